This design comes from an exercise in tuning for a short achievable clock period and few clock cycles on the open sky130 flow, not from production work. In this exercise RTL edits were held to simulation tests only and were not proved equivalent to the original. The runs stand in the order in which they began. Some may have run side by side, so a run need not build on the results above it, and the first need not be the original design. Some runs may be left out. An edit can pass the tests and still lose a function that they never use. Power and IR drop assume default switching activity.

<file path="design/flow/run.sh">
#!/bin/bash
# synth_recipe.tcl (not shown) runs the flow's synth.tcl, then flattens the netlist and writes it again
# the make line also repeats each setting of config.mk as NAME=value (left out here)
make -C /OpenROAD-flow-scripts/flow DESIGN_CONFIG=/design/flow/config.mk WORK_HOME=/design/flow/orfs CLKGATE_MAP_FILE= SYNTH_SCRIPT=/design/flow/synth_recipe.tcl finish
</file>
<file path="design/flow/config.mk">
export PLATFORM = sky130hd
export DESIGN_NAME = cpu
export DESIGN_NICKNAME = cpu
export VERILOG_FILES = /design/flow/design.v
export SDC_FILE = /design/flow/constraint.sdc
export NUM_CORES = 4
export LEC_CHECK = 0
export ABC_CLOCK_PERIOD_IN_PS = 2500
export CAP_MARGIN = 20
export CORE_MARGIN = 2
export CORE_UTILIZATION = 40
export PLACE_DENSITY = 0.6
export SETUP_SLACK_MARGIN = 4.5
export SLEW_MARGIN = 20
export TNS_END_PERCENT = 100
</file>
<file path="design/flow/constraint.sdc">
create_clock -name core_clock -period 7.5 [get_ports {clk}]
set_input_delay 1.5000 -clock core_clock [delete_from_list [all_inputs] [get_ports {clk}]]
set_output_delay 1.5000 -clock core_clock [all_outputs]
set_load 0.01 [all_outputs]
</file>
<file path="design/flow/design.v">
module cpu #(
    parameter W = 32
) (
    input wire clk, rst,
    output wire[W-1:0] pc,
    input wire[W-1:0] read_inst,
    output reg load_en,
    output reg[W-1:0] l_addr,
    input wire[W-1:0] l_data,
    output reg store_en,
    output reg[W-1:0] s_addr,
    output reg[W-1:0] s_data
);
    reg [31:0] pc_r;
    assign pc = pc_r;
    reg        vD;
    reg [31:0] ir;
    reg [31:0] pcD;
    reg        vE;
    reg [31:0] A, B, SD, ALT;
    reg        e_add, e_sub, e_inv, e_and, e_or, e_xor, e_nor, e_slt, e_sltu, e_sll, e_srl, e_sra;
    reg        e_load, e_store, e_we;
    reg [4:0]  e_dest;
    reg [2:0]  e_mode;
    reg        e_br, e_jr, e_pred;
    reg [2:0]  e_bt;             
    reg        m_we, m_load;
    reg [4:0]  m_dest;
    reg [2:0]  m_mode;
    reg [31:0] m_res;
    reg [31:0] regs [1:31];
    reg [31:0] ld_ext;
    always @(*) begin
        case (m_mode)
            3'd1: ld_ext = {{16{l_data[15]}}, l_data[15:0]};    
            3'd2: ld_ext = {16'b0, l_data[15:0]};               
            3'd3: ld_ext = {{24{l_data[7]}}, l_data[7:0]};      
            3'd4: ld_ext = {24'b0, l_data[7:0]};                
            default: ld_ext = l_data;                           
        endcase
    end
    wire [31:0] wb_val = m_load ? ld_ext : m_res;
    always @(posedge clk) begin
        if (m_we) regs[m_dest] <= wb_val;
    end
    wire [31:0] Bx = e_inv ? ~B : B;
    wire [32:0] sum = {1'b0, A} + {1'b0, Bx} + {32'b0, e_inv};
    wire        lt_s = (A[31] ^ B[31]) ? A[31] : sum[31];
    wire        lt_u = ~sum[32];
    wire [4:0]  sa = B[4:0];
    wire [31:0] sh_l = A << sa;
    wire [31:0] sh_r = $signed({e_sra & A[31], A}) >>> sa;
    wire [31:0] e_result =
          ({32{e_add | e_sub}} & sum[31:0])
        | ({32{e_and}} & (A & B))
        | ({32{e_or}}  & (A | B))
        | ({32{e_xor}} & (A ^ B))
        | ({32{e_nor}} & ~(A | B))
        | ({32{e_slt}} & {31'b0, lt_s})
        | ({32{e_sltu}} & {31'b0, lt_u})
        | ({32{e_sll}} & sh_l)
        | ({32{e_srl | e_sra}} & sh_r);
    wire a_zero = (A == 32'b0);
    wire a_eq_b = (A == B);
    reg  taken;
    always @(*) begin
        case (e_bt)
            3'd0: taken = a_eq_b;
            3'd1: taken = ~a_eq_b;
            3'd2: taken = A[31] | a_zero;
            3'd3: taken = ~A[31] & ~a_zero;
            3'd4: taken = A[31];
            default: taken = ~A[31];
        endcase
    end
    wire e_redirect = vE & (e_jr | (e_br & (taken ^ e_pred)));
    wire [31:0] e_target = ALT;
    wire [5:0] op = ir[31:26];
    wire [5:0] fn = ir[5:0];
    wire [4:0] rs = ir[25:21];
    wire [4:0] rt = ir[20:16];
    wire [4:0] rd = ir[15:11];
    wire [15:0] im = ir[15:0];
    wire rtype = (op == 6'b000000);
    wire d_shi  = rtype & (fn == 6'b000000 || fn == 6'b000010 || fn == 6'b000011);
    wire d_shv  = rtype & (fn == 6'b000100 || fn == 6'b000110 || fn == 6'b000111);
    wire d_jr   = rtype & (fn == 6'b001000);
    wire d_jalr = rtype & (fn == 6'b001001);
    wire d_rr   = rtype & fn[5];                       
    wire d_jal  = (op == 6'b000011);
    wire d_beq  = (op == 6'b000100);
    wire d_bne  = (op == 6'b000101);
    wire d_blez = (op == 6'b000110);
    wire d_bgtz = (op == 6'b000111);
    wire d_rimm = (op == 6'b000001);
    wire d_bcond = d_beq | d_bne | d_blez | d_bgtz | d_rimm;
    wire d_br   = d_bcond & (im != 16'b0);             
    wire d_imm  = (op[5:3] == 3'b001);                 
    wire d_lui  = (op == 6'b001111);
    wire d_load = (op[5:3] == 3'b100);
    wire d_store = (op[5:3] == 3'b101);
    wire use_rs = d_rr | d_shv | d_jr | d_jalr | d_bcond | (d_imm & ~d_lui) | d_load | d_store;
    wire use_rt = d_rr | d_shi | d_shv | d_beq | d_bne | d_store;
    reg [4:0] d_dest;
    always @(*) begin
        if (rtype) d_dest = (d_rr | d_shi | d_shv | d_jalr) ? rd : 5'd0;
        else if (d_jal) d_dest = 5'd31;
        else if (d_imm | d_load) d_dest = rt;
        else d_dest = 5'd0;
    end
    wire d_we = (d_dest != 5'd0);
    wire stall = vD & vE & e_load &
                 ((use_rs & (rs == e_dest)) | (use_rt & (rt == e_dest)));
    wire e_fwd_ok = vE & e_we & ~e_load;
    wire [31:0] rf_rs = (rs == 5'd0) ? 32'b0 : regs[rs];
    wire [31:0] rf_rt = (rt == 5'd0) ? 32'b0 : regs[rt];
    wire [31:0] rs_v = (e_fwd_ok & (e_dest == rs)) ? e_result :
                       (m_we & (m_dest == rs))     ? wb_val : rf_rs;
    wire [31:0] rt_v = (e_fwd_ok & (e_dest == rt)) ? e_result :
                       (m_we & (m_dest == rt))     ? wb_val : rf_rt;
    wire [31:0] sext = {{16{im[15]}}, im};
    wire [31:0] zext = {16'b0, im};
    wire [31:0] pc4D = pcD + 32'd4;
    wire [31:0] btgt = pc4D + {sext[29:0], 2'b00};
    wire d_back = im[15];
    wire d_redirect = vD & d_br & d_back & ~stall;
    wire [5:0] f_op = read_inst[31:26];
    wire f_j = (f_op == 6'b000010) | (f_op == 6'b000011);
    wire [31:0] f_jt = {4'b0000, read_inst[25:0], 2'b00};
    always @(posedge clk) begin
        if (rst) pc_r <= 32'b0;
        else if (e_redirect) pc_r <= e_target;
        else if (stall) pc_r <= pc_r;
        else if (d_redirect) pc_r <= btgt;
        else if (f_j) pc_r <= f_jt;
        else pc_r <= pc_r + 32'd4;
    end
    always @(posedge clk) begin
        if (rst | e_redirect) vD <= 1'b0;
        else if (!stall) vD <= ~d_redirect;
        if (!stall) begin
            ir <= read_inst;
            pcD <= pc_r;
        end
    end
    wire go_E = vD & ~stall & ~e_redirect;
    always @(posedge clk) begin
        if (rst) vE <= 1'b0;
        else vE <= go_E;
        if (d_jal | d_jalr) A <= pc4D;
        else if (d_lui) A <= 32'b0;
        else if (d_shi | d_shv) A <= rt_v;
        else A <= rs_v;
        if (d_jal | d_jalr) B <= 32'b0;
        else if (d_shi) B <= {27'b0, ir[10:6]};
        else if (d_shv) B <= rs_v;
        else if (d_lui) B <= {im, 16'b0};
        else if (d_imm & op[2]) B <= zext;             
        else if (d_imm | d_load | d_store) B <= sext;
        else B <= rt_v;
        case (op[1:0])
            2'b00: SD <= {{24{rt_v[7]}}, rt_v[7:0]};
            2'b01: SD <= {{16{rt_v[15]}}, rt_v[15:0]};
            default: SD <= rt_v;
        endcase
        if (d_jr | d_jalr) ALT <= rs_v;
        else if (d_back) ALT <= pc4D;
        else ALT <= btgt;
        e_add  <= (d_rr & (fn[3:1] == 3'b000)) | d_load | d_store |
                  (d_imm & (op[2:1] == 2'b00));
        e_sub  <= d_rr & (fn[3:1] == 3'b001);
        e_inv  <= (d_rr & ((fn[3:1] == 3'b001) | (fn[3:1] == 3'b101))) | (d_imm & (op[2:1] == 2'b01));
        e_and  <= (d_rr & (fn[3:0] == 4'b0100)) | (d_imm & (op[2:0] == 3'b100));
        e_or   <= (d_rr & (fn[3:0] == 4'b0101)) | (d_imm & (op[2:0] == 3'b101)) |
                  d_lui | d_jal | d_jalr;
        e_xor  <= (d_rr & (fn[3:0] == 4'b0110)) | (d_imm & (op[2:0] == 3'b110));
        e_nor  <= (d_rr & (fn[3:0] == 4'b0111));
        e_slt  <= (d_rr & (fn[3:0] == 4'b1010)) | (d_imm & (op[2:0] == 3'b010));
        e_sltu <= (d_rr & (fn[3:0] == 4'b1011)) | (d_imm & (op[2:0] == 3'b011));
        e_sll  <= (d_shi | d_shv) & (fn[1:0] == 2'b00);
        e_srl  <= (d_shi | d_shv) & (fn[1:0] == 2'b10);
        e_sra  <= (d_shi | d_shv) & (fn[1:0] == 2'b11);
        e_load  <= d_load;
        e_store <= d_store;
        e_we    <= d_we;
        e_dest  <= d_dest;
        case (op)
            6'b100001: e_mode <= 3'd1;
            6'b100101: e_mode <= 3'd2;
            6'b100000: e_mode <= 3'd3;
            6'b100100: e_mode <= 3'd4;
            default:   e_mode <= 3'd0;
        endcase
        e_br   <= d_br;
        e_jr   <= d_jr | d_jalr;
        e_pred <= d_back;
        if (d_beq) e_bt <= 3'd0;
        else if (d_bne) e_bt <= 3'd1;
        else if (d_blez) e_bt <= 3'd2;
        else if (d_bgtz) e_bt <= 3'd3;
        else if (rt[0]) e_bt <= 3'd5;
        else e_bt <= 3'd4;
    end
    always @(posedge clk) begin
        if (rst) begin
            m_we <= 1'b0;
            load_en <= 1'b0;
            store_en <= 1'b0;
        end else begin
            m_we <= vE & e_we;
            load_en <= vE & e_load;
            store_en <= vE & e_store;
        end
        m_load <= e_load;
        m_dest <= e_dest;
        m_mode <= e_mode;
        m_res <= e_result;
        l_addr <= sum[31:0];
        s_addr <= sum[31:0];
        s_data <= SD;
    end
endmodule
</file>
==> results_dict.tcl, run 1 <==
set metrics [dict create \
    status "timing/DRC/antenna clean" \
    via_count 55300 \
    tightest_slew_ps 1160 \
    routed_via_density 6.66 \
    ios 196 \
    wl_met1_um 106000 \
    slew_headroom_pct 21.4 \
    ys_seq_elements 1365 \
    dr_wl_met3_um 32000 \
    root_buffer "clkbuf_16" \
    first_global_vias 53800 \
    num_rows 154 \
    intPower_uw 15900 \
    cts_buffers 152 \
    gp_congestion 1.01 \
    clock_path_buffers 3 \
    synth_flop_cell "edfxtp_1" \
    clock_latency_ps 840 \
    cts.hold.buffers_added 0 \
    post-route-period-util_pct 52.2 \
    top_layer "met5" \
    dr.pass1.iters 8 \
    fmax_mhz 255 \
    setup_viol 0 \
    grt_pass1_wl_um 422000 \
    start_kind "register" \
    met2_length_um 141000 \
    cp_max_fo 7 \
    drv_cap 0 \
    place_hpwl_um 180000 \
    power_uw 23100 \
    synth_edf_count 1056 \
    hp-class "register to register" \
    synth-seq-area-share_pct 53.1 \
    synth.distinct_cells 91 \
    yosysWarnings 1 \
    combPwrFrac_pct 27.0 \
    numPortBuffers 195 \
    cellPowerDensity_nw_per_um2 246 \
    cts_max_level 4 \
    syn_to_final_growth_pct 31.7 \
    fill_cells 14100 \
    syn_inst 5120 \
    clock_sinks 1365 \
    overflow 0 \
    dieArea_um2 182000 \
    drive_gt1_share_pct 42.2 \
    die_h_um 426 \
    finalSetupTns_ps 0 \
    pwr-share-clk_pct 33.5 \
    p_seq_share_pct 39.4 \
    wl_um 307000 \
    antenna_found_initial 14 \
    cts_tree "done" \
    finalHoldViolations 0 \
    syn_area_um2 71300 \
    syn_avg_cell_area_um2 13.9 \
    holdWs_ps 324 \
    multiInputGateArea_um2 36800 \
    finalNetCount 6041 \
    initial_core_util_pct 40.4 \
    power_switching_uw 7130 \
    drt_iter0_markers 7566 \
    grt_setup_unrepaired "yes" \
    fp.dieW_um 426 \
    wire_per_inst_um 36.9 \
    p_sw_share_pct 30.9 \
    synthArstFlopShare_pct 0 \
    p_leak_uw 0.0332 \
    finalMaxSlewViolations 0 \
    peakVddDrop_uv 210 \
    grt_usage_pct 33.1 \
    coreArea_um2 177000 \
    endpoint_kind "register" \
    drcViolationCount 0 \
    ant_nets 0 \
    path_class "register to register" \
    final.min_clock_period_ps 3920 \
    fin_skew_ps 42.5 \
    crit_arrival_ps 4610 \
    worstPathRequired_ps 8190 \
    grt_max_degree 60 \
    synth_fp_nets 5318 \
    seq_area_um2 38100 \
    clk_pin_slew_ps 70 \
]
state kept, by name, summed over array words and instances, names as in the netlist, 32 cells and up, named ones only:
name / flops
pc_r: 32
regs: 992
ALT: 32
s_data: 32
SD: 32
m_res: 32
s_addr: 32
B: 32
ir: 32
A: 32
pcD: 32
stage by stage:
step                      utilization (%)  instance area (µm²)  instances  setup slack (ps)
after floorplan                         -                72200       5120              4030
after global placement               43.3                76500       7408              2290
after detailed placement             43.3                76500       7409              2380
after CTS                            51.6                91300       8153              3690
after global routing                 53.1                93900       8308              3540
final                                53.1                93900       8314              3580
cells in the mapped netlist, drive strengths merged (86+ instances only):
cell type	instances	area share [%]
nor2	311	1.6
nand2	309	1.7
a21oi	273	1.9
a211oi	146	1.5
inv	130	0.68
xor2	86	1.1
dfxtp	309	8.7
ha	130	2.3
mux2i	190	2.7
o211ai	98	1.0
mux4	601	19
o21ai	200	1.4
clkbuf	227	1.2
edfxtp	1056	44
nand3	90	0.63
buf	179	1.5
power by group through the flow:
stage               combinational (µW)  sequential, µW  clock (µW)
floorplan                         2500            9110           0
global placement                  4060            9300           0
detailed placement                4070            9290           0
CTS                               5560            9070        7790
global route                      6410            9090        8100
finish                            6240            9090        7730
cell usage in the layout (no fill, tap or decap), drive strengths merged, types with 22 or more instances in the layout:
| master | Yosys | final |
|---|---|---|
| and3 | 35 | 36 |
| nor3 | 46 | 46 |
| nor2 | 311 | 312 |
| clkdlybuf4s50 | 0 | 66 |
| a21o | 31 | 31 |
| nand2 | 309 | 310 |
| nor4 | 30 | 30 |
| dfxtp | 309 | 309 |
| buf | 179 | 727 |
| a21oi | 273 | 288 |
| xnor2 | 70 | 70 |
| inv | 130 | 132 |
| o21a | 25 | 26 |
| edfxtp | 1056 | 1056 |
| o21ai | 200 | 200 |
| xor2 | 86 | 86 |
| mux2 | 62 | 62 |
| a221oi | 37 | 37 |
| nand3 | 90 | 93 |
| a31oi | 27 | 27 |
| dlygate4sd2 | 0 | 70 |
| o31ai | 22 | 22 |
| a22oi | 33 | 33 |
| ha | 130 | 130 |
| clkbuf | 227 | 200 |
| o221ai | 29 | 29 |
| a211oi | 146 | 146 |
| clkinv | 4 | 63 |
| mux2i | 190 | 190 |
| and2 | 36 | 36 |
| mux4 | 601 | 601 |
| o211ai | 98 | 98 |
| nand4 | 32 | 32 |
| clkdlybuf4s15 | 0 | 50 |
final cells by class:
cell class	instances	area share (%)
Sequential cell	1365	40.6
Multi-Input combinational cell	3239	39.2
Timing Repair Buffer	942	11.0
Clock buffer	191	4.37
Tap cell	2340	3.12
Clock inverter	88	1.05
Inverter	134	0.670
Timing Repair inverter	9	0.0813
Antenna cell	6	0.0160
routing by layer:
| metal | up-vias | global-route usage (%) |
|---|---|---|
| li1 | 22000 | - |
| met1 | 28400 | 39.4 |
| met2 | 3788 | 52.2 |
| met3 | 1178 | 8.60 |
| met4 | 6 | 24.0 |
| met5 | - | 0 |
worst max-delay path, stage by stage, from the launching register on:
cell and delay, ps:
dfxtp_4 440, xor2_1 210, ha_1 280, and2_4 150, or4_4 560, o211ai_1 390, nand3_2 170, a311o_1 390
xor2_2 260, a221o_2 490, o21ai_4 210, buf_12 160, a21oi_2 60
repair_timing:
item / in CTS / in global routing
buffers inserted: 409 / 148
setup endpoints to repair: 854 / 498
pin swaps: 278 / 205
gates resized for setup: 1267 / 301
cloned: 56 / 6
cells by family after synthesis:
| group | count (synthesis) | synth area share [%] |
|---|---|---|
| fa+ha+maj | 132 | 2.34 |
| simple gates | 997 | 6.50 |
| xor+xnor | 156 | 1.92 |
| flops | 1365 | 53.1 |
| mux | 853 | 22.7 |
| buf+inv | 540 | 3.42 |
| compound gates | 1077 | 10.0 |
worst paths after layout:
kind,cells after the start,slack (ps),from,endpoint
max,12,3580,e_inv,ALT[27]
max reg2reg,12,3580,e_inv,ALT[27]
min reg2reg,0,320,e_mode[0],m_mode[0]
min,0,320,e_mode[0],m_mode[0]
Testbench counts, summed over its fixed seeds: cycles 60,175.
==> run 2: changes to the inputs <==
--- a/design/flow/design.v
+++ b/design/flow/design.v
@@ -13,3 +13,4 @@
 );
-    reg [31:0] pc_r;
+    reg [31:0] pc_r;             
+    reg [31:0] pc_n;             
     assign pc = pc_r;
@@ -17,3 +18,4 @@
     reg [31:0] ir;
-    reg [31:0] pcD;
+    reg [31:0] pcD, pc4D;
+    reg        fhitD, fokD, fptD;    
     reg        vE;
@@ -26,2 +28,5 @@
     reg [2:0]  e_bt;             
+    reg        e_sdld;           
+    reg [1:0]  e_sdm;            
+    reg [31:0] pcE, e_btgt;
     reg        m_we, m_load;
@@ -31,2 +36,8 @@
     reg [31:0] regs [1:31];
+    localparam NB = 8;
+    reg [31:0] bt_tag [0:NB-1];
+    reg [31:0] bt_tgt [0:NB-1];
+    reg [1:0]  bt_ctr [0:NB-1];
+    reg [NB-1:0] bt_v;
+    reg [2:0]  bt_ptr;
     reg [31:0] ld_ext;
@@ -89,2 +100,3 @@
     wire d_rr   = rtype & fn[5];                       
+    wire d_j    = (op == 6'b000010) | (op == 6'b000011);
     wire d_jal  = (op == 6'b000011);
@@ -111,4 +123,7 @@
     wire d_we = (d_dest != 5'd0);
-    wire stall = vD & vE & e_load &
-                 ((use_rs & (rs == e_dest)) | (use_rt & (rt == e_dest)));
+    wire e_ld = vE & e_load & e_we;
+    wire use_rt_x = use_rt & ~d_store;      
+    wire stall = vD & e_ld &
+                 ((use_rs & (rs == e_dest)) | (use_rt_x & (rt == e_dest)));
+    wire d_sdld = e_ld & (rt == e_dest);
     wire e_fwd_ok = vE & e_we & ~e_load;
@@ -116,12 +131,20 @@
     wire [31:0] rf_rt = (rt == 5'd0) ? 32'b0 : regs[rt];
-    wire [31:0] rs_v = (e_fwd_ok & (e_dest == rs)) ? e_result :
-                       (m_we & (m_dest == rs))     ? wb_val : rf_rs;
-    wire [31:0] rt_v = (e_fwd_ok & (e_dest == rt)) ? e_result :
-                       (m_we & (m_dest == rt))     ? wb_val : rf_rt;
+    wire fE_rs = e_fwd_ok & (e_dest == rs);
+    wire fE_rt = e_fwd_ok & (e_dest == rt);
+    wire fL_rs = m_we & m_load & (m_dest == rs);
+    wire fL_rt = m_we & m_load & (m_dest == rt);
+    wire [31:0] rs_r = (m_we & ~m_load & (m_dest == rs)) ? m_res : rf_rs;
+    wire [31:0] rt_r = (m_we & ~m_load & (m_dest == rt)) ? m_res : rf_rt;
+    wire [31:0] rs_m = fL_rs ? ld_ext : rs_r;
+    wire [31:0] rt_m = fL_rt ? ld_ext : rt_r;
     wire [31:0] sext = {{16{im[15]}}, im};
     wire [31:0] zext = {16'b0, im};
-    wire [31:0] pc4D = pcD + 32'd4;
     wire [31:0] btgt = pc4D + {sext[29:0], 2'b00};
+    wire [31:0] jtD = {4'b0000, ir[25:0], 2'b00};
     wire d_back = im[15];
-    wire d_redirect = vD & d_br & d_back & ~stall;
+    wire d_hit = fhitD & fokD;
+    wire d_bogus = fptD & ~fokD;            
+    wire d_pred = d_hit ? fptD : d_back;
+    wire d_redirect = vD & ~stall & (d_bogus | (d_br & d_back & ~d_hit));
+    wire [31:0] d_target = (d_br & d_back) ? btgt : d_j ? jtD : pc4D;
     wire [5:0] f_op = read_inst[31:26];
@@ -129,9 +152,34 @@
     wire [31:0] f_jt = {4'b0000, read_inst[25:0], 2'b00};
-    always @(posedge clk) begin
-        if (rst) pc_r <= 32'b0;
-        else if (e_redirect) pc_r <= e_target;
-        else if (stall) pc_r <= pc_r;
-        else if (d_redirect) pc_r <= btgt;
-        else if (f_j) pc_r <= f_jt;
-        else pc_r <= pc_r + 32'd4;
+    reg [NB-1:0] f_hitv;
+    reg [31:0] f_tgt;
+    reg f_pt, f_ok;
+    integer i;
+    always @(*) begin
+        f_tgt = 32'b0;
+        f_pt = 1'b0;
+        f_ok = 1'b0;
+        for (i = 0; i < NB; i = i + 1) begin
+            f_hitv[i] = bt_v[i] & (bt_tag[i][11:2] == ~pc_n[11:2]);
+            if (f_hitv[i] & bt_ctr[i][1]) begin
+                f_pt = 1'b1;
+                f_tgt = f_tgt | bt_tgt[i];
+            end
+            if (f_hitv[i] & (bt_tag[i] == ~pc_n)) f_ok = 1'b1;
+        end
+    end
+    wire f_hit = |f_hitv;
+    wire [31:0] pc_p4 = pc_r + 32'd4;
+    reg [31:0] pc_next;
+    always @(*) begin
+        if (rst) pc_next = 32'b0;
+        else if (e_redirect) pc_next = e_target;
+        else if (stall) pc_next = pc_r;
+        else if (d_redirect) pc_next = d_target;
+        else if (f_pt) pc_next = f_tgt;
+        else if (f_j) pc_next = f_jt;
+        else pc_next = pc_p4;
+    end
+    always @(posedge clk) begin
+        pc_r <= pc_next;
+        pc_n <= ~pc_next;
     end
@@ -143,3 +191,31 @@
             pcD <= pc_r;
-        end
+            pc4D <= pc_p4;
+            fhitD <= f_hit;
+            fokD <= f_ok;
+            fptD <= f_pt;
+        end
+    end
+    wire selA_pc = d_jal | d_jalr;
+    wire selA_rt = d_shi | d_shv;
+    wire selA_rs = ~selA_pc & ~d_lui & ~selA_rt;
+    wire selA_fwd = (selA_rs & fE_rs) | (selA_rt & fE_rt);
+    reg [31:0] A_early;
+    always @(*) begin
+        if (selA_pc) A_early = pc4D;
+        else if (d_lui) A_early = 32'b0;
+        else if (selA_rt) A_early = rt_m;
+        else A_early = rs_m;
+    end
+    wire selB_rs = d_shv;
+    wire selB_rt = ~selA_pc & ~d_shi & ~d_shv & ~d_imm & ~d_load & ~d_store;
+    wire selB_fwd = (selB_rs & fE_rs) | (selB_rt & fE_rt);
+    reg [31:0] B_early;
+    always @(*) begin
+        if (selA_pc) B_early = 32'b0;
+        else if (d_shi) B_early = {27'b0, ir[10:6]};
+        else if (d_shv) B_early = rs_m;
+        else if (d_lui) B_early = {im, 16'b0};
+        else if (d_imm & op[2]) B_early = zext;             
+        else if (d_imm | d_load | d_store) B_early = sext;
+        else B_early = rt_m;
     end
@@ -149,21 +225,15 @@
         else vE <= go_E;
-        if (d_jal | d_jalr) A <= pc4D;
-        else if (d_lui) A <= 32'b0;
-        else if (d_shi | d_shv) A <= rt_v;
-        else A <= rs_v;
-        if (d_jal | d_jalr) B <= 32'b0;
-        else if (d_shi) B <= {27'b0, ir[10:6]};
-        else if (d_shv) B <= rs_v;
-        else if (d_lui) B <= {im, 16'b0};
-        else if (d_imm & op[2]) B <= zext;             
-        else if (d_imm | d_load | d_store) B <= sext;
-        else B <= rt_v;
-        case (op[1:0])
-            2'b00: SD <= {{24{rt_v[7]}}, rt_v[7:0]};
-            2'b01: SD <= {{16{rt_v[15]}}, rt_v[15:0]};
-            default: SD <= rt_v;
-        endcase
-        if (d_jr | d_jalr) ALT <= rs_v;
-        else if (d_back) ALT <= pc4D;
+        if (selA_fwd) A <= e_result;
+        else A <= A_early;
+        if (selB_fwd) B <= e_result;
+        else B <= B_early;
+        if (fE_rt) SD <= e_result;
+        else SD <= rt_m;
+        if (d_jr | d_jalr) ALT <= fE_rs ? e_result : rs_m;
+        else if (d_pred) ALT <= pc4D;
         else ALT <= btgt;
+        pcE <= pcD;
+        e_btgt <= btgt;
+        e_sdld <= d_sdld;
+        e_sdm <= op[1:0];
         e_add  <= (d_rr & (fn[3:1] == 3'b000)) | d_load | d_store |
@@ -195,3 +265,3 @@
         e_jr   <= d_jr | d_jalr;
-        e_pred <= d_back;
+        e_pred <= d_pred;
         if (d_beq) e_bt <= 3'd0;
@@ -203,2 +273,3 @@
     end
+    wire [31:0] sd_v = e_sdld ? ld_ext : SD;
     always @(posedge clk) begin
@@ -219,3 +290,46 @@
         s_addr <= sum[31:0];
-        s_data <= SD;
+        case (e_sdm)
+            2'b00: s_data <= {{24{sd_v[7]}}, sd_v[7:0]};
+            2'b01: s_data <= {{16{sd_v[15]}}, sd_v[15:0]};
+            default: s_data <= sd_v;
+        endcase
+    end
+    reg        u_v, u_taken;
+    reg [31:0] u_pc, u_tgt;
+    always @(posedge clk) begin
+        u_v <= vE & e_br & ~rst;
+        u_taken <= taken;
+        u_pc <= pcE;
+        u_tgt <= e_btgt;
+    end
+    reg [NB-1:0] u_hitv, u_phitv;
+    integer k;
+    always @(*)
+        for (k = 0; k < NB; k = k + 1) begin
+            u_phitv[k] = bt_v[k] & (bt_tag[k][11:2] == u_pc[11:2]);
+            u_hitv[k] = u_phitv[k] & (bt_tag[k] == u_pc);
+        end
+    wire [NB-1:0] u_slot = (|u_phitv) ? u_phitv : ({{(NB-1){1'b0}}, 1'b1} << bt_ptr);
+    always @(posedge clk) begin
+        if (rst) begin
+            bt_v <= {NB{1'b0}};
+            bt_ptr <= 3'd0;
+        end else if (u_v) begin
+            if (|u_hitv) begin
+                for (k = 0; k < NB; k = k + 1)
+                    if (u_hitv[k]) begin
+                        if (u_taken & (bt_ctr[k] != 2'd3)) bt_ctr[k] <= bt_ctr[k] + 2'd1;
+                        if (~u_taken & (bt_ctr[k] != 2'd0)) bt_ctr[k] <= bt_ctr[k] - 2'd1;
+                    end
+            end else if (u_taken) begin
+                for (k = 0; k < NB; k = k + 1)
+                    if (u_slot[k]) begin
+                        bt_v[k] <= 1'b1;
+                        bt_tag[k] <= u_pc;
+                        bt_tgt[k] <= u_tgt;
+                        bt_ctr[k] <= 2'd2;
+                    end
+                if (~|u_phitv) bt_ptr <= bt_ptr + 3'd1;
+            end
+        end
     end
==> run 2 against run 1 <==
Net effect: largest cell class unchanged; critical path depth is 2 higher; sequential power rose by about 50%; first-iteration DRC count is 55% higher; area after synthesis up 41%; sequential cell count rose by 717; clock power rose by 47%; synthesized cell count rose by 41%; still clean; register-to-register slack gained 190 ps.
==> results_dict.tcl, run 2 <==
set metrics [dict create \
    grt_max_degree 66 \
    root_buffer "clkbuf_16" \
    clock_latency_ps 940 \
    yosysMostFrequentCell "edfxtp_1" \
    path_class "register to register" \
    fin_skew_ps 103 \
    cts_max_level 4 \
    overflow 0 \
    drive_gt1_share_pct 36.3 \
    tightest_slew_ps 1170 \
    cts.hold.buffers_added 0 \
    top_register "regs" \
    die_h_um 505 \
    syn_area_um2 100000 \
    finalNetCount 8306 \
    dr.pass1.iters 6 \
    wire_per_inst_um 35.4 \
    cts_tree "done" \
    crit_arrival_ps 4460 \
    cts_buffers 219 \
    ios 196 \
    reg_top3 "regs (992), bt_tgt (254), bt_tag (242)" \
    yosysTopAreaCellShare_pct 47.9 \
    slowest_delay_ps 400 \
    ys_seq_elements 2082 \
    ant_nets 0 \
    cellPowerDensity_nw_per_um2 241 \
    p_leak_uw 0.0455 \
    grt_usage_pct 31.0 \
    place_hpwl_um 239000 \
    yosysTopAreaCell "edfxtp_1" \
    gp_congestion 1.03 \
    initial_core_util_pct 40.3 \
    post-route-period-util_pct 49.7 \
    finalSetupTns_ps 0 \
    final_cells 11600 \
    fmax_mhz 269 \
    clock_sinks 2082 \
    slew_headroom_pct 21.7 \
    first_global_vias 71300 \
    critPathBufInv 1 \
    syn_inst 7228 \
    fp.dieW_um 505 \
    critPathTopFamily "compound AO/OA/AOI/OAI gates" \
    routed_via_density 6.45 \
    num_rows 183 \
    setup_viol 0 \
    coreArea_um2 249000 \
    synth_flop_cell "edfxtp_1" \
    start_kind "register" \
    yosysWarnings 4 \
    finalHoldViolations 0 \
    numPortBuffers 195 \
    synthArstFlopShare_pct 0 \
    synth.distinct_cells 94 \
    hp-class "register to register" \
    drt_iter0_markers 11700 \
    drv_cap 0 \
    syn_avg_cell_area_um2 13.9 \
    drcViolationCount 0 \
    place_inst 10400 \
    layout_commonest_cell "edfxtp_1" \
    r2r_slack_ps 3780 \
    peakVddDrop_uv 283 \
    grt_pass1_wl_um 561000 \
    syn_to_final_growth_pct 29.5 \
    synth_edf_count 1601 \
    worstPathRequired_ps 8240 \
    via_count 75100 \
    synth-seq-area-share_pct 57.6 \
    cp_max_fo 4 \
    dieArea_um2 255000 \
    synth_area_leaders "edfxtp_1 (48%), mux4_2 (13%), dfxtp_1 (9.6%)" \
    clk_pin_slew_ps 70 \
    largest_register_ffs 992 \
    finalMaxSlewViolations 0 \
    path_cells "xor2_1 -> ha_1 -> and3_4 -> and2_4 -> a221o_1 -> a21o_4 -> a21bo_4 -> a31o_4 -> xor2_4 -> a211oi_4 -> buf_12 -> nand2_2 -> o211ai_1 -> o21ai_1" \
    antenna_found_initial 22 \
    clock_path_buffers 3 \
    endpoint_kind "register" \
    status "timing/DRC/antenna clean" \
    synth_fp_nets 7428 \
    crit_slowest_cell "o211ai_1" \
    layout_common_cells "edfxtp_1 (1601), mux4_2 (592), buf_4 (529)" \
    wl_um 412000 \
    grt_setup_unrepaired "yes" \
    synth_common_cells "edfxtp_1 (1601), mux4_2 (592), dfxtp_1 (481), xor2_1 (452), nor2_1 (451)" \
    final.min_clock_period_ps 3720 \
]
run 2: per-stage QoR:
step                worst slack [ps]  util, %  instance area [µm²]  hold WS (ps)  power (µW)
floorplan                       3960        -               101000           309       16300
global placement                2330     42.8               106000           310       18200
global route                    3730     52.1               130000           282       32000
finish                          3780     52.2               130000           265       31200
detailed placement              2300     42.8               106000           312       18300
CTS                             3900     50.3               125000           278       30600
run 2: worst register-to-register path, stage by stage, from the launching register on:
cell and delay [ps]:
dfxtp_4 390, xor2_1 170, ha_1 330, and3_4 170, and2_4 160, a221o_1 320, a21o_4 240, a21bo_4 260
a31o_4 250, xor2_4 180, a211oi_4 250, buf_12 160, nand2_2 50, o211ai_1 400, o21ai_1 230
run 2: logic make-up (layout without fill, tap and decap cells):
| kind of cell | after synthesis | in the layout | share of synthesized area [%] |
|---|---|---|---|
| flops | 2082 | 2082 | 57.6 |
| simple gates | 1386 | 1400 | 6.59 |
| compound gates | 1359 | 1363 | 8.88 |
| mux | 905 | 905 | 16.5 |
| buf+inv | 704 | 1756 | 3.06 |
| xor+xnor | 658 | 658 | 5.75 |
| fa+ha+maj | 134 | 134 | 1.69 |
| other cells | 0 | 11 | 0 |
run 2: final cells by class:
class / count / area, µm²
Fill cell: 20200 / 119000
Timing Repair Buffer: 1171 / 14000
Timing Repair inverter: 11 / 85.1
Antenna cell: 11 / 27.5
Sequential cell: 2082 / 58100
Inverter: 161 / 738
Clock buffer: 274 / 5980
Clock inverter: 139 / 1580
Multi-Input combinational cell: 4460 / 45200
Tap cell: 3330 / 4170
run 2: final timing paths:
| check | startpoint | end | cells after the start |
|---|---|---|---|
| worst max-delay path | B[8] | ALT[17] | 14 |
| worst min-delay path | e_btgt[30] | u_tgt[30] | 0 |
| worst max register to register | B[8] | ALT[17] | 14 |
| worst min register to register | e_btgt[30] | u_tgt[30] | 0 |
run 2: power by group:
part | internal, µW | leakage, µW | total (µW) | switching, µW
Combinational | 2580 | 0.0230 | 6250 | 3680
Clock | 6460 | 0.00368 | 11400 | 4940
Sequential | 13100 | 0.0188 | 13600 | 459
Total | 22200 | 0.0455 | 31200 | 9080
run 2: what timing repair did:
| item | in CTS | in global routing |
|---|---|---|
| buffers inserted | 489 | 206 |
| setup endpoints to repair | 1723 | 1565 |
| resized for setup | 1582 | 495 |
| cloned | 95 | 31 |
| pin swaps | 144 | 155 |
run 2: metal layers:
metal | global-route usage [%] | wire length, µm | vias to the layer above
li1 | - | - | 30000
met1 | 40.5 | 150000 | 38300
met2 | 46.9 | 184000 | 5564
met3 | 7.97 | 50200 | 1225
met4 | 17.6 | 28100 | 6
met5 | 0 | 39 | -
Testbench counts for the RTL of run 2, summed over its fixed seeds: cycles 53,454.
==> run 3: changes to the inputs <==
--- a/design/flow/design.v
+++ b/design/flow/design.v
@@ -19,2 +19,3 @@
     reg [31:0] pcD, pc4D;
+    reg [31:1] rs_oh, rt_oh;     
     reg        fhitD, fokD, fptD;    
@@ -22,3 +23,4 @@
     reg [31:0] A, B, SD, ALT;
-    reg        e_add, e_sub, e_inv, e_and, e_or, e_xor, e_nor, e_slt, e_sltu, e_sll, e_srl, e_sra;
+    reg [31:0] An;               
+    reg        e_add, e_sub, e_and, e_or, e_xor, e_nor, e_slt, e_sltu, e_sll, e_srl, e_sra;
     reg        e_load, e_store, e_we;
@@ -28,2 +30,3 @@
     reg [2:0]  e_bt;             
+    reg        r_eq, r_ne, r_le, r_gt, r_lt, r_ge, r_jr;
     reg        e_sdld;           
@@ -56,6 +59,24 @@
     end
-    wire [31:0] Bx = e_inv ? ~B : B;
-    wire [32:0] sum = {1'b0, A} + {1'b0, Bx} + {32'b0, e_inv};
-    wire        lt_s = (A[31] ^ B[31]) ? A[31] : sum[31];
-    wire        lt_u = ~sum[32];
+    function [32:0] ks_add;          
+        input [31:0] x, g, t;        
+        input cin;
+        reg [31:0] G, T;
+        begin
+            G = g;
+            G[0] = g[0] | (t[0] & cin);
+            T = t;
+            G = G | (T & {G[30:0], 1'b0});    T = T & {T[30:0], 1'b1};
+            G = G | (T & {G[29:0], 2'b0});    T = T & {T[29:0], 2'b11};
+            G = G | (T & {G[27:0], 4'b0});    T = T & {T[27:0], 4'hf};
+            G = G | (T & {G[23:0], 8'b0});    T = T & {T[23:0], 8'hff};
+            G = G | (T & {G[15:0], 16'b0});
+            ks_add = {G[31], x ^ {G[30:0], cin}};
+        end
+    endfunction
+    wire [32:0] add_r = ks_add(~(An ^ B), A & B, A | B, 1'b0);
+    wire [32:0] sub_r = ks_add(An ^ B, A & ~B, A | ~B, 1'b1);
+    wire [31:0] sum_a = add_r[31:0];
+    wire [31:0] sum_s = sub_r[31:0];
+    wire        lt_s = (A[31] ^ B[31]) ? A[31] : sum_s[31];
+    wire        lt_u = ~sub_r[32];
     wire [4:0]  sa = B[4:0];
@@ -63,7 +84,6 @@
     wire [31:0] sh_r = $signed({e_sra & A[31], A}) >>> sa;
-    wire [31:0] e_result =
-          ({32{e_add | e_sub}} & sum[31:0])
-        | ({32{e_and}} & (A & B))
+    wire [31:0] e_rest =
+          ({32{e_and}} & (A & B))
         | ({32{e_or}}  & (A | B))
-        | ({32{e_xor}} & (A ^ B))
+        | ({32{e_xor}} & ~(An ^ B))
         | ({32{e_nor}} & ~(A | B))
@@ -73,4 +93,5 @@
         | ({32{e_srl | e_sra}} & sh_r);
+    wire [31:0] e_result = e_add ? sum_a : e_sub ? sum_s : e_rest;
     wire a_zero = (A == 32'b0);
-    wire a_eq_b = (A == B);
+    wire a_eq_b = &(An ^ B);
     reg  taken;
@@ -86,3 +107,5 @@
     end
-    wire e_redirect = vE & (e_jr | (e_br & (taken ^ e_pred)));
+    wire e_redirect = r_jr | (r_eq & a_eq_b) | (r_ne & ~a_eq_b) |
+                      (r_le & (A[31] | a_zero)) | (r_gt & ~A[31] & ~a_zero) |
+                      (r_lt & A[31]) | (r_ge & ~A[31]);
     wire [31:0] e_target = ALT;
@@ -129,4 +152,12 @@
     wire e_fwd_ok = vE & e_we & ~e_load;
-    wire [31:0] rf_rs = (rs == 5'd0) ? 32'b0 : regs[rs];
-    wire [31:0] rf_rt = (rt == 5'd0) ? 32'b0 : regs[rt];
+    reg [31:0] rf_rs, rf_rt;
+    integer j;
+    always @(*) begin
+        rf_rs = 32'b0;
+        rf_rt = 32'b0;
+        for (j = 1; j < 32; j = j + 1) begin
+            rf_rs = rf_rs | ({32{rs_oh[j]}} & regs[j]);
+            rf_rt = rf_rt | ({32{rt_oh[j]}} & regs[j]);
+        end
+    end
     wire fE_rs = e_fwd_ok & (e_dest == rs);
@@ -171,12 +202,11 @@
     wire [31:0] pc_p4 = pc_r + 32'd4;
-    reg [31:0] pc_next;
+    reg [31:0] pc_seq;
     always @(*) begin
-        if (rst) pc_next = 32'b0;
-        else if (e_redirect) pc_next = e_target;
-        else if (stall) pc_next = pc_r;
-        else if (d_redirect) pc_next = d_target;
-        else if (f_pt) pc_next = f_tgt;
-        else if (f_j) pc_next = f_jt;
-        else pc_next = pc_p4;
+        if (stall) pc_seq = pc_r;
+        else if (d_redirect) pc_seq = d_target;
+        else if (f_pt) pc_seq = f_tgt;
+        else if (f_j) pc_seq = f_jt;
+        else pc_seq = pc_p4;
     end
+    wire [31:0] pc_next = rst ? 32'b0 : e_redirect ? e_target : pc_seq;
     always @(posedge clk) begin
@@ -190,2 +220,6 @@
             ir <= read_inst;
+            for (j = 1; j < 32; j = j + 1) begin
+                rs_oh[j] <= (read_inst[25:21] == j);
+                rt_oh[j] <= (read_inst[20:16] == j);
+            end
             pcD <= pc_r;
@@ -221,3 +255,5 @@
     end
-    wire go_E = vD & ~stall & ~e_redirect;
+    wire [31:0] A_nx = (selA_fwd & e_add) ? sum_a : (selA_fwd & e_sub) ? sum_s :
+                       selA_fwd ? e_rest : A_early;
+    wire go_E = vD & ~stall & ~e_redirect & ~rst;
     always @(posedge clk) begin
@@ -225,9 +261,13 @@
         else vE <= go_E;
-        if (selA_fwd) A <= e_result;
-        else A <= A_early;
-        if (selB_fwd) B <= e_result;
+        A <= A_nx;
+        An <= ~A_nx;
+        if (selB_fwd & e_add) B <= sum_a;
+        else if (selB_fwd & e_sub) B <= sum_s;
+        else if (selB_fwd) B <= e_rest;
         else B <= B_early;
-        if (fE_rt) SD <= e_result;
+        if (fE_rt & e_add) SD <= sum_a;
+        else if (fE_rt & e_sub) SD <= sum_s;
+        else if (fE_rt) SD <= e_rest;
         else SD <= rt_m;
-        if (d_jr | d_jalr) ALT <= fE_rs ? e_result : rs_m;
+        if (d_jr | d_jalr) ALT <= (fE_rs & e_add) ? sum_a : (fE_rs & e_sub) ? sum_s : fE_rs ? e_rest : rs_m;
         else if (d_pred) ALT <= pc4D;
@@ -241,3 +281,2 @@
         e_sub  <= d_rr & (fn[3:1] == 3'b001);
-        e_inv  <= (d_rr & ((fn[3:1] == 3'b001) | (fn[3:1] == 3'b101))) | (d_imm & (op[2:1] == 2'b01));
         e_and  <= (d_rr & (fn[3:0] == 4'b0100)) | (d_imm & (op[2:0] == 3'b100));
@@ -264,2 +303,9 @@
         e_br   <= d_br;
+        r_jr <= go_E & (d_jr | d_jalr);
+        r_eq <= go_E & d_br & ((d_beq & ~d_pred) | (d_bne & d_pred));
+        r_ne <= go_E & d_br & ((d_bne & ~d_pred) | (d_beq & d_pred));
+        r_le <= go_E & d_br & ((d_blez & ~d_pred) | (d_bgtz & d_pred));
+        r_gt <= go_E & d_br & ((d_bgtz & ~d_pred) | (d_blez & d_pred));
+        r_lt <= go_E & d_br & d_rimm & ((~rt[0] & ~d_pred) | (rt[0] & d_pred));
+        r_ge <= go_E & d_br & d_rimm & ((rt[0] & ~d_pred) | (~rt[0] & d_pred));
         e_jr   <= d_jr | d_jalr;
@@ -288,4 +334,4 @@
         m_res <= e_result;
-        l_addr <= sum[31:0];
-        s_addr <= sum[31:0];
+        l_addr <= sum_a;
+        s_addr <= sum_a;
         case (e_sdm)
@@ -312,2 +358,3 @@
     wire [NB-1:0] u_slot = (|u_phitv) ? u_phitv : ({{(NB-1){1'b0}}, 1'b1} << bt_ptr);
+    wire u_hit = |u_hitv;
     always @(posedge clk) begin
@@ -317,11 +364,5 @@
         end else if (u_v) begin
-            if (|u_hitv) begin
-                for (k = 0; k < NB; k = k + 1)
-                    if (u_hitv[k]) begin
-                        if (u_taken & (bt_ctr[k] != 2'd3)) bt_ctr[k] <= bt_ctr[k] + 2'd1;
-                        if (~u_taken & (bt_ctr[k] != 2'd0)) bt_ctr[k] <= bt_ctr[k] - 2'd1;
-                    end
-            end else if (u_taken) begin
-                for (k = 0; k < NB; k = k + 1)
-                    if (u_slot[k]) begin
+            for (k = 0; k < NB; k = k + 1)
+                if (u_slot[k]) begin
+                    if (u_taken) begin
                         bt_v[k] <= 1'b1;
@@ -329,6 +370,10 @@
                         bt_tgt[k] <= u_tgt;
-                        bt_ctr[k] <= 2'd2;
                     end
-                if (~|u_phitv) bt_ptr <= bt_ptr + 3'd1;
-            end
+                    if (u_hit) begin
+                        if (u_taken & (bt_ctr[k] != 2'd3)) bt_ctr[k] <= bt_ctr[k] + 2'd1;
+                        if (~u_taken & (bt_ctr[k] != 2'd0)) bt_ctr[k] <= bt_ctr[k] - 2'd1;
+                    end else if (u_taken)
+                        bt_ctr[k] <= 2'd2;
+                end
+            if (u_taken & ~|u_phitv) bt_ptr <= bt_ptr + 3'd1;
         end
==> run 3 against run 2 <==
Net effect: design area shrank 1.1%; sequential share of layout area increased by 2.4 points; clock power grew 4%; critical endpoint is now pc_n[22]; sequential cell count rose by 88; largest cell class unchanged; critical path type unchanged.
==> results_dict.tcl, run 3 <==
set metrics [dict create \
    status "timing/DRC/antenna clean" \
    p_leak_uw 0.0452 \
    met2_length_um 204000 \
    hp-class "register to register" \
    syn_to_final_growth_pct 29.8 \
    die_h_um 501 \
    synth-seq-area-share_pct 60.7 \
    clock_latency_ps 950 \
    clk_pin_slew_ps 60 \
    synth.distinct_cells 93 \
    yosysTopAreaCell "edfxtp_1" \
    largest_register_ffs 992 \
    peakVddDrop_uv 255 \
    critPathBufInv 1 \
    finalHoldViolations 0 \
    drcViolationCount 0 \
    dr.pass1.iters 15 \
    worstPathRequired_ps 8310 \
    endpoint_kind "register" \
    cts_buffers 226 \
    numPortBuffers 195 \
    ios 196 \
    grt_usage_pct 37.0 \
    r2r_slack_ps 3910 \
    coreArea_um2 246000 \
    wire_per_inst_um 40.1 \
    overflow 0 \
    top_register "regs" \
    clock_sinks 2170 \
    dr_wl_met3_um 74600 \
    crit_slowest_cell "edfxtp_1" \
    slowest_delay_ps 440 \
    crit_arrival_ps 4400 \
    layout_commonest_cell "edfxtp_1" \
    synthArstFlopShare_pct 0 \
    reg2reg_depth 14 \
    cp_max_fo 3 \
    post-route-period-util_pct 47.9 \
    synth_common_cells "edfxtp_1 (1663), dfxtp_1 (507), clkbuf_1 (482), xor2_1 (474), nor2_1 (473)" \
    grt_pass1_wl_um 652000 \
    synth_edf_count 1663 \
    fin_skew_ps 118 \
    yosysMostFrequentCell "edfxtp_1" \
    syn_avg_cell_area_um2 12.4 \
    routed_via_density 7.13 \
    place_hpwl_um 283000 \
    whs_path_depth 0 \
    start_kind "register" \
    syn_area_um2 98900 \
    synth_area_leaders "edfxtp_1 (50%), dfxtp_1 (10%), xor2_1 (4.2%)" \
    gp_congestion 1.02 \
    antenna_found_initial 31 \
    final.min_clock_period_ps 3590 \
    layout_common_cells "edfxtp_1 (1663), buf_4 (679), xor2_1 (443)" \
    cts_max_level 4 \
    syn_inst 7994 \
    drive_gt1_share_pct 30.0 \
    drt_iter0_markers 17400 \
    yosysTopAreaCellShare_pct 50.5 \
    r2r_end "pc_n[22]" \
    tightest_slew_ps 1360 \
    top_layer "met5" \
    path_cells "ha_2 -> fa_2 -> a21o_1 -> a21oi_2 -> o21bai_1 -> a31o_2 -> a41o_1 -> a41o_1 -> buf_6 -> o41ai_4 -> xnor2_2 -> o21ai_1 -> o2111a_1 -> or3_1" \
    ant_nets 0 \
    place_inst 11100 \
    synth_fp_nets 8101 \
    wl_met1_um 163000 \
    wl_um 494000 \
    cpMostUsedCell "a41o_1" \
    fmax_mhz 278 \
    final_cells 12300 \
    fill_cells 20400 \
    dieArea_um2 251000 \
    min_to "u_pc[28]" \
    timing.rr.start "pc4D[2]" \
    path_class "register to register" \
    seq_area_um2 60500 \
    multiInputGateArea_um2 42700 \
    yosysWarnings 4 \
    finalNetCount 8949 \
    via_count 87700 \
    fp.dieW_um 501 \
    synth_flop_cell "edfxtp_1" \
    cellPowerDensity_nw_per_um2 256 \
    num_rows 182 \
    ys_seq_elements 2170 \
    finalMaxSlewViolations 0 \
    clock_path_buffers 3 \
    root_buffer "clkbuf_16" \
    first_global_vias 80300 \
    cts_tree "done" \
    grt_setup_unrepaired "yes" \
    slew_headroom_pct 8.82 \
    reg_top3 "regs (992), bt_tag (256), bt_tgt (240)" \
    initial_core_util_pct 40.2 \
    min-delay-start "pcE[28]" \
    setup_viol 0 \
    drv_cap 0 \
    finalSetupTns_ps 0 \
    grt_max_degree 70 \
    critPathTopFamily "compound AO/OA/AOI/OAI gates" \
]
==> run 3: metal layers <==
metal	track usage (%)	vias up
met5	1.47	-
met4	28.8	39
met3	14.5	2910
met2	53.5	9053
met1	43.9	42500
li1	-	33200
==> run 3: area by class of cell <==
class                      instances  share of cell area, %
inverter                         153                  0.518
timing repair inverter             7                 0.0409
clock inverter                   137                   1.26
tap                             3220                   3.14
multi-input combinational       5055                   33.2
timing repair buffer            1229                   9.76
sequential                      2170                   47.1
antenna                           34                 0.0663
clock buffer                     294                   4.84
==> run 3: metrics by stage <==
step / hold WS, ps / total power, µW / setup WS [ps] / util, % / instance area (µm²)
3_5_place_dp: 312 / 19000 / 2520 / 43.0 / 106000
6_report: 311 / 32800 / 3910 / 52.2 / 128000
3_3_place_gp: 311 / 19000 / 2560 / 43.0 / 106000
2_1_floorplan: 310 / 16900 / 4220 / - / 99700
5_1_grt: 322 / 33500 / 3820 / 52.2 / 128000
4_1_cts: 311 / 31600 / 4000 / 49.9 / 123000
==> run 3: where the power goes <==
part | total, µW | switching (µW) | internal, µW | leakage (µW)
sequential | 14300 | 597 | 13700 | 0.0198
combinational | 6760 | 4100 | 2660 | 0.0216
clock | 11800 | 5160 | 6610 | 0.00380
==> run 3: kinds of logic after synthesis <==
| kind of cell | Yosys count | synth area share [%] |
|---|---|---|
| fa+ha+maj | 78 | 0.907 |
| buf+inv | 793 | 3.23 |
| mux | 245 | 3.24 |
| simple gates | 1796 | 8.89 |
| xor+xnor | 685 | 6.06 |
| flops | 2170 | 60.7 |
| compound gates | 2227 | 16.9 |
==> run 3: how the worst max path moves through the flow <==
stage | startpoint | endpoint | cells after the start
floorplan | rst | bt_tag[0][0] | 4
global placement | l_data[0] | B[0] | 10
detailed placement | l_data[0] | B[0] | 10
CTS | pc4D[2] | ALT[24] | 13
global route | pc4D[2] | pc_n[22] | 14
finish | pc4D[2] | pc_n[22] | 14
==> run 3: repair_timing <==
| item | CTS | global route |
|---|---|---|
| pin swaps | 240 | 311 |
| gates cloned | 51 | 21 |
| gates resized for setup | 1562 | 768 |
| hold buffers | 0 | 0 |
| setup buffers | 413 | 260 |
| endpoints found under the setup margin | 1654 | 896 |
==> run 3: worst register-to-register path, cell delays in order, from the launching register on <==
cell and delay, ps:
edfxtp_1 440, ha_2 220, fa_2 350, a21o_1 170, a21oi_2 160, o21bai_1 110
a31o_2 270, a41o_1 260, a41o_1 270, buf_6 150, o41ai_4 330, xnor2_2 210
o21ai_1 110, o2111a_1 160, or3_1 300
Testbench counts for the RTL of run 3, summed over its fixed seeds: cycles 53,454.
==> run 4: changes to the inputs <==
--- a/design/flow/design.v
+++ b/design/flow/design.v
@@ -19,2 +19,3 @@
     reg [31:0] pcD, pc4D;
+    reg [31:0] pc4Dn;            
     reg [31:1] rs_oh, rt_oh;     
@@ -43,2 +44,5 @@
     reg [1:0]  bt_ctr [0:NB-1];
+    reg [4:0]  bt_cur [0:NB-1];
+    reg [4:0]  bt_trip [0:NB-1];
+    reg [NB-1:0] bt_tv, bt_ex;
     reg [NB-1:0] bt_v;
@@ -172,3 +176,5 @@
     wire [31:0] zext = {16'b0, im};
-    wire [31:0] btgt = pc4D + {sext[29:0], 2'b00};
+    wire [31:0] boff = {sext[29:0], 2'b00};
+    wire [32:0] btgt_r = ks_add(~(pc4Dn ^ boff), pc4D & boff, pc4D | boff, 1'b0);
+    wire [31:0] btgt = btgt_r[31:0];
     wire [31:0] jtD = {4'b0000, ir[25:0], 2'b00};
@@ -193,3 +199,3 @@
             f_hitv[i] = bt_v[i] & (bt_tag[i][11:2] == ~pc_n[11:2]);
-            if (f_hitv[i] & bt_ctr[i][1]) begin
+            if (f_hitv[i] & bt_ctr[i][1] & ~bt_ex[i]) begin
                 f_pt = 1'b1;
@@ -226,2 +232,3 @@
             pc4D <= pc_p4;
+            pc4Dn <= ~pc_p4;
             fhitD <= f_hit;
@@ -303,2 +310,3 @@
         e_br   <= d_br;
+        e_back <= d_back;
         r_jr <= go_E & (d_jr | d_jalr);
@@ -342,3 +350,3 @@
     end
-    reg        u_v, u_taken;
+    reg        u_v, u_taken, u_back, e_back;
     reg [31:0] u_pc, u_tgt;
@@ -347,2 +355,3 @@
         u_taken <= taken;
+        u_back <= e_back;
         u_pc <= pcE;
@@ -374,4 +383,20 @@
                         if (~u_taken & (bt_ctr[k] != 2'd0)) bt_ctr[k] <= bt_ctr[k] - 2'd1;
-                    end else if (u_taken)
+                        if (u_taken) begin
+                            if (bt_cur[k] != 5'd31) bt_cur[k] <= bt_cur[k] + 5'd1;
+                            bt_ex[k] <= bt_tv[k] & (bt_cur[k] != 5'd31) &
+                                        (bt_cur[k] + 5'd1 == bt_trip[k]);
+                        end else begin
+                            bt_cur[k] <= 5'd0;
+                            if (u_back) begin
+                                bt_trip[k] <= bt_cur[k];
+                                bt_tv[k] <= (bt_cur[k] != 5'd31);
+                            end
+                            bt_ex[k] <= u_back & (bt_cur[k] == 5'd0);
+                        end
+                    end else if (u_taken) begin
                         bt_ctr[k] <= 2'd2;
+                        bt_cur[k] <= 5'd1;
+                        bt_tv[k] <= 1'b0;
+                        bt_ex[k] <= 1'b0;
+                    end
                 end
==> run 4 against run 3 <==
Net effect: still clean; clock power increased by 9%; global-route usage up 0.71 points; non-clock buffer count shrank 29; sequential power rose by 7%; wire length increased by 7.1%; setup slack got worse by 16 ps; die area rose by 6.2%; synthesized cell count is 5.9% higher; combinational power grew 3%; power up 7.0%; area after synthesis grew 6.2%; critical path depth stayed put; critical path type unchanged; critical endpoint is now ALT[8]; largest power group unchanged.
==> results_dict.tcl, run 4 <==
set metrics [dict create \
    status "timing/DRC/antenna clean" \
    hp-class "register to register" \
    largest_register_ffs 992 \
    cts_tree "done" \
    cts_buffers 237 \
    grt_setup_unrepaired "yes" \
    slew_headroom_pct 14.4 \
    synth_fp_nets 8566 \
    layout_common_cells "edfxtp_1 (1806), buf_4 (639), xor2_1 (424)" \
    synth.distinct_cells 105 \
    drt_iter0_markers 20300 \
    timing.rr.start "B[0]" \
    synth_common_cells "edfxtp_1 (1806), nor2_1 (526), dfxtp_1 (513), clkbuf_1 (505), xor2_1 (451)" \
    clock_latency_ps 990 \
    cts.hold.buffers_added 0 \
    place_hpwl_um 305000 \
    drcViolationCount 0 \
    yosysTopAreaCellShare_pct 51.6 \
    finalMaxSlewViolations 0 \
    antenna_found_initial 50 \
    wire_per_inst_um 40.6 \
    syn_avg_cell_area_um2 12.4 \
    finalHoldViolations 0 \
    setup_viol 0 \
    endpoint_kind "register" \
    finalNetCount 9379 \
    combPwrFrac_pct 19.7 \
    p_leak_uw 0.0468 \
    grt_usage_pct 37.7 \
    num_rows 188 \
    dieArea_um2 267000 \
    p_seq_share_pct 43.6 \
    synth-seq-area-share_pct 61.4 \
    gp_congestion 1.02 \
    initial_core_util_pct 40.1 \
    clock_sinks 2319 \
    pwr-share-clk_pct 36.7 \
    reg_top3 "regs (992), bt_tag (256), bt_tgt (256)" \
    reg2reg_depth 14 \
    tightest_slew_ps 1280 \
    cp_max_fo 5 \
    ios 196 \
    fin_ws_ps 3890 \
    grt-busiest-layer "met2" \
    intPower_uw 24600 \
    numPortBuffers 195 \
    p_sw_share_pct 29.9 \
    fin_skew_ps 150 \
    cts_max_level 4 \
    finalSetupTns_ps 0 \
    first_global_vias 85300 \
    routed_via_density 7.07 \
    synthArstFlopShare_pct 0 \
    peakVddDrop_uv 288 \
    min-delay-start "e_mode[1]" \
    dr.pass1.iters 17 \
    fp.dieW_um 517 \
    min_to "m_mode[1]" \
    coreArea_um2 262000 \
    syn_inst 8465 \
    via_count 92100 \
    use_met1_pct 46.5 \
    grt_pass1_wl_um 700000 \
    layout_commonest_cell "edfxtp_1" \
    r2r_slack_ps 3890 \
    globalRouteMet2Util_pct 51.4 \
    fmax_mhz 277 \
    clock_path_buffers 3 \
    r2r_end "ALT[8]" \
    yosysMostFrequentCell "edfxtp_1" \
    ys_seq_elements 2319 \
    use_met3_pct 17.7 \
    syn_to_final_growth_pct 28.9 \
    whs_path_depth 0 \
    power_uw 35100 \
    dp_slack_ps 2500 \
    root_buffer "clkbuf_16" \
    drv_cap 0 \
    synth_area_leaders "edfxtp_1 (52%), dfxtp_1 (9.8%), xor2_1 (3.8%)" \
    crit_arrival_ps 4300 \
    path_class "register to register" \
    ant_nets 0 \
    cellPowerDensity_nw_per_um2 259 \
    grt_max_degree 70 \
    syn_area_um2 105000 \
    power_switching_uw 10500 \
    worstPathRequired_ps 8190 \
    die_h_um 517 \
    overflow 0 \
    synth_flop_cell "edfxtp_1" \
    synth_edf_count 1806 \
    yosysTopAreaCell "edfxtp_1" \
    wl_um 529000 \
    top_register "regs" \
    yosysWarnings 6 \
    post-route-period-util_pct 48.1 \
    start_kind "register" \
    clk_pin_slew_ps 80 \
    final_util_pct 51.7 \
    final.min_clock_period_ps 3610 \
    drive_gt1_share_pct 29.0 \
]
[run 4: routing by layer]
metal	vias up	wire [µm]	share of wire, %
met5	-	442	0.084
li1	34800	-	-
met2	9760	207000	39
met1	44800	178000	34
met4	44	50400	9.5
met3	2732	92600	18
[run 4: final cells by class]
class                   instances  area (µm²)
well taps                    3515        4400
inverters                     177         704
diodes                         23        57.6
fillers                     21800      126000
repair inverters                6        77.6
flip-flops and latches       2319       64900
clock inverters               170        2110
multi-input cells            5337       44300
clock buffers                 283        6440
repair buffers               1200       12400
[run 4: critical path, stage by stage (launching register included)]
cell      delay (ps)
dfxtp_4          420
buf_6            130
buf_6             90
buf_12           100
mux2_2           330
a21oi_1          240
a21oi_1          220
o21ai_1          260
o21ai_2          120
a221o_1          350
o221ai_2         120
buf_4            200
nor2_1            60
a211oi_4         660
a31oi_1          100
[run 4: cell families after synthesis]
| group | Yosys count | share of synthesized area (%) |
|---|---|---|
| flip-flops | 2319 | 61.4 |
| multiplexers | 202 | 2.68 |
| AO/OA/AOI/OAI | 2279 | 16.2 |
| AND/OR/NAND/NOR | 1987 | 9.37 |
| buffers and inverters | 846 | 3.26 |
| XOR/XNOR | 767 | 6.39 |
| adder cells (fa/ha/maj) | 65 | 0.704 |
[run 4: worst max path at each step]
stage,from,end,slack [ps],cells after the start
CTS,B[0],ALT[21],4020,12
floorplan,rst,bt_tag[0][0],4060,5
detailed placement,l_data[7],An[30],2500,9
finish,B[0],ALT[8],3890,14
global placement,l_data[7],An[22],2540,9
global route,B[0],ALT[21],3930,12
[run 4: timing repair]
action                                  in CTS  in global routing
endpoints found under the setup margin    1957               1089
pin swaps                                  289                205
resized for setup                         1832                505
cloned                                      63                 29
buffers inserted                           484                135
[run 4: per-stage QoR]
step / instances / area [µm²] / hold WS [ps]
floorplan: 8465 / 106000 / 310
global placement: 11800 / 112000 / 310
detailed placement: 11800 / 113000 / 312
CTS: 12800 / 131000 / 304
global route: 13000 / 135000 / 299
finish: 13000 / 135000 / 297
[run 4: power by group through the flow]
stage	sequential, µW	combinational [µW]	clock (µW)
6_report	15300	6930	12900
5_1_grt	15300	7020	13400
4_1_cts	15300	6120	12900
3_5_place_dp	15600	4670	0
3_3_place_gp	15500	4650	0
2_1_floorplan	15200	2790	0
Testbench counts for the RTL of run 4, summed over its fixed seeds: cycles 52,872.
==> run 5: changes to the inputs <==
--- a/design/flow/design.v
+++ b/design/flow/design.v
@@ -20,4 +20,8 @@
     reg [31:0] pc4Dn;            
-    reg [31:1] rs_oh, rt_oh;     
+    reg [31:0] rsF, rtF;         
+    reg        w_we;             
+    reg [4:0]  w_dest;
+    reg [31:0] w_val;
     reg        fhitD, fokD, fptD;    
+    reg        pd_bb, pd_j, pd_rs, pd_rt;
     reg        vE;
@@ -62,2 +66,5 @@
         if (m_we) regs[m_dest] <= wb_val;
+        w_we <= m_we & ~rst;
+        w_dest <= m_dest;
+        w_val <= wb_val;
     end
@@ -153,15 +160,11 @@
     wire stall = vD & e_ld &
-                 ((use_rs & (rs == e_dest)) | (use_rt_x & (rt == e_dest)));
+                 ((pd_rs & (rs == e_dest)) | (pd_rt & (rt == e_dest)));
     wire d_sdld = e_ld & (rt == e_dest);
     wire e_fwd_ok = vE & e_we & ~e_load;
-    reg [31:0] rf_rs, rf_rt;
-    integer j;
-    always @(*) begin
-        rf_rs = 32'b0;
-        rf_rt = 32'b0;
-        for (j = 1; j < 32; j = j + 1) begin
-            rf_rs = rf_rs | ({32{rs_oh[j]}} & regs[j]);
-            rf_rt = rf_rt | ({32{rt_oh[j]}} & regs[j]);
-        end
-    end
+    wire [4:0] f_rs = read_inst[25:21];
+    wire [4:0] f_rt = read_inst[20:16];
+    wire [31:0] f_rsv = (f_rs == 5'd0) ? 32'b0 : regs[f_rs];
+    wire [31:0] f_rtv = (f_rt == 5'd0) ? 32'b0 : regs[f_rt];
+    wire [31:0] rf_rs = (w_we & (w_dest == rs)) ? w_val : rsF;
+    wire [31:0] rf_rt = (w_we & (w_dest == rt)) ? w_val : rtF;
     wire fE_rs = e_fwd_ok & (e_dest == rs);
@@ -184,4 +187,4 @@
     wire d_pred = d_hit ? fptD : d_back;
-    wire d_redirect = vD & ~stall & (d_bogus | (d_br & d_back & ~d_hit));
-    wire [31:0] d_target = (d_br & d_back) ? btgt : d_j ? jtD : pc4D;
+    wire d_redirect = vD & ~stall & (d_bogus | (pd_bb & ~d_hit));
+    wire [31:0] d_target = pd_bb ? btgt : pd_j ? jtD : pc4D;
     wire [5:0] f_op = read_inst[31:26];
@@ -189,2 +192,15 @@
     wire [31:0] f_jt = {4'b0000, read_inst[25:0], 2'b00};
+    wire [5:0] f_fn = read_inst[5:0];
+    wire f_rtype = (f_op == 6'b000000);
+    wire f_bcond = (f_op[5:2] == 4'b0001) | (f_op == 6'b000001);
+    wire f_imm = (f_op[5:3] == 3'b001);
+    wire f_lui = (f_op == 6'b001111);
+    wire f_load = (f_op[5:3] == 3'b100);
+    wire f_store = (f_op[5:3] == 3'b101);
+    wire f_shi = f_rtype & (f_fn == 6'b000000 || f_fn == 6'b000010 || f_fn == 6'b000011);
+    wire f_shv = f_rtype & (f_fn == 6'b000100 || f_fn == 6'b000110 || f_fn == 6'b000111);
+    wire f_jrr = f_rtype & (f_fn[5:1] == 5'b00100);     
+    wire f_rr = f_rtype & f_fn[5];
+    wire f_use_rs = f_rr | f_shv | f_jrr | f_bcond | (f_imm & ~f_lui) | f_load | f_store;
+    wire f_use_rt = f_rr | f_shi | f_shv | (f_op[5:1] == 5'b00010);    
     reg [NB-1:0] f_hitv;
@@ -224,8 +240,10 @@
         else if (!stall) vD <= ~d_redirect;
+        if (stall) begin
+            rsF <= rs_m;
+            rtF <= rt_m;
+        end
         if (!stall) begin
             ir <= read_inst;
-            for (j = 1; j < 32; j = j + 1) begin
-                rs_oh[j] <= (read_inst[25:21] == j);
-                rt_oh[j] <= (read_inst[20:16] == j);
-            end
+            rsF <= f_rsv;
+            rtF <= f_rtv;
             pcD <= pc_r;
@@ -234,2 +252,6 @@
             fhitD <= f_hit;
+            pd_bb <= f_bcond & (read_inst[15:0] != 16'b0) & read_inst[15];
+            pd_j <= f_j;
+            pd_rs <= f_use_rs;
+            pd_rt <= f_use_rt;
             fokD <= f_ok;
==> run 5 against run 4 <==
Net effect: synthesized cell count is 1.1% lower; combinational power rose by 2%; sequential power about the same; largest cell class unchanged; largest power group unchanged; critical path type unchanged; still clean on timing, DRC and antenna; design area increased by 6.6%; setup slack gained 54 ps; power rose by 1.3%; non-clock buffer count is 9 lower; clock power about the same.
==> results_dict.tcl, run 5 <==
set metrics [dict create \
    status "timing/DRC/antenna clean" \
    syn_inst 8375 \
    path_class "register to register" \
    yosysMostFrequentCell "edfxtp_1" \
    p_leak_uw 0.0499 \
    fmax_mhz 281 \
    first_global_vias 81800 \
    ys_seq_elements 2363 \
    yosysTopAreaCellShare_pct 46.3 \
    tightest_slew_ps 1260 \
    dr_wl_met3_um 62300 \
    coreArea_um2 282000 \
    ant_nets 0 \
    top_layer "met5" \
    fin_skew_ps 86.2 \
    synth_simple_gate_area_share_pct 7.27 \
    dr.pass1.iters 10 \
    synthArstFlopShare_pct 0 \
    reg_top3 "regs (992), bt_tag (256), bt_tgt (256)" \
    cts.hold.buffers_added 0 \
    clk_pin_slew_ps 70 \
    synthAdderAreaFrac_pct 0.591 \
    clock_path_buffers 4 \
    worstPathRequired_ps 8230 \
    root_buffer "clkbuf_16" \
    start_kind "register" \
    clock_sinks 2363 \
    synth_fp_nets 8476 \
    clock_latency_ps 920 \
    crit_slowest_cell "o211ai_1" \
    antenna_found_initial 35 \
    grt_usage_pct 31.0 \
    met2_length_um 202000 \
    synth_edf_count 1748 \
    crit_arrival_ps 4290 \
    layout_commonest_cell "edfxtp_1" \
    pwr-share-clk_pct 36.2 \
    num_rows 195 \
    drt_iter0_markers 13800 \
    p_sw_share_pct 29.3 \
    wl_um 469000 \
    syn_avg_cell_area_um2 13.5 \
    drv_cap 0 \
    routed_via_density 6.56 \
    synth-seq-area-share_pct 57.1 \
    path_cells "buf_12 -> buf_12 -> buf_6 -> mux4_2 -> mux4_2 -> nand2_2 -> nand4_1 -> o21ai_4 -> inv_2 -> o211ai_1 -> o21ai_1" \
    syn_area_um2 113000 \
    slowest_delay_ps 980 \
    power_uw 35600 \
    final_util_pct 51.2 \
    via_count 86300 \
    wire_per_inst_um 35.6 \
    fp.dieW_um 537 \
    p_seq_share_pct 43.9 \
    intPower_uw 25200 \
    post-route-period-util_pct 47.4 \
    final.min_clock_period_ps 3550 \
    holdWs_ps 309 \
    final_cells 13200 \
    place_inst 11900 \
    endpoint_kind "register" \
    synth_common_cells "edfxtp_1 (1748), mux4_2 (626), dfxtp_1 (615), nor2_1 (566), xor2_1 (491)" \
    finalHoldViolations 0 \
    synth_area_leaders "edfxtp_1 (46%), mux4_2 (12%), dfxtp_1 (11%)" \
    cts_max_level 5 \
    drive_gt1_share_pct 35.4 \
    fill_cells 23100 \
    finalMaxSlewViolations 0 \
    slew_headroom_pct 15.8 \
    peakVddDrop_uv 183 \
    finalNetCount 9297 \
    cp_max_fo 6 \
    grt_setup_unrepaired "yes" \
    dieArea_um2 288000 \
    yosysWarnings 6 \
    numPortBuffers 195 \
    synth_compound_area_share_pct 9.75 \
    layout_common_cells "edfxtp_1 (1748), mux4_2 (627), buf_4 (622)" \
    synth_flop_cell "edfxtp_1" \
    gp_congestion 0.991 \
    cts_buffers 263 \
    wl_met1_um 172000 \
    overflow 0 \
    ios 196 \
    grt_pass1_wl_um 634000 \
    finalSetupTns_ps 0 \
    cts_tree "done" \
    cellPowerDensity_nw_per_um2 246 \
    die_h_um 537 \
    largest_register_ffs 992 \
    synth_xor_area_share_pct 5.97 \
    syn_to_final_growth_pct 27.2 \
    hp-class "register to register" \
    setup_viol 0 \
    drcViolationCount 0 \
    initial_core_util_pct 40.2 \
    place_hpwl_um 265000 \
    combPwrFrac_pct 19.9 \
    power_switching_uw 10400 \
    grt_max_degree 92 \
    muxShareOfSynthArea_pct 16.0 \
    yosysTopAreaCell "edfxtp_1" \
    synth.distinct_cells 134 \
    synth_top_family_by_area "multiplexers" \
    top_register "regs" \
]
[run 5: cell types whose count changed in the layout (fill, tap and decap cells not counted), moves of 82 or more]
cell      delta
nand4_1    -122
a22oi_1    -261
mux4_2     +566
a221oi_1   -331
mux2i_1    +189
a22o_1     -327
dfxtp_1     +86
o22ai_1     +82
[run 5: cell type report]
class	instances	area [µm²]	area share (%)
inverter	200	812	0.562
clock buffer	350	7250	5.02
sequential	2363	65300	45.2
multi-input combinational	5174	51900	35.9
timing repair buffer	1191	13200	9.17
timing repair inverter	3	28.8	0.0199
tap	3743	4680	3.24
antenna	19	47.5	0.0329
clock inverter	124	1140	0.790
[run 5: routing by layer]
layer,track usage (%),up-vias
met2,45.5,6828
li1,-,34200
met4,17.4,20
met1,41.0,43700
met5,0,-
met3,9.29,1521
[run 5: logic make-up (layout without fill, tap and decap cells)]
group,after synthesis,count (layout)
AND/OR/NAND/NOR,1682,1693
adder cells (fa/ha/maj),58,58
XOR/XNOR,770,770
buffers and inverters,865,1868
flip-flops,2363,2363
multiplexers,1018,1018
AO/OA/AOI/OAI,1619,1635
other,0,19
[run 5: power by group through the flow]
stage	clock network, µW	registers, µW	logic (µW)
6_report	12900	15600	7080
5_1_grt	13400	15700	7280
3_3_place_gp	0	15900	4880
3_5_place_dp	0	15900	4920
2_1_floorplan	0	15500	3250
4_1_cts	12900	15600	6300
[run 5: timing repair]
action                                  in CTS  in global routing
gates resized for setup                   1767                576
setup buffers                              505                210
cloned                                      79                 28
endpoints found under the setup margin    2000               1297
pin swaps                                  301                228
[run 5: critical path: cells and delay by family (launching register included)]
family                 cells  cell delay, ps
AND/OR/NAND/NOR            2             250
flip-flops                 1             420
AO/OA/AOI/OAI              3            1310
buffers and inverters      4             410
multiplexers               2             990
[run 5: per-stage QoR]
step           area, µm²  setup slack [ps]
2_1_floorplan     115000              4050
3_3_place_gp      119000              2370
5_1_grt           144000              4040
4_1_cts           140000              4110
3_5_place_dp      119000              2370
6_report          144000              3950
[run 5: final timing paths]
path                            startpoint  slack (ps)       end  cells after the start
worst max-delay path                  B[0]        3950    ALT[1]                     11
worst min-delay path               pcE[27]         310  u_pc[27]                      0
worst max register to register        B[0]        3950    ALT[1]                     11
worst min register to register     pcE[27]         310  u_pc[27]                      0
Testbench counts for the RTL of run 5, summed over its fixed seeds: cycles 52,872.
==> run 6: changes to the inputs <==
--- a/design/flow/design.v
+++ b/design/flow/design.v
@@ -37,2 +37,3 @@
     reg        e_sdld;           
+    reg        e_sdfw, e_altfw;   
     reg [1:0]  e_sdm;            
@@ -121,3 +122,3 @@
                       (r_lt & A[31]) | (r_ge & ~A[31]);
-    wire [31:0] e_target = ALT;
+    wire [31:0] e_target = e_altfw ? m_res : ALT;
     wire [5:0] op = ir[31:26];
@@ -296,7 +297,6 @@
         else B <= B_early;
-        if (fE_rt & e_add) SD <= sum_a;
-        else if (fE_rt & e_sub) SD <= sum_s;
-        else if (fE_rt) SD <= e_rest;
-        else SD <= rt_m;
-        if (d_jr | d_jalr) ALT <= (fE_rs & e_add) ? sum_a : (fE_rs & e_sub) ? sum_s : fE_rs ? e_rest : rs_m;
+        SD <= rt_m;
+        e_sdfw <= fE_rt;
+        e_altfw <= (d_jr | d_jalr) & fE_rs;
+        if (d_jr | d_jalr) ALT <= rs_m;
         else if (d_pred) ALT <= pc4D;
@@ -349,3 +349,3 @@
     end
-    wire [31:0] sd_v = e_sdld ? ld_ext : SD;
+    wire [31:0] sd_v = e_sdld ? ld_ext : e_sdfw ? m_res : SD;
     always @(posedge clk) begin
==> run 6 against run 5 <==
Net effect: sequential cell count is 2 higher; power is 0.65% lower; area after synthesis is 1.0% lower; sequential share of layout area is 0.11 points higher; first-iteration DRC count is 7.7% lower; setup slack better by 270 ps; wire length is 2.7% lower; clock skew is 20 ps higher; non-clock buffer count is 74 higher; combinational power is 7.1% lower; clock power hardly changed; die area is 1.0% lower; critical endpoint is now pc_r[30].
==> results_dict.tcl, run 6 <==
set metrics [dict create \
    finalSetupTns_ps 0 \
    drcViolationCount 0 \
    fin_skew_ps 106 \
    coreArea_um2 279000 \
    grt_usage_pct 30.0 \
    tightest_slew_ps 1150 \
    synth_edf_count 1748 \
    hp-class "register to register" \
    path_class "register to register" \
    crit_arrival_ps 4000 \
    dieArea_um2 285000 \
    layout_commonest_cell "edfxtp_1" \
    synthArstFlopShare_pct 0 \
    post-route-period-util_pct 43.8 \
    synth-seq-area-share_pct 57.7 \
    yosysTopAreaCell "edfxtp_1" \
    top_register "regs" \
    clock_path_buffers 4 \
    peakVddDrop_uv 156 \
    first_global_vias 79400 \
    drv_cap 0 \
    cts_max_level 5 \
    critPathLaunch "ir[20]" \
    finalNetCount 9256 \
    syn_to_final_growth_pct 28.3 \
    slew_headroom_pct 22.1 \
    fp.dieW_um 534 \
    ys_seq_elements 2365 \
    clock_sinks 2365 \
    synth_fp_nets 8364 \
    largest_register_ffs 992 \
    dr.pass1.iters 8 \
    gp_congestion 0.992 \
    setup_viol 0 \
    initial_core_util_pct 40.2 \
    worstPathRequired_ps 8210 \
    cts_buffers 263 \
    grt_pass1_wl_um 612000 \
    final.min_clock_period_ps 3290 \
    min-delay-start "pcE[13]" \
    final_cells 13100 \
    clock_latency_ps 920 \
    via_count 84000 \
    finalHoldViolations 0 \
    wl_um 456000 \
    syn_avg_cell_area_um2 13.6 \
    ant_nets 0 \
    status "timing/DRC/antenna clean" \
    grt_setup_unrepaired "yes" \
    synth_flop_cell "edfxtp_1" \
    overflow 0 \
    place_inst 11700 \
    grt_max_degree 78 \
    p_leak_uw 0.0503 \
    reg_top3 "regs (992), bt_tag (256), bt_tgt (256)" \
    root_buffer "clkbuf_16" \
    final_util_pct 51.6 \
    syn_inst 8263 \
    synth.distinct_cells 110 \
    cellPowerDensity_nw_per_um2 245 \
    wire_per_inst_um 34.8 \
    cts_tree "done" \
    timing.rr.start "ir[20]" \
    clk_pin_slew_ps 60 \
    fmax_mhz 304 \
    routed_via_density 6.41 \
    die_h_um 534 \
    layout_common_cells "edfxtp_1 (1748), buf_4 (698), mux4_2 (606)" \
    yosysMostFrequentCell "edfxtp_1" \
    yosysWarnings 6 \
    ios 196 \
    numPortBuffers 195 \
    cp_max_fo 7 \
    start_kind "register" \
    drt_iter0_markers 12700 \
    place_hpwl_um 263000 \
    yosysTopAreaCellShare_pct 46.7 \
    num_rows 194 \
    endpoint_kind "register" \
    syn_area_um2 112000 \
    synth_common_cells "edfxtp_1 (1748), dfxtp_1 (617), mux4_2 (606), nor2_1 (535), xor2_1 (509)" \
    cts.hold.buffers_added 0 \
    finalMaxSlewViolations 0 \
    synth_area_leaders "edfxtp_1 (47%), mux4_2 (12%), dfxtp_1 (11%)" \
    antenna_found_initial 29 \
    drive_gt1_share_pct 35.8 \
]
-- run 6: kinds of logic (layout without fill, tap and decap cells) --
group | count (synthesis) | in the layout | synth area share, %
other cells | 0 | 8 | 0
compound gates | 1525 | 1527 | 9.00
simple gates | 1598 | 1608 | 6.93
xor+xnor | 781 | 781 | 6.10
fa+ha+maj | 71 | 71 | 0.720
buf+inv | 850 | 1939 | 3.13
mux | 1073 | 1073 | 16.4
flops | 2365 | 2365 | 57.7
-- run 6: worst paths after layout --
path | cells after the start | slack (ps) | to
setup / recovery | 13 | 4210 | pc_r[30]
hold reg to reg | 0 | 270 | u_pc[13]
setup reg to reg | 13 | 4210 | pc_r[30]
hold / removal | 0 | 270 | u_pc[13]
-- run 6: final cells by class --
type	instances	area [µm²]
repair buffers	1265	14100
flip-flops and latches	2365	65300
repair inverters	3	26.3
diodes	8	20.0
well taps	3724	4660
clock inverters	127	1360
fillers	22700	135000
inverters	197	825
clock buffers	347	7180
multi-input cells	5060	50600
-- run 6: report_power, final --
| group | internal, µW | leakage, µW | switching (µW) |
|---|---|---|---|
| clock | 7420 | 0.00416 | 5600 |
| combinational | 2720 | 0.0250 | 3850 |
| sequential | 14900 | 0.0212 | 806 |
-- run 6: timing repair --
item	in CTS	in global routing
pin swaps	255	348
buffers inserted	513	256
endpoints found under the setup margin	1528	1367
resized for setup	1635	718
gates cloned	66	47
-- run 6: layer usage --
metal  part of all wire (%)  global-route usage [%]  vias to the layer above
met4                    7.6                    17.2                       18
met1                     36                    39.2                    42400
met2                     44                    45.6                     6300
met5                  0.054                       0                        -
met3                     13                    7.40                     1528
li1                       -                       -                    33700
-- run 6: worst max-delay path, stage by stage, from the launching register on --
cell and delay [ps]:
edfxtp_1 500, xnor2_1 210, nand3_1 150, or4b_4 530
a21oi_4 250, nand3b_1 210, buf_6 140, buf_6 120
buf_12 140, nand4_1 240, a21oi_2 190, or3_1 150
a2bb2oi_2 170, a211oi_1 100
-- run 6: stage by stage --
step           hold WS (ps)  cell area, µm²  total power [µW]  setup slack (ps)
2_1_floorplan           310          113000             18600              3980
3_3_place_gp            311          118000             20800              2530
3_5_place_dp            312          118000             20800              2480
4_1_cts                 265          138000             34500              4230
5_1_grt                 288          144000             36100              4150
6_report                269          144000             35300              4210
Testbench counts for the RTL of run 6, summed over its fixed seeds: cycles 52,872.
==> run 7: changes to the inputs <==
--- a/design/flow/design.v
+++ b/design/flow/design.v
@@ -119,5 +119,5 @@
     end
-    wire e_redirect = r_jr | (r_eq & a_eq_b) | (r_ne & ~a_eq_b) |
+    wire e_redirect = vE & (r_jr | (r_eq & a_eq_b) | (r_ne & ~a_eq_b) |
                       (r_le & (A[31] | a_zero)) | (r_gt & ~A[31] & ~a_zero) |
-                      (r_lt & A[31]) | (r_ge & ~A[31]);
+                      (r_lt & A[31]) | (r_ge & ~A[31]));
     wire [31:0] e_target = e_altfw ? m_res : ALT;
@@ -288,2 +288,3 @@
     wire go_E = vD & ~stall & ~e_redirect & ~rst;
+    wire go_Er = vD & ~stall & ~rst;         
     always @(posedge clk) begin
@@ -333,9 +334,9 @@
         e_back <= d_back;
-        r_jr <= go_E & (d_jr | d_jalr);
-        r_eq <= go_E & d_br & ((d_beq & ~d_pred) | (d_bne & d_pred));
-        r_ne <= go_E & d_br & ((d_bne & ~d_pred) | (d_beq & d_pred));
-        r_le <= go_E & d_br & ((d_blez & ~d_pred) | (d_bgtz & d_pred));
-        r_gt <= go_E & d_br & ((d_bgtz & ~d_pred) | (d_blez & d_pred));
-        r_lt <= go_E & d_br & d_rimm & ((~rt[0] & ~d_pred) | (rt[0] & d_pred));
-        r_ge <= go_E & d_br & d_rimm & ((rt[0] & ~d_pred) | (~rt[0] & d_pred));
+        r_jr <= go_Er & (d_jr | d_jalr);
+        r_eq <= go_Er & d_br & ((d_beq & ~d_pred) | (d_bne & d_pred));
+        r_ne <= go_Er & d_br & ((d_bne & ~d_pred) | (d_beq & d_pred));
+        r_le <= go_Er & d_br & ((d_blez & ~d_pred) | (d_bgtz & d_pred));
+        r_gt <= go_Er & d_br & ((d_bgtz & ~d_pred) | (d_blez & d_pred));
+        r_lt <= go_Er & d_br & d_rimm & ((~rt[0] & ~d_pred) | (rt[0] & d_pred));
+        r_ge <= go_Er & d_br & d_rimm & ((rt[0] & ~d_pred) | (~rt[0] & d_pred));
         e_jr   <= d_jr | d_jalr;
==> run 7 against run 6 <==
Net effect: core utilization about the same; sequential cell count unchanged; still clean; combinational power grew 3.6%; clock skew down 23 ps; design area increased by 0.11%; register-to-register slack lost 160 ps; worst hold slack improved by 51 ps; global-route usage increased by 0.48 points; largest power group unchanged.
==> results_dict.tcl, run 7 <==
set metrics [dict create \
    grt_max_degree 92 \
    cts.hold.buffers_added 0 \
    drive_gt1_share_pct 35.3 \
    layout_common_cells "edfxtp_1 (1748), buf_4 (702), mux4_2 (614)" \
    fill_cells 23000 \
    syn_inst 8376 \
    largest_register_ffs 992 \
    antenna_found_initial 29 \
    intPower_uw 25400 \
    place_hpwl_um 268000 \
    start_kind "register" \
    slew_headroom_pct 23.5 \
    p_sw_share_pct 28.9 \
    use_met1_pct 40.0 \
    pwr-share-clk_pct 37.0 \
    routed_via_density 6.39 \
    setup_viol 0 \
    fp.dieW_um 535 \
    multiInputGateArea_um2 50600 \
    drv_cap 0 \
    finalSetupTns_ps 0 \
    synthArstFlopShare_pct 0 \
    critPathTopFamily "simple AND/OR/NAND/NOR gates" \
    critPathBufInv 1 \
    cellPowerDensity_nw_per_um2 248 \
    tightest_slew_ps 1120 \
    cts_buffers 262 \
    grt_usage_pct 30.5 \
    drcViolationCount 0 \
    p_seq_share_pct 43.9 \
    power_switching_uw 10300 \
    syn_to_final_growth_pct 28.0 \
    first_global_vias 79900 \
    clock_latency_ps 920 \
    wl_um 460000 \
    layout_commonest_cell "edfxtp_1" \
    synth-seq-area-share_pct 57.5 \
    crit_arrival_ps 4160 \
    via_count 84400 \
    fmax_mhz 290 \
    muxShareOfSynthArea_pct 16.2 \
    clock_sinks 2365 \
    grt_pass1_wl_um 621000 \
    worstPathRequired_ps 8220 \
    root_buffer "clkbuf_16" \
    ys_seq_elements 2365 \
    synth_compound_area_share_pct 9.22 \
    grt-busiest-layer "met2" \
    synth_simple_gate_area_share_pct 7.28 \
    ios 196 \
    synth_area_leaders "edfxtp_1 (47%), mux4_2 (12%), dfxtp_1 (11%)" \
    seq_area_um2 65300 \
    numPortBuffers 195 \
    num_rows 194 \
    initial_core_util_pct 40.3 \
    endpoint_kind "register" \
    die_h_um 535 \
    overflow 0 \
    yosysMostFrequentCell "edfxtp_1" \
    globalRouteMet2Util_pct 46.8 \
    dp_slack_ps 2660 \
    p_leak_uw 0.0504 \
    place_inst 11900 \
    reg_top3 "regs (992), bt_tag (256), bt_tgt (256)" \
    fin_ws_ps 4050 \
    top_register "regs" \
    synthAdderAreaFrac_pct 0.665 \
    clk_pin_slew_ps 60 \
    synth_xor_area_share_pct 6.03 \
    dieArea_um2 286000 \
    final_cells 13200 \
    drt_iter0_markers 11700 \
    peakVddDrop_uv 189 \
    synth_fp_nets 8477 \
    gp_congestion 0.994 \
    finalHoldViolations 0 \
    cts_max_level 5 \
    grt_setup_unrepaired "yes" \
    synth.distinct_cells 89 \
    yosysTopAreaCell "edfxtp_1" \
    slowest_delay_ps 570 \
    synth_edf_count 1748 \
    combPwrFrac_pct 19.1 \
    path_class "register to register" \
    path_cells "xnor2_2 -> nor2_1 -> nand4_1 -> nor4_4 -> buf_4 -> mux2i_4 -> a31oi_4 -> or2_4 -> nor2_4 -> o21ai_2 -> o32a_1" \
    synth_top_family_by_area "multiplexers" \
    coreArea_um2 280000 \
    cp_max_fo 12 \
    syn_area_um2 113000 \
    use_met3_pct 6.91 \
    final.min_clock_period_ps 3450 \
    post-route-period-util_pct 45.9 \
    status "timing/DRC/antenna clean" \
    ant_nets 0 \
    holdWs_ps 320 \
    crit_slowest_cell "dfxtp_2" \
    hp-class "register to register" \
    yosysTopAreaCellShare_pct 46.6 \
    syn_avg_cell_area_um2 13.5 \
    synth_common_cells "edfxtp_1 (1748), dfxtp_1 (617), mux4_2 (614), nor2_1 (533), xor2_1 (492)" \
    synth_flop_cell "edfxtp_1" \
    clock_path_buffers 4 \
    yosysWarnings 6 \
    cts_tree "done" \
    wire_per_inst_um 34.8 \
    fin_skew_ps 83.2 \
    dr.pass1.iters 8 \
    finalNetCount 9372 \
    finalMaxSlewViolations 0 \
]
run 7: cell count changes in the layout (fill, tap and decap cells not counted), moves of 22 or more:
cell / delta
o22ai_1: +42
o22ai_2: -49
mux2i_1: -40
a21oi_1: +22
clkinv_2: -23
a211oi_2: +32
nand2_1: +28
run 7: repair_timing:
action	in CTS	in global routing
endpoints found under the setup margin	1567	1286
buffers inserted	505	284
gates cloned	57	32
pin swaps	249	325
resized for setup	1731	627
run 7: path summary, 6_finish.rpt:
kind | from | to | slack [ps] | depth (start not counted)
max | B[17] | pc_n[20] | 4050 | 11
min | pcE[24] | u_pc[24] | 320 | 0
max reg2reg | B[17] | pc_n[20] | 4050 | 11
min reg2reg | pcE[24] | u_pc[24] | 320 | 0
run 7: layout make-up:
| type | count | share of cell area, % |
|---|---|---|
| Clock buffer | 359 | 5.15 |
| Sequential cell | 2365 | 45.3 |
| Multi-Input combinational cell | 5162 | 35.1 |
| Inverter | 187 | 0.519 |
| Tap cell | 3724 | 3.23 |
| Timing Repair inverter | 1 | 0.00607 |
| Clock inverter | 113 | 0.892 |
| Timing Repair Buffer | 1292 | 9.82 |
| Antenna cell | 9 | 0.0156 |
run 7: power groups by stage:
stage          combinational (µW)  clock, µW  sequential, µW
6_report                     6820      13200           15700
5_1_grt                      7020      13800           15700
4_1_cts                      6010      13300           15600
3_5_place_dp                 4900          0           16000
3_3_place_gp                 4880          0           15900
2_1_floorplan                3120          0           15500
run 7: layer usage:
| layer | vias up | wire (µm) | part of all wire [%] |
|---|---|---|---|
| met2 | 6005 | 205000 | 44 |
| met1 | 42800 | 169000 | 37 |
| met5 | - | 85 | 0.018 |
| met4 | 14 | 33500 | 7.3 |
| li1 | 34200 | - | - |
| met3 | 1389 | 52900 | 11 |
run 7: logic make-up after synthesis:
group,after synthesis
flip-flops,2365
AND/OR/NAND/NOR,1694
buffers and inverters,858
multiplexers,1045
XOR/XNOR,776
AO/OA/AOI/OAI,1572
adder cells (fa/ha/maj),66
run 7: through the flow:
step / cell area [µm²] / util (%) / total power (µW)
CTS: 139000 / 49.5 / 34900
finish: 144000 / 51.5 / 35700
global placement: 119000 / 42.5 / 20800
global route: 144000 / 51.5 / 36500
floorplan: 114000 / - / 18600
detailed placement: 119000 / 42.5 / 20900
Testbench counts for the RTL of run 7, summed over its fixed seeds: cycles 52,872.
==> run 8: changes to the inputs <==
--- a/design/flow/config.mk
+++ b/design/flow/config.mk
@@ -12,4 +12,4 @@
 export PLACE_DENSITY = 0.6
-export SETUP_SLACK_MARGIN = 4.5
+export SETUP_SLACK_MARGIN = 4.2
 export SLEW_MARGIN = 20
-export TNS_END_PERCENT = 100
+export TNS_END_PERCENT = 20
==> run 8 against run 7 <==
Net effect: combinational power decreased by 15%; power decreased by 3.5%; setup slack got worse by 3.2 ps; design area decreased by 6.8%; die area unchanged; sequential cell count unchanged; first-iteration DRC count decreased by 5.0%; sequential share of layout area increased by 3.2 points; non-clock buffer count decreased by 541; critical path type unchanged; critical endpoint is now B[19]; largest power group unchanged.
==> results_dict.tcl, run 8 <==
set metrics [dict create \
    wire_per_inst_um 33.2 \
    synth-seq-area-share_pct 57.5 \
    cts_max_level 5 \
    pwr-share-clk_pct 37.8 \
    cts_buffers 265 \
    post-route-period-util_pct 46.0 \
    drive_gt1_share_pct 24.9 \
    ant_nets 0 \
    fill_cells 23900 \
    fmax_mhz 290 \
    power_switching_uw 9670 \
    coreArea_um2 280000 \
    slew_headroom_pct 19.6 \
    setup_viol 0 \
    hp-class "register to register" \
    clock_path_buffers 4 \
    crit_arrival_ps 4220 \
    start_kind "register" \
    top_register "regs" \
    place_hpwl_um 261000 \
    first_global_vias 76400 \
    layout_common_cells "edfxtp_1 (1748), mux4_2 (614), dfxtp_1 (493)" \
    gp_congestion 0.972 \
    via_count 80100 \
    synth_common_cells "edfxtp_1 (1748), dfxtp_1 (617), mux4_2 (614), nor2_1 (533), xor2_1 (492)" \
    synth.distinct_cells 89 \
    intPower_uw 24800 \
    path_class "register to register" \
    layout_commonest_cell "edfxtp_1" \
    grt_setup_unrepaired "yes" \
    overflow 0 \
    grt_pass1_wl_um 581000 \
    syn_area_um2 113000 \
    finalMaxSlewViolations 0 \
    initial_core_util_pct 40.3 \
    clk_pin_slew_ps 60 \
    peakVddDrop_uv 164 \
    status "timing/DRC/antenna clean" \
    worstPathRequired_ps 8270 \
    synth_fp_nets 8477 \
    dieArea_um2 286000 \
    die_h_um 535 \
    yosysWarnings 6 \
    endpoint_kind "register" \
    synthArstFlopShare_pct 0 \
    grt_max_degree 108 \
    ys_seq_elements 2365 \
    numPortBuffers 195 \
    root_buffer "clkbuf_16" \
    num_rows 194 \
    final_util_pct 48.0 \
    p_sw_share_pct 28.0 \
    p_leak_uw 0.0459 \
    fp.dieW_um 535 \
    clock_latency_ps 900 \
    reg_top3 "regs (992), bt_tag (256), bt_tgt (256)" \
    yosysTopAreaCellShare_pct 46.6 \
    dr.pass1.iters 8 \
    drv_cap 0 \
    finalNetCount 8833 \
    finalHoldViolations 0 \
    p_seq_share_pct 45.4 \
    syn_inst 8376 \
    syn_avg_cell_area_um2 13.5 \
    fin_skew_ps 89.2 \
    yosysMostFrequentCell "edfxtp_1" \
    wl_um 421000 \
    cp_max_fo 5 \
    synth_area_leaders "edfxtp_1 (47%), mux4_2 (12%), dfxtp_1 (11%)" \
    largest_register_ffs 992 \
    drt_iter0_markers 11100 \
    syn_to_final_growth_pct 19.3 \
    tightest_slew_ps 1190 \
    antenna_found_initial 27 \
    drcViolationCount 0 \
    grt_usage_pct 28.2 \
    ios 196 \
    clock_sinks 2365 \
    finalSetupTns_ps 0 \
    synth_edf_count 1748 \
    final.min_clock_period_ps 3450 \
    routed_via_density 6.32 \
    cts_tree "done" \
    synth_flop_cell "edfxtp_1" \
    yosysTopAreaCell "edfxtp_1" \
    cellPowerDensity_nw_per_um2 256 \
    combPwrFrac_pct 16.8 \
]
## run 8: what timing repair did
action	CTS	global route
cloned	16	18
pin swaps	56	96
endpoints found under the hold margin	0	0
resized for setup	523	346
setup endpoints to repair	1176	984
hold buffers	0	0
buffers inserted	173	149
## run 8: through the flow
stage               power (µW)  cell area, µm²  setup WS, ps  hold slack (ps)  cells
global placement         20800          119000          2500              311  11800
detailed placement       20900          119000          2600              312  11800
global route             35400          134000          4000              324  12700
finish                   34500          134000          4050              323  12700
floorplan                18600          113000          3560              310   8376
CTS                      34100          131000          4040              324  12500
## run 8: worst paths after layout
kind              startpoint        to  slack (ps)  cells after the start
setup reg to reg        B[4]     B[19]        4050                     12
hold / removal       pcE[23]  u_pc[23]         320                      0
setup / recovery        B[4]     B[19]        4050                     12
hold reg to reg      pcE[23]  u_pc[23]         320                      0
## run 8: power by group through the flow
| stage | Combinational [µW] | Clock, µW | Sequential, µW |
|---|---|---|---|
| final | 5790 | 13000 | 15700 |
| after floorplan | 3070 | 0 | 15500 |
| after detailed placement | 4900 | 0 | 16000 |
| after global placement | 4860 | 0 | 15900 |
| after global routing | 6020 | 13700 | 15700 |
| after CTS | 5300 | 13200 | 15600 |
## run 8: area by class of cell
class                           instances  area [µm²]  area share, %
Inverter                              187         726          0.540
Clock buffer                          364        7410           5.51
Timing Repair Buffer                  751        7830           5.82
Tap cell                             3724        4660           3.47
Multi-Input combinational cell       5162       47400           35.3
Sequential cell                      2365       65200           48.5
Clock inverter                        115        1210          0.902
Antenna cell                            6        15.0         0.0112
## run 8: critical path: stages, from the launching register on
cell      delay (ps)
dfxtp_4          360
buf_12           130
a222oi_1          90
buf_4            160
or4_4            470
o22a_4           260
a31o_4           270
o31a_1           290
maj3_2           370
xnor2_2          200
o221ai_2         260
inv_2            130
a22o_1           320
## run 8: cell families after synthesis
logic type / Yosys count / share of synthesized area (%)
AND/OR/NAND/NOR: 1694 / 7.28
adder cells (fa/ha/maj): 66 / 0.665
multiplexers: 1045 / 16.2
AO/OA/AOI/OAI: 1572 / 9.22
flip-flops: 2365 / 57.5
XOR/XNOR: 776 / 6.03
buffers and inverters: 858 / 3.08
## run 8: routing by layer
layer	track usage (%)	share of wire, %	up-vias
met3	5.71	10	1087
met4	13.3	6.0	8
li1	-	-	33000
met5	0	0.010	-
met1	38.1	39	40900
met2	43.8	45	5003
==> run 9: changes to the inputs <==
--- a/design/flow/design.v
+++ b/design/flow/design.v
@@ -26,2 +26,3 @@
     reg        pd_bb, pd_j, pd_rs, pd_rt;
+    reg        stall_r;          
     reg        vE;
@@ -160,4 +161,3 @@
     wire use_rt_x = use_rt & ~d_store;      
-    wire stall = vD & e_ld &
-                 ((pd_rs & (rs == e_dest)) | (pd_rt & (rt == e_dest)));
+    wire stall = vD & stall_r;
     wire d_sdld = e_ld & (rt == e_dest);
@@ -288,2 +288,5 @@
     wire go_E = vD & ~stall & ~e_redirect & ~rst;
+    always @(posedge clk)
+        stall_r <= go_E & d_load & d_we &
+                   ((f_use_rs & (f_rs == d_dest)) | (f_use_rt & (f_rt == d_dest)));
     wire go_Er = vD & ~stall & ~rst;         
--- a/design/flow/config.mk
+++ b/design/flow/config.mk
@@ -12,4 +12,4 @@
 export PLACE_DENSITY = 0.6
-export SETUP_SLACK_MARGIN = 4.2
+export SETUP_SLACK_MARGIN = 4.5
 export SLEW_MARGIN = 20
-export TNS_END_PERCENT = 20
+export TNS_END_PERCENT = 100
==> run 9 against run 8 <==
Net effect: highest routed layer unchanged; area after synthesis barely moved; critical path type unchanged; count of clock-buffer cells in the layout fell by 17; largest cell class unchanged; cell count rose by 3.2%.
==> results_dict.tcl, run 9 <==
set metrics [dict create \
    antenna_found_initial 25 \
    cts_buffers 265 \
    yosysWarnings 6 \
    synth_fp_nets 8480 \
    grt_setup_unrepaired "yes" \
    grt_max_degree 95 \
    synth_common_cells "edfxtp_1 (1746), dfxtp_1 (618), mux4_2 (589), nor2_1 (538), xor2_1 (488)" \
    place_hpwl_um 268000 \
    clock_latency_ps 920 \
    ant_nets 0 \
    top_register "regs" \
    slew_headroom_pct 17.5 \
    ys_seq_elements 2364 \
    largest_register_ffs 992 \
    synth_edf_count 1746 \
    critPathLaunch "B[25]" \
    path_class "register to register" \
    dr.pass1.iters 6 \
    cts_tree "done" \
    finalMaxSlewViolations 0 \
    coreArea_um2 280000 \
    die_h_um 535 \
    syn_avg_cell_area_um2 13.4 \
    synthArstFlopShare_pct 0 \
    fp.dieW_um 535 \
    wire_per_inst_um 34.0 \
    tightest_slew_ps 1240 \
    routed_via_density 6.34 \
    layout_commonest_cell "edfxtp_1" \
    cellPowerDensity_nw_per_um2 248 \
    clock_path_buffers 4 \
    clock_sinks 2364 \
    finalSetupTns_ps 0 \
    post-route-period-util_pct 45.4 \
    timing.rr.start "B[25]" \
    p_seq_share_pct 44.5 \
    yosysTopAreaCell "edfxtp_1" \
    combPwrFrac_pct 18.1 \
    endpoint_kind "register" \
    reg2reg_depth 12 \
    overflow 0 \
    first_global_vias 78800 \
    clk_pin_slew_ps 60 \
    synth-seq-area-share_pct 57.6 \
    synth_area_leaders "edfxtp_1 (47%), mux4_2 (12%), dfxtp_1 (11%)" \
    numPortBuffers 195 \
    fin_skew_ps 93.1 \
    start_kind "register" \
    layout_common_cells "edfxtp_1 (1746), buf_4 (655), mux4_2 (589)" \
    status "timing/DRC/antenna clean" \
    drt_iter0_markers 11000 \
    r2r_end "pc_n[22]" \
    drv_cap 0 \
    crit_arrival_ps 4120 \
    setup_viol 0 \
    syn_area_um2 113000 \
    power_switching_uw 10100 \
    initial_core_util_pct 40.3 \
    cts.hold.buffers_added 0 \
    root_buffer "clkbuf_16" \
    grt_usage_pct 29.6 \
    pwr-share-clk_pct 37.4 \
    synth_flop_cell "edfxtp_1" \
    fmax_mhz 294 \
    cp_max_fo 10 \
    syn_to_final_growth_pct 25.4 \
    reg_top3 "regs (992), bt_tag (256), bt_tgt (256)" \
    finalHoldViolations 0 \
    intPower_uw 25000 \
    grt_pass1_wl_um 605000 \
    p_leak_uw 0.0493 \
    cts_max_level 5 \
    wl_um 444000 \
    drive_gt1_share_pct 32.9 \
    cp-endpoint "pc_n[22]" \
    finalNetCount 9246 \
    p_sw_share_pct 28.7 \
    drcViolationCount 0 \
    final.min_clock_period_ps 3400 \
    dieArea_um2 286000 \
    peakVddDrop_uv 166 \
    num_rows 194 \
    synth.distinct_cells 86 \
    worstPathRequired_ps 8210 \
    yosysTopAreaCellShare_pct 46.6 \
    gp_congestion 0.983 \
    holdWs_ps 263 \
    hp-class "register to register" \
    via_count 83000 \
    yosysMostFrequentCell "edfxtp_1" \
    r2r_slack_ps 4100 \
    ios 196 \
    syn_inst 8379 \
]
[run 9: changes by cell type in the layout (fill, tap and decap cells not counted), moves of 42 or more]
cell             delta
buf_4             +248
clkdlybuf4s50_1   -128
buf_6              +93
nand2_1            -57
o21ai_0            -52
nor2_1             -47
nor2_4             +45
a21oi_2            +42
buf_2              +42
[run 9: logic make-up after synthesis]
| kind of cell | after synthesis | share of synthesized area (%) |
|---|---|---|
| buffers and inverters | 849 | 2.98 |
| adder cells (fa/ha/maj) | 63 | 0.638 |
| AND/OR/NAND/NOR | 1616 | 6.92 |
| AO/OA/AOI/OAI | 1632 | 9.64 |
| XOR/XNOR | 788 | 6.13 |
| flip-flops | 2364 | 57.6 |
| multiplexers | 1067 | 16.1 |
[run 9: metal layers]
metal / global-route usage, % / vias up / part of all wire [%]
li1: - / 33900 / -
met4: 15.8 / 16 / 6.8
met1: 38.3 / 42500 / 37
met3: 6.18 / 1210 / 10
met2: 46.9 / 5308 / 46
met5: 0 / - / 0.024
[run 9: worst min-delay path by stage]
stage / from / end / cells after the start
floorplan: pcE[10] / u_pc[10] / 0
detailed placement: pcE[13] / u_pc[13] / 0
global route: e_btgt[29] / u_tgt[29] / 0
finish: e_btgt[29] / u_tgt[29] / 0
CTS: e_btgt[29] / u_tgt[29] / 0
global placement: e_btgt[10] / u_tgt[10] / 0
[run 9: final cells by class]
| class | count | area (µm²) |
|---|---|---|
| fillers | 23400 | 138000 |
| flip-flops and latches | 2364 | 65300 |
| multi-input cells | 5182 | 49900 |
| repair buffers | 1148 | 12000 |
| clock buffers | 347 | 7280 |
| well taps | 3724 | 4660 |
| clock inverters | 130 | 1360 |
| inverters | 184 | 732 |
| diodes | 4 | 10.0 |
[run 9: power by group through the flow]
stage | Sequential (µW) | Clock (µW) | Combinational [µW]
floorplan | 15400 | 0 | 3090
global placement | 15800 | 0 | 4840
detailed placement | 15900 | 0 | 4860
CTS | 15600 | 13200 | 5650
global route | 15600 | 13700 | 6570
finish | 15600 | 13100 | 6350
[run 9: repair_timing]
item	CTS	global route
cloned	45	21
pin swaps	187	255
setup buffers	415	267
resized for setup	1399	617
setup endpoints to repair	1431	996
[run 9: through the flow]
step / utilization (%) / total power [µW] / worst slack [ps] / instances / cell area, µm²
6_report: 50.5 / 35000 / 4100 / 13100 / 141000
5_1_grt: 50.5 / 35900 / 4110 / 13100 / 141000
4_1_cts: 48.6 / 34400 / 4230 / 12800 / 136000
3_5_place_dp: 42.6 / 20700 / 2550 / 11900 / 119000
3_3_place_gp: 42.6 / 20700 / 2600 / 11900 / 119000
2_1_floorplan: - / 18500 / 3990 / 8379 / 114000
[run 9: critical path, cell delays in order (launching register included)]
cell	delay [ps]
dfxtp_2	390
xnor2_1	770
nor4_4	110
nand4_1	130
buf_6	140
mux2i_4	250
a31oi_4	170
buf_12	210
buf_12	120
or3_4	410
a221oi_4	230
o21ai_2	110
o21a_1	170
Testbench counts for the RTL of run 9, summed over its fixed seeds: cycles 52,872.
==> run 10: changes to the inputs <==
--- a/design/flow/design.v
+++ b/design/flow/design.v
@@ -120,5 +120,5 @@
     end
-    wire e_redirect = vE & (r_jr | (r_eq & a_eq_b) | (r_ne & ~a_eq_b) |
+    wire e_redirect = r_jr | (r_eq & a_eq_b) | (r_ne & ~a_eq_b) |
                       (r_le & (A[31] | a_zero)) | (r_gt & ~A[31] & ~a_zero) |
-                      (r_lt & A[31]) | (r_ge & ~A[31]));
+                      (r_lt & A[31]) | (r_ge & ~A[31]);
     wire [31:0] e_target = e_altfw ? m_res : ALT;
@@ -291,3 +291,2 @@
                    ((f_use_rs & (f_rs == d_dest)) | (f_use_rt & (f_rt == d_dest)));
-    wire go_Er = vD & ~stall & ~rst;         
     always @(posedge clk) begin
@@ -337,9 +336,9 @@
         e_back <= d_back;
-        r_jr <= go_Er & (d_jr | d_jalr);
-        r_eq <= go_Er & d_br & ((d_beq & ~d_pred) | (d_bne & d_pred));
-        r_ne <= go_Er & d_br & ((d_bne & ~d_pred) | (d_beq & d_pred));
-        r_le <= go_Er & d_br & ((d_blez & ~d_pred) | (d_bgtz & d_pred));
-        r_gt <= go_Er & d_br & ((d_bgtz & ~d_pred) | (d_blez & d_pred));
-        r_lt <= go_Er & d_br & d_rimm & ((~rt[0] & ~d_pred) | (rt[0] & d_pred));
-        r_ge <= go_Er & d_br & d_rimm & ((rt[0] & ~d_pred) | (~rt[0] & d_pred));
+        r_jr <= go_E & (d_jr | d_jalr);
+        r_eq <= go_E & d_br & ((d_beq & ~d_pred) | (d_bne & d_pred));
+        r_ne <= go_E & d_br & ((d_bne & ~d_pred) | (d_beq & d_pred));
+        r_le <= go_E & d_br & ((d_blez & ~d_pred) | (d_bgtz & d_pred));
+        r_gt <= go_E & d_br & ((d_bgtz & ~d_pred) | (d_blez & d_pred));
+        r_lt <= go_E & d_br & d_rimm & ((~rt[0] & ~d_pred) | (rt[0] & d_pred));
+        r_ge <= go_E & d_br & d_rimm & ((rt[0] & ~d_pred) | (~rt[0] & d_pred));
         e_jr   <= d_jr | d_jalr;
==> run 10 against run 9 <==
Net effect: still clean on timing, DRC and antenna; via count grew 3.8%; power grew 1.5%; combinational power grew 7.1%; global-route usage grew 0.97 points; first-iteration DRC count grew 20%; fmax grew 1.9%; sequential power is essentially flat; critical path depth grew 2; non-clock buffer count grew 168; sequential cell count is the same; register-to-register slack gained 60 ps; critical endpoint is now bt_cur[1][3]; largest cell class unchanged.
==> results_dict.tcl, run 10 <==
set metrics [dict create \
    dieArea_um2 287000 \
    coreArea_um2 282000 \
    largest_register_ffs 992 \
    endpoint_kind "register" \
    setup_viol 0 \
    syn_inst 8388 \
    multiInputGateArea_um2 51300 \
    place_hpwl_um 273000 \
    grt_setup_unrepaired "yes" \
    reg2reg_depth 14 \
    drcViolationCount 0 \
    routed_via_density 6.48 \
    min-delay-start "e_btgt[18]" \
    r2r_end "bt_cur[1][3]" \
    start_kind "register" \
    tightest_slew_ps 1220 \
    numPortBuffers 195 \
    initial_core_util_pct 40.1 \
    synth_area_leaders "edfxtp_1 (46%), mux4_2 (12%), dfxtp_1 (11%)" \
    r2r_slack_ps 4160 \
    min_to "u_tgt[18]" \
    gp_congestion 0.985 \
    ys_seq_elements 2364 \
    overflow 0 \
    post-route-period-util_pct 44.5 \
    first_global_vias 80800 \
    cp_max_fo 16 \
    num_rows 195 \
    timing.rr.start "u_pc[29]" \
    clock_latency_ps 930 \
    synthAdderAreaFrac_pct 0.719 \
    final.min_clock_period_ps 3340 \
    synth_top_family_by_area "multiplexers" \
    grt_max_degree 140 \
    clk_pin_slew_ps 60 \
    synthArstFlopShare_pct 0 \
    grt_usage_pct 30.6 \
    drive_gt1_share_pct 36.3 \
    finalSetupTns_ps 0 \
    crit_arrival_ps 3910 \
    yosysWarnings 6 \
    p_leak_uw 0.0508 \
    slew_headroom_pct 17.9 \
    synth_simple_gate_area_share_pct 7.13 \
    grt_pass1_wl_um 624000 \
    fp.dieW_um 536 \
    yosysTopAreaCell "edfxtp_1" \
    drv_cap 0 \
    root_buffer "clkbuf_16" \
    path_class "register to register" \
    wire_per_inst_um 35.0 \
    reg_top3 "regs (992), bt_tag (256), bt_tgt (256)" \
    yosysMostFrequentCell "edfxtp_1" \
    die_h_um 536 \
    synth_compound_area_share_pct 9.49 \
    cts_tree "done" \
    fill_cells 23000 \
    synth_flop_cell "edfxtp_1" \
    synth_common_cells "edfxtp_1 (1746), dfxtp_1 (618), mux4_2 (612), xor2_1 (534), nor2_1 (520)" \
    fin_ws_ps 4160 \
    synth-seq-area-share_pct 57.3 \
    status "timing/DRC/antenna clean" \
    finalHoldViolations 0 \
    yosysTopAreaCellShare_pct 46.4 \
    fmax_mhz 299 \
    top_register "regs" \
    dr.pass1.iters 7 \
    muxShareOfSynthArea_pct 16.1 \
    ios 196 \
    cellPowerDensity_nw_per_um2 246 \
    syn_avg_cell_area_um2 13.5 \
    syn_area_um2 113000 \
    cts_buffers 266 \
    synth_xor_area_share_pct 6.11 \
    synth.distinct_cells 103 \
    peakVddDrop_uv 165 \
    dp_slack_ps 2640 \
    drt_iter0_markers 13100 \
    via_count 86100 \
    syn_to_final_growth_pct 28.1 \
    finalNetCount 9415 \
    fin_skew_ps 97.3 \
    synth_edf_count 1746 \
    layout_common_cells "edfxtp_1 (1746), buf_4 (731), mux4_2 (612)" \
    whs_path_depth 0 \
    worstPathRequired_ps 8070 \
    hp-class "register to register" \
    antenna_found_initial 34 \
    seq_area_um2 65200 \
    cts_max_level 5 \
    layout_commonest_cell "edfxtp_1" \
    clock_path_buffers 4 \
    ant_nets 0 \
    wl_um 465000 \
    finalMaxSlewViolations 0 \
    synth_fp_nets 8489 \
    holdWs_ps 293 \
    clock_sinks 2364 \
]
==> run 10: cell types whose count changed in the layout (fill, tap and decap cells not counted), moves of 34 or more <==
cell | previous run | this run
buf_12 | 83 | 120
o21ai_1 | 37 | 73
mux2i_1 | 347 | 303
buf_4 | 655 | 731
a21oi_1 | 289 | 249
buf_6 | 142 | 176
==> run 10: worst max path at each step <==
stage | start | end | slack [ps] | cells past startpoint
finish | u_pc[29] | bt_cur[1][3] | 4160 | 14
global route | u_pc[15] | bt_cur[2][2] | 4100 | 15
CTS | B[10] | pc_n[27] | 4240 | 12
detailed placement | read_inst[21] | rsF[9] | 2640 | 6
global placement | l_data[7] | A[14] | 2450 | 8
floorplan | read_inst[29] | pc_n[10] | 3980 | 11
==> run 10: cell type report <==
| class | instances | share of cell area, % |
|---|---|---|
| Timing Repair inverter | 5 | 0.0423 |
| Sequential cell | 2364 | 45.0 |
| Multi-Input combinational cell | 5166 | 35.4 |
| Inverter | 195 | 0.567 |
| Timing Repair Buffer | 1316 | 9.67 |
| Clock buffer | 345 | 5.06 |
| Antenna cell | 16 | 0.0276 |
| Tap cell | 3743 | 3.23 |
| Clock inverter | 134 | 0.946 |
==> run 10: cell families after synthesis <==
| logic type | Yosys count |
|---|---|
| multiplexers | 1048 |
| buffers and inverters | 866 |
| AO/OA/AOI/OAI | 1606 |
| XOR/XNOR | 789 |
| flip-flops | 2364 |
| adder cells (fa/ha/maj) | 72 |
| AND/OR/NAND/NOR | 1643 |
==> run 10: per-layer routing <==
metal | part of all wire [%] | vias to the layer above | global-route usage (%)
met1 | 37 | 43800 | 40.5
met2 | 43 | 6468 | 45.3
met3 | 13 | 1503 | 8.70
li1 | - | 34300 | -
met4 | 7.1 | 16 | 16.7
met5 | 0.10 | - | 0
==> run 10: through the flow <==
step | utilization [%] | area, µm² | std cells | power, µW
global placement | 42.4 | 120000 | 11900 | 20700
detailed placement | 42.4 | 120000 | 11900 | 20700
finish | 51.4 | 145000 | 13300 | 35600
global route | 51.4 | 145000 | 13300 | 36400
floorplan | - | 114000 | 8388 | 18500
CTS | 49.3 | 139000 | 13000 | 34700
==> run 10: repair_timing <==
item	in CTS	in global routing
gates cloned	49	35
setup buffers	524	275
hold buffers	0	0
pin swaps	262	298
setup endpoints to repair	2042	1237
gates resized for setup	1734	693
==> run 10: worst max-delay path: stages (launching register included) <==
cell and delay (ps):
dfxtp_1 320, buf_12 160, xor2_1 160, nor4_1 360, nand4_1 370, nor4_2 280, nand4_1 140, nand4_1 140
nand4b_1 160, buf_12 150, buf_6 100, nor2_4 40, buf_12 200, buf_12 130, a211oi_4 280
==> run 10: where the power goes <==
group          internal, µW  switching (µW)
sequential            14900             680
combinational          2770            4030
clock                  7500            5700
Testbench counts for the RTL of run 10, summed over its fixed seeds: cycles 52,872.
==> run 11: changes to the inputs <==
--- a/design/flow/design.v
+++ b/design/flow/design.v
@@ -14,3 +14,3 @@
     reg [31:0] pc_r;             
-    reg [31:0] pc_n;             
+    reg [11:2] pc_n;             
     assign pc = pc_r;
@@ -220,3 +220,3 @@
             end
-            if (f_hitv[i] & (bt_tag[i] == ~pc_n)) f_ok = 1'b1;
+            if (f_hitv[i] & (bt_tag[i] == pc_r)) f_ok = 1'b1;
         end
@@ -236,3 +236,3 @@
         pc_r <= pc_next;
-        pc_n <= ~pc_next;
+        pc_n <= ~pc_next[11:2];
     end
==> run 11 against run 10 <==
Net effect: critical path depth fell by 6; sequential cell count fell by 22; fmax fell by 5.6%; setup slack got worse by 200 ps; synthesized cell count barely moved; highest routed layer unchanged.
==> results_dict.tcl, run 11 <==
set metrics [dict create \
    grt_usage_pct 29.2 \
    cts_tree "done" \
    tightest_slew_ps 1110 \
    slew_headroom_pct 26.3 \
    setup_viol 0 \
    cts.hold.buffers_added 0 \
    first_global_vias 78800 \
    largest_register_ffs 992 \
    synth-seq-area-share_pct 57.1 \
    p_leak_uw 0.0493 \
    cp_max_fo 48 \
    worstPathRequired_ps 8240 \
    syn_inst 8392 \
    synth_common_cells "edfxtp_1 (1746), dfxtp_1 (596), mux4_2 (595), nor2_1 (521), clkbuf_1 (464)" \
    overflow 0 \
    drive_gt1_share_pct 32.6 \
    p_seq_share_pct 44.4 \
    grt_max_degree 106 \
    finalNetCount 9192 \
    endpoint_kind "register" \
    cts_buffers 264 \
    via_count 83700 \
    top_register "regs" \
    routed_via_density 6.42 \
    final_cells 13000 \
    synth_flop_cell "edfxtp_1" \
    reg2reg_depth 8 \
    fmax_mhz 283 \
    drcViolationCount 0 \
    yosysTopAreaCell "edfxtp_1" \
    fp.dieW_um 535 \
    wire_per_inst_um 34.1 \
    combPwrFrac_pct 17.9 \
    cellPowerDensity_nw_per_um2 245 \
    synthArstFlopShare_pct 0 \
    fin_skew_ps 85.4 \
    drv_cap 0 \
    status "timing/DRC/antenna clean" \
    clock_latency_ps 910 \
    hp-class "register to register" \
    layout_commonest_cell "edfxtp_1" \
    reg_top3 "regs (992), bt_tag (256), bt_tgt (256)" \
    cts_max_level 5 \
    intPower_uw 24800 \
    finalSetupTns_ps 0 \
    ys_seq_elements 2342 \
    root_buffer "clkbuf_16" \
    dr.pass1.iters 8 \
    post-route-period-util_pct 47.2 \
    p_sw_share_pct 28.7 \
    final.min_clock_period_ps 3540 \
    numPortBuffers 195 \
    grt_setup_unrepaired "yes" \
    peakVddDrop_uv 190 \
    start_kind "register" \
    pwr-share-clk_pct 37.7 \
    path_class "register to register" \
    wl_um 446000 \
    finalHoldViolations 0 \
    clock_path_buffers 4 \
    syn_area_um2 113000 \
    initial_core_util_pct 40.3 \
    ant_nets 0 \
    synth.distinct_cells 110 \
    finalMaxSlewViolations 0 \
    place_hpwl_um 263000 \
    place_inst 11900 \
    syn_avg_cell_area_um2 13.4 \
    yosysMostFrequentCell "edfxtp_1" \
    layout_common_cells "edfxtp_1 (1746), mux4_2 (595), buf_4 (573)" \
    synth_edf_count 1746 \
    clock_sinks 2342 \
    drt_iter0_markers 13000 \
    coreArea_um2 280000 \
    num_rows 194 \
    final_util_pct 50.7 \
    synth_fp_nets 8493 \
    whs_path_depth 0 \
    yosysTopAreaCellShare_pct 46.5 \
    gp_congestion 0.999 \
    clk_pin_slew_ps 70 \
    yosysWarnings 6 \
    antenna_found_initial 33 \
    crit_arrival_ps 4280 \
    die_h_um 535 \
    dieArea_um2 286000 \
    power_switching_uw 9980 \
    syn_to_final_growth_pct 25.8 \
    synth_area_leaders "edfxtp_1 (47%), mux4_2 (12%), dfxtp_1 (11%)" \
    ios 196 \
    grt_pass1_wl_um 601000 \
]
## run 11: cells by family after synthesis
| family | share of synthesized area (%) |
|---|---|
| AND/OR/NAND/NOR | 7.03 |
| AO/OA/AOI/OAI | 9.12 |
| buffers and inverters | 3.24 |
| XOR/XNOR | 6.77 |
| adder cells (fa/ha/maj) | 0.770 |
| flip-flops | 57.1 |
| multiplexers | 16.0 |
## run 11: per-stage QoR
step                      hold slack [ps]  worst slack, ps  instance area, µm²  power (µW)
after floorplan                       310             4060              114000       18400
after CTS                             298             3940              137000       34100
final                                 300             3960              142000       34800
after global routing                  304             3910              142000       35600
after global placement                310             2650              119000       20400
after detailed placement              312             2640              119000       20400
## run 11: layout make-up
| cell class | instances | area (µm²) |
|---|---|---|
| Clock inverter | 132 | 1480 |
| Sequential cell | 2342 | 64700 |
| Inverter | 221 | 870 |
| Clock buffer | 338 | 7120 |
| Multi-Input combinational cell | 5151 | 50200 |
| Tap cell | 3724 | 4660 |
| Fill cell | 23100 | 138000 |
| Antenna cell | 29 | 72.6 |
| Timing Repair Buffer | 1111 | 12700 |
## run 11: critical path: stages, from the launching register on
cell     delay (ps)
dfxtp_1         310
buf_4           610
inv_1           670
nor2_1          800
a31oi_1         160
o21ai_0         330
nor3_4           70
buf_12          150
a22o_1          240
## run 11: final timing paths
path,slack [ps],startpoint,to
setup reg to reg,3960,e_sub,B[28]
hold reg to reg,300,pcE[17],u_pc[17]
hold / removal,300,pcE[17],u_pc[17]
setup / recovery,3960,e_sub,B[28]
## run 11: metal layers
| metal | GRT usage [%] | up-vias | part of all wire, % | routed length, µm |
|---|---|---|---|---|
| met4 | 15.1 | 20 | 6.3 | 28100 |
| met1 | 38.6 | 42500 | 37 | 164000 |
| met5 | 0 | - | 0.037 | 166 |
| met2 | 44.6 | 6115 | 44 | 198000 |
| met3 | 7.47 | 1295 | 12 | 54800 |
| li1 | - | 33800 | - | - |
## run 11: power by group through the flow
stage	clock network (µW)	logic (µW)	registers [µW]
after floorplan	0	3040	15300
after global placement	0	4720	15700
after detailed placement	0	4750	15700
after CTS	13200	5550	15400
after global routing	13700	6440	15500
final	13100	6220	15400
## run 11: what timing repair did
| action | in CTS | in global routing |
|---|---|---|
| resized for setup | 1563 | 565 |
| setup buffers | 399 | 202 |
| cloned | 42 | 53 |
| endpoints found under the hold margin | 0 | 0 |
| pin swaps | 154 | 196 |
| endpoints found under the setup margin | 2008 | 1183 |
Testbench counts for the RTL of run 11, summed over its fixed seeds: cycles 52,872.

[port drivers added, routing unchanged]
Ports are ideal in the flow. The routed layouts listed here were re-timed in OpenROAD. Step 1 (the two cells are an assumption about what drives the block):
set clk [get_ports {clk}]
set_driving_cell -lib_cell sky130_fd_sc_hd__clkbuf_16 $clk
set_driving_cell -lib_cell sky130_fd_sc_hd__buf_2 [delete_from_list [all_inputs] $clk]
Step 2 moves the port delays by t, midway between the first and last clock arrival at a register: inputs arrive t later, outputs are due t later. That takes back most of the time a late clock gives input paths. a / b / c = ideal / step 1 / step 2; a / b = the first two.
run | t, ns | setup WS [ns] | hold slack, ns | slew at the worst register clock pin (ns)
run 1 | 0.903 | 3.584 / 3.584 / 3.062 | 0.324 / 0.324 / 0.324 | 0.07 / 0.07
run 2 | 0.996 | 3.776 / 3.776 / 3.042 | 0.265 / 0.265 / 0.265 | 0.08 / 0.08
run 3 | 1.004 | 3.908 / 3.908 / 3.316 | 0.311 / 0.311 / 0.311 | 0.07 / 0.07
run 4 | 1.024 | 3.891 / 3.891 / 3.141 | 0.297 / 0.297 / 0.297 | 0.08 / 0.08
run 5 | 0.969 | 3.946 / 3.946 / 3.270 | 0.309 / 0.309 / 0.309 | 0.07 / 0.07
run 6 | 0.962 | 4.213 / 4.213 / 3.254 | 0.269 / 0.269 / 0.269 | 0.07 / 0.07
run 7 | 0.986 | 4.054 / 4.054 / 3.309 | 0.320 / 0.320 / 0.320 | 0.07 / 0.07
run 8 | 0.954 | 4.051 / 3.962 / 3.121 | 0.323 / 0.323 / 0.323 | 0.07 / 0.07
run 9 | 0.980 | 4.095 / 4.095 / 3.331 | 0.263 / 0.263 / 0.263 | 0.07 / 0.07
run 10 | 0.991 | 4.159 / 4.159 / 3.247 | 0.293 / 0.293 / 0.293 | 0.08 / 0.08
run 11 | 0.968 | 3.962 / 3.962 / 3.278 | 0.300 / 0.300 / 0.300 | 0.08 / 0.08
After both steps every run listed still meets setup and hold. The setup slack of run 6, which loses most, moves by 0.000 ns with the drivers and by -0.959 ns with both steps.
